What follows belongs to an exercise in optimizing a design on an open flow for a short achievable clock period and few clock cycles; a production flow would make more cautious choices. The RTL was checked by simulation tests, not by an equivalence proof against the original design. The runs stand in the order in which they began. Some may have run side by side, so a run need not build on the results above it, and the first need not be the original design. The series may have gaps, and a smaller design here may also do less where the tests do not look. No activity file was given, so power comes from the tool's default toggle rates.

[flow/run.sh]
#!/bin/bash
# synth_recipe.tcl (not shown) runs the flow's synth.tcl, then flattens the netlist and writes it again
# the make line also repeats each setting of config.mk as NAME=value (left out here)
make -C /OpenROAD-flow-scripts/flow DESIGN_CONFIG=/design/flow/config.mk WORK_HOME=/design/flow/orfs CLKGATE_MAP_FILE= SYNTH_SCRIPT=/design/flow/synth_recipe.tcl finish
[flow/config.mk]
export PLATFORM = sky130hd
export DESIGN_NAME = openmips
export DESIGN_NICKNAME = openmips
export VERILOG_FILES = /design/flow/design.v
export SDC_FILE = /design/flow/constraint.sdc
export NUM_CORES = 4
export LEC_CHECK = 0
export ABC_CLOCK_PERIOD_IN_PS = 4000
export CAP_MARGIN = 20
export CORE_MARGIN = 2
export CORE_UTILIZATION = 40
export SETUP_SLACK_MARGIN = 5
export SLEW_MARGIN = 20
[flow/constraint.sdc]
create_clock -name core_clock -period 12.0 [get_ports {clk}]
set_input_delay 2.4000 -clock core_clock [delete_from_list [all_inputs] [get_ports {clk}]]
set_output_delay 2.4000 -clock core_clock [all_outputs]
set_load 0.01 [all_outputs]
[flow/design.v]
module openmips(
	input  wire        clk,
	input  wire        rst,
	input  wire [31:0] rom_data_i,
	output wire [31:0] rom_addr_o,
	output wire        rom_ce_o,
	input  wire [31:0] ram_data_i,
	output wire [31:0] ram_addr_o,
	output wire [31:0] ram_data_o,
	output wire        ram_we_o,
	output wire [3:0]  ram_sel_o,
	output wire        ram_ce_o,
	output wire        artificial_go_out
);
	reg  [31:0] pc;
	reg         fd_valid;
	reg  [31:0] fd_inst;
	reg  [31:0] fd_pc;
	reg         fd_pred;           
	reg         dx_valid;
	reg         dx_we;             
	reg  [4:0]  dx_rd;
	reg         dx_early;          
	reg         dx_load;
	reg         dx_mem;            
	reg         dx_store;
	reg  [2:0]  dx_f3;
	reg  [31:0] dx_a, dx_b;
	reg         dx_fa, dx_fb, dx_fs;    
	reg         dx_sub, dx_sra;
	reg  [31:0] dx_addr;
	reg  [3:0]  dx_sel;
	reg  [31:0] dx_sdata;
	reg  [31:0] xw_res;
	reg  [31:0] regs [1:31];
	assign rom_addr_o        = pc;
	assign rom_ce_o          = 1'b1;
	assign ram_addr_o        = dx_addr;
	assign ram_sel_o         = dx_sel;
	assign ram_ce_o          = dx_mem;
	assign artificial_go_out = dx_mem;
	assign ram_we_o          = dx_store & ~rst;
	wire [31:0] st_w = dx_fs ? xw_res : dx_sdata;
	assign ram_data_o = (dx_f3[1:0] == 2'b00) ? {4{st_w[7:0]}} :
	                    (dx_f3[1:0] == 2'b01) ? {2{st_w[7:0], st_w[15:8]}} :
	                    {st_w[7:0], st_w[15:8], st_w[23:16], st_w[31:24]};
	wire [31:0] xa = dx_fa ? xw_res : dx_a;
	wire [31:0] xb = dx_fb ? xw_res : dx_b;
	wire [31:0] x_sum = dx_sub ? (xa - xb) : (xa + xb);
	wire        x_lt  = ($signed(xa) < $signed(xb));
	wire        x_ltu = (xa < xb);
	wire [31:0] x_sll = xa << xb[4:0];
	wire signed [31:0] x_sra = $signed(xa) >>> xb[4:0];
	wire [31:0] x_srl = dx_sra ? x_sra : (xa >> xb[4:0]);
	reg  [31:0] x_alu;
	always @(*) begin
		case (dx_f3)
			3'd0: x_alu = x_sum;
			3'd1: x_alu = x_sll;
			3'd2: x_alu = {31'b0, x_lt};
			3'd3: x_alu = {31'b0, x_ltu};
			3'd4: x_alu = xa ^ xb;
			3'd5: x_alu = x_srl;
			3'd6: x_alu = xa | xb;
			default: x_alu = xa & xb;
		endcase
	end
	wire [1:0] lo = dx_addr[1:0];
	wire [7:0] ld_b = (lo == 2'd0) ? ram_data_i[31:24] : (lo == 2'd1) ? ram_data_i[23:16] :
	                  (lo == 2'd2) ? ram_data_i[15:8] : ram_data_i[7:0];
	wire [15:0] ld_h = lo[1] ? {ram_data_i[7:0], ram_data_i[15:8]} : {ram_data_i[23:16], ram_data_i[31:24]};
	reg  [31:0] x_ld;
	always @(*) begin
		case (dx_f3)
			3'd0: x_ld = {{24{ld_b[7]}}, ld_b};
			3'd1: x_ld = {{16{ld_h[15]}}, ld_h};
			3'd4: x_ld = {24'b0, ld_b};
			3'd5: x_ld = {16'b0, ld_h};
			default: x_ld = {ram_data_i[7:0], ram_data_i[15:8], ram_data_i[23:16], ram_data_i[31:24]};
		endcase
	end
	wire [31:0] x_res = dx_load ? x_ld : dx_early ? dx_a : x_alu;
	wire        x_wr  = dx_valid & dx_we;
	always @(posedge clk) begin
		xw_res <= x_res;
		if (x_wr) regs[dx_rd] <= x_res;
	end
	wire [31:0] ins = fd_inst;
	wire [6:0]  op  = ins[6:0];
	wire [2:0]  f3  = ins[14:12];
	wire [4:0]  rs1 = ins[19:15];
	wire [4:0]  rs2 = ins[24:20];
	wire [4:0]  rd  = ins[11:7];
	wire is_lui   = (op == 7'b0110111);
	wire is_auipc = (op == 7'b0010111);
	wire is_jal   = (op == 7'b1101111);
	wire is_jalr  = (op == 7'b1100111);
	wire is_br    = (op == 7'b1100011);
	wire is_load  = (op == 7'b0000011);
	wire is_store = (op == 7'b0100011);
	wire is_opi   = (op == 7'b0010011);
	wire is_op    = (op == 7'b0110011);
	wire [31:0] imm_i = {{20{ins[31]}}, ins[31:20]};
	wire [31:0] imm_s = {{20{ins[31]}}, ins[31:25], ins[11:7]};
	wire [31:0] imm_b = {{19{ins[31]}}, ins[31], ins[7], ins[30:25], ins[11:8], 1'b0};
	wire [31:0] imm_u = {ins[31:12], 12'b0};
	wire [31:0] rf1 = (rs1 == 5'd0) ? 32'b0 : regs[rs1];
	wire [31:0] rf2 = (rs2 == 5'd0) ? 32'b0 : regs[rs2];
	wire m1 = dx_valid & dx_we & (dx_rd == rs1);
	wire m2 = dx_valid & dx_we & (dx_rd == rs2);
	wire [31:0] c1 = m1 ? x_res : rf1;
	wire [31:0] c2 = m2 ? x_res : rf2;
	wire [31:0] e1 = m1 ? dx_a : rf1;
	wire needs_base = is_jalr | is_load | is_store;
	wire d_stall = fd_valid & needs_base & m1 & ~dx_early;
	reg br_taken;
	always @(*) begin
		case (f3)
			3'd0: br_taken = (c1 == c2);
			3'd1: br_taken = (c1 != c2);
			3'd4: br_taken = ($signed(c1) < $signed(c2));
			3'd5: br_taken = ($signed(c1) >= $signed(c2));
			3'd6: br_taken = (c1 < c2);
			default: br_taken = (c1 >= c2);
		endcase
	end
	wire [31:0] pc_plus4  = fd_pc + 32'd4;
	wire [31:0] br_target = fd_pc + imm_b;
	wire [31:0] jalr_target = (e1 + imm_i) & 32'hfffffffe;
	wire br_mis = is_br & (br_taken != fd_pred);
	wire d_go = fd_valid & ~d_stall;
	wire d_redirect = d_go & (is_jalr | br_mis);
	wire [31:0] d_target = is_jalr ? jalr_target : (fd_pred ? pc_plus4 : br_target);
	wire [31:0] mem_addr = e1 + (is_store ? imm_s : imm_i);
	always @(posedge clk) begin
		if (rst) begin
			dx_valid <= 1'b0;
			dx_mem   <= 1'b0;
			dx_store <= 1'b0;
		end else begin
			dx_valid <= d_go;
			dx_mem   <= d_go & (is_load | is_store);
			dx_store <= d_go & is_store;
		end
		dx_we    <= (is_lui | is_auipc | is_jal | is_jalr | is_load | is_opi | is_op) & (rd != 5'd0);
		dx_rd    <= rd;
		dx_early <= is_lui | is_auipc | is_jal | is_jalr;
		dx_load  <= is_load;
		dx_f3    <= is_load | is_store ? f3 : (is_opi | is_op) ? f3 : 3'd0;
		dx_sub   <= is_op & ins[30] & (f3 == 3'd0);
		dx_sra   <= ins[30];
		dx_a     <= is_lui ? imm_u : is_auipc ? (fd_pc + imm_u) : (is_jal | is_jalr) ? pc_plus4 : rf1;
		dx_fa    <= m1 & (is_opi | is_op);
		dx_b     <= is_op ? rf2 : imm_i;
		dx_fb    <= m2 & is_op;
		dx_fs    <= m2;
		dx_sdata <= rf2;
		dx_addr  <= mem_addr;
		dx_sel   <= (f3[1:0] == 2'b00) ? (4'b0001 << mem_addr[1:0]) :
		            (f3[1:0] == 2'b01) ? (mem_addr[1] ? 4'b1100 : 4'b0011) : 4'b1111;
	end
	reg  [31:0] ic_data [0:15];
	reg  [9:0]  ic_tag  [0:15];
	reg  [15:0] ic_valid;
	wire [3:0]  ic_idx = pc[5:2];
	wire ic_hit = ic_valid[ic_idx] & (ic_tag[ic_idx] == pc[15:6]) &
	              ~(dx_store & (dx_addr[15:2] == pc[15:2]));
	wire [3:0]  st_idx = dx_addr[5:2];
	wire st_inv = dx_store & (ic_tag[st_idx] == dx_addr[15:6]);
	always @(posedge clk) begin
		if (!dx_mem) begin
			ic_data[ic_idx] <= rom_data_i;
			ic_tag[ic_idx]  <= pc[15:6];
		end
		if (rst)
			ic_valid <= 16'b0;
		else if (!dx_mem)
			ic_valid[ic_idx] <= 1'b1;
		else if (st_inv)
			ic_valid[st_idx] <= 1'b0;
	end
	wire [31:0] f_ins = dx_mem ? ic_data[ic_idx] : rom_data_i;
	wire f_jal = (f_ins[6:0] == 7'b1101111);
	wire f_bbr = (f_ins[6:0] == 7'b1100011) & f_ins[31];
	wire f_pred = f_jal | f_bbr;
	wire [31:0] f_off = f_jal ? {{12{f_ins[31]}}, f_ins[19:12], f_ins[20], f_ins[30:21], 1'b0}
	                          : {{20{f_ins[31]}}, f_ins[7], f_ins[30:25], f_ins[11:8], 1'b0};
	wire f_fetch = ~dx_mem | ic_hit;
	always @(posedge clk) begin
		if (rst) begin
			pc       <= 32'b0;
			fd_valid <= 1'b0;
		end else if (d_redirect) begin
			pc       <= d_target;
			fd_valid <= 1'b0;
		end else if (d_stall) begin
		end else if (f_fetch) begin
			pc       <= f_pred ? (pc + f_off) : (pc + 32'd4);
			fd_valid <= 1'b1;
		end else begin
			fd_valid <= 1'b0;
		end
		if (!d_stall) begin
			fd_inst <= f_ins;
			fd_pc   <= pc;
			fd_pred <= f_pred;
		end
	end
endmodule
==> impl.org, run 1 <==
** Logic synthesis
- Top cells by area, synth :: sky130_fd_sc_hd__edfxtp_1 50%, sky130_fd_sc_hd__mux4_2 17%, sky130_fd_sc_hd__dfxtp_1 4.7%
- The share of synthesized area in the top cell type comes to 0.500.
- Post-Syn Area per Cell :: 14.1 sq um
- Counting flops with an async set or reset pin after synthesis yields a share of 0.
- Synthesized instance count :: 7347
- In this run, synthesis inferred 1729 flip-flops with an integrated enable.
- Dominant cell type by area after synthesis :: sky130_fd_sc_hd__edfxtp_1
- Of the synthesized area, sequential elements account for 0.547.
- The mapped netlist covers 0.104 sq mm.
- Syn Nets :: 7674
- For this run, the number of Yosys warnings is 1.
- Flip-flop and latch count after synthesis :: 1975
- Most instantiated flip-flop cell in the synthesis netlist :: sky130_fd_sc_hd__edfxtp_1
- The synthesized netlist contains 95 unique library cells.

** Worst hold path
- Start point of the worst min-delay path :: pc[9]$_SDFFE_PP0P_
- The path with the worst hold slack has its endpoint at fd_pc[9]$_DFFE_PN_.
- Hold crit path type :: reg2reg
- WHS Path Cells :: 0

** Worst setup path
- In this run the critical register-to-register path is launched from dx_fa$_DFF_P_.
- The worst setup path is captured at a register.
- Capture instance of the worst register-to-register path :: pc[29]$_SDFFE_PP0P_
- Measured in cells, the most critical reg-to-reg path has a length of 29.
- The setup check on the worst reg-to-reg path leaves a slack of 4280 ps.
- Critical path's largest stage delay :: 770 ps
- Data on the critical path arrives at its endpoint at 8510 ps.
- Critical path class :: reg2reg
- In this design, the critical path's most frequently occurring cell is sky130_fd_sc_hd__mux2i_1.
- Crit path max-delay cell type :: sky130_fd_sc_hd__a2111oi_0
- Critical path launch point type :: register
- At the worst endpoint, the required time is 12790 ps.
- Crit path max fanout :: 7

** Power
- Across the VDD grid, the largest voltage drop is 0.000150 V.
- Power dissipated by switching net loads :: 5.75 mW
- Of the total power, the share spent switching nets is 0.306.
- Leak pwr :: 40.6 nW
- Power consumption :: 18.8 mW
- Power spread over the standard cell area amounts to 158 mW/mm^2.
- Sequential Power Share :: 0.449
- Gate power share :: 0.215
- Internal power comes to 13.1 mW.
- The share of total power dissipated in the clock network is 0.336.

** STA
- Actual transition at the worst max-transition pin :: 1280 ps
- For the final database, setup skew stands at 77.5 ps.
- Unrepaired setup endpoints after global routing :: true
- Maximum clock frequency :: 130 MHz
- Fin Setup TNS :: 0 ps
- Count of final max-slew check failures :: 0
- Setup slack closes at 4280 ps.
- Max-slew headroom :: 0.149
- Setup violations remaining at the end of the flow were counted as 0.
- In the finished design, the share of the clock period the worst path needs comes to 0.643.
- Shortest clock period the worst path allows after layout :: 7720 ps
- The tightest hold path in the finished design has a slack of 444 ps.
- The final-report hold violation count is 0.

** Global routing
- Initial antenna violation count :: 22
- The via count of the first global-routing pass was 70000.
- Maximum number of pins on one net before global-route repair :: 123
- For this run, the total global-route usage over all layers was measured as 0.275.
- Aggregate global routing overflow :: 0
- Global-route wire length before repair :: 521000 um

** Die
- The floorplan step defined a die boundary enclosing 0.264 sq mm.
- For this design the top-level I/O count stands at 170.
- Std-Cell Rows :: 187
- Measured along the y axis, the die boundary spans 514 um.
- For this configuration, the core starts out at a cell density of 0.401.
- Area of the core :: 0.259 sq mm
- In this run the horizontal extent of the chip is 514 um.

** Detailed routing
- Using the TritonRoute via totals, the vias-per-cell ratio works out to 6.43.
- The routed layout has 71200 vias.
- For this block, the routed nets add up to 371000 um of wire.
- Pre-Repair DR Iteration Count :: 8
- In this run, the number of DRC markers left after iteration 0 of detailed routing was 9133.
- After detailed routing, the average wire length per cell comes to 33.4 um.
- DRC viols :: 0
- Number of nets still failing antenna checks after routing :: 0

** Placement
- Post-placement worst setup slack :: 2690 ps
- The number of placed instances, taps included, is 10600.
- Sum of net half-perimeters after detailed placement :: 234000 um
- After detailed placement, the total cell area comes to 0.110 sq mm.
- The congestion estimate from routability-driven global placement came to 0.980.
- Input and output buffers added on the ports amount to 168.

** Clock tree
- Clock tree from TritonCTS :: done
- Buffer depth of the longest clock path :: 3
- Clk Tree Root Cell :: sky130_fd_sc_hd__clkbuf_16
- Number of buffers created by CTS :: 205
- In this run the number of H-tree levels came out at 4.
- Counting every sink on the clock net gives 1975.
- Clock transition at path regs :: 70 ps
- Clock latency on the worst-skew pair, taken at its later pin, is 870 ps.

** Final layout
- In the final layout, the share of cells above drive strength 1 is 0.230.
- Post-layout util :: 0.459
- The register with the most flip-flops in the layout has 992 of them.
- The largest registers in the layout are regs x992, ic_data x512, ic_tag x160.
- The filler cells instantiated in the layout total 22500.
- Once layout is complete, the cells apart from fillers number 11100.
- Ranked by flip-flop count, first place goes to regs.
- Layout Area Growth over Synthesis :: 14.5%
- The finished cells cover 0.119 sq mm.
- After the last flow step, the layout net total stands at 7828.

** Outcome
- The run finished with no timing, DRC or antenna violations.

** Run
- Max-cap violations :: 0
[Yosys cell counts (18+ instances only)]
cell type / number
sky130_fd_sc_hd__a211oi_1: 69
sky130_fd_sc_hd__a21o_1: 126
sky130_fd_sc_hd__a21oi_1: 519
sky130_fd_sc_hd__a221oi_1: 48
sky130_fd_sc_hd__a22oi_1: 33
sky130_fd_sc_hd__a31oi_1: 34
sky130_fd_sc_hd__and3_1: 43
sky130_fd_sc_hd__buf_1: 85
sky130_fd_sc_hd__buf_2: 70
sky130_fd_sc_hd__clkbuf_1: 332
sky130_fd_sc_hd__dfxtp_1: 246
sky130_fd_sc_hd__edfxtp_1: 1729
sky130_fd_sc_hd__ha_1: 254
sky130_fd_sc_hd__inv_1: 168
sky130_fd_sc_hd__mux2_2: 71
sky130_fd_sc_hd__mux2i_1: 430
sky130_fd_sc_hd__mux4_2: 803
sky130_fd_sc_hd__nand2_1: 352
sky130_fd_sc_hd__nand2b_1: 38
sky130_fd_sc_hd__nand3_1: 84
sky130_fd_sc_hd__nand4_1: 47
sky130_fd_sc_hd__nor2_1: 539
sky130_fd_sc_hd__nor2b_1: 59
sky130_fd_sc_hd__nor3_1: 123
sky130_fd_sc_hd__nor4_1: 18
sky130_fd_sc_hd__o211ai_1: 62
sky130_fd_sc_hd__o21a_1: 25
sky130_fd_sc_hd__o21ai_0: 307
sky130_fd_sc_hd__o21bai_1: 41
sky130_fd_sc_hd__o221ai_1: 23
sky130_fd_sc_hd__o22ai_1: 49
sky130_fd_sc_hd__o31ai_1: 29
sky130_fd_sc_hd__xnor2_1: 136
sky130_fd_sc_hd__xor2_1: 90
[kinds of logic after synthesis]
logic type	after synthesis	share of synthesized area
buffers and inverters	675	0.0260
AND/OR/NAND/NOR	1392	0.0607
flip-flops	1975	0.547
adder cells (fa/ha/maj)	261	0.0320
AO/OA/AOI/OAI	1511	0.0913
multiplexers	1306	0.224
XOR/XNOR	226	0.0191
other	1	0.0000361
[area by class of cell]
| class | count | area [sq um] | area share |
|---|---|---|---|
| Antenna cell | 7 | 17.5 | 0.000147 |
| Multi-Input combinational cell | 4706 | 46200 | 0.388 |
| Clock inverter | 128 | 1290 | 0.0108 |
| Timing Repair Buffer | 439 | 4280 | 0.0360 |
| Inverter | 174 | 661 | 0.00555 |
| Clock buffer | 251 | 5360 | 0.0451 |
| Sequential cell | 1975 | 56900 | 0.479 |
| Tap cell | 3402 | 4260 | 0.0358 |
[critical path, delay by kind of cell, from the launching register on]
family | cells | cell delay (ps)
AO/OA/AOI/OAI | 9 | 2530
adder cells (fa/ha/maj) | 1 | 280
buffers and inverters | 7 | 1190
flip-flops | 1 | 410
multiplexers | 6 | 2110
AND/OR/NAND/NOR | 6 | 1130
[power groups by stage]
stage | sequential (mW) | combinational [mW] | clock [mW]
2_1_floorplan | 8.38 | 2.27 | 0
6_report | 8.45 | 4.04 | 6.32
3_5_place_dp | 8.57 | 3.73 | 0
5_1_grt | 8.45 | 4.25 | 6.67
3_3_place_gp | 8.56 | 3.70 | 0
4_1_cts | 8.43 | 3.93 | 6.41
[timing repair]
item / in CTS / in global routing
setup endpoints to repair: 37 / 37
gates resized for setup: 183 / 67
hold buffers: 0 / 0
pin swaps: 50 / 32
cloned: 14 / 3
buffers inserted: 51 / 19
[worst max-delay path by stage]
| stage | slack, ps | startpoint | depth (start not counted) | to |
|---|---|---|---|---|
| after floorplan | 4850 | dx_fb$_DFF_P_ | 31 | pc[31]$_SDFFE_PP0P_ |
| after global placement | 2890 | dx_fb$_DFF_P_ | 28 | register |
| after detailed placement | 2690 | dx_fa$_DFF_P_ | 29 | register |
| after CTS | 4550 | dx_fa$_DFF_P_ | 30 | pc[31]$_SDFFE_PP0P_ |
| after global routing | 4190 | dx_fa$_DFF_P_ | 32 | pc[5]$_SDFFE_PP0P_ |
| final | 4280 | dx_fa$_DFF_P_ | 29 | pc[29]$_SDFFE_PP0P_ |
[routing by layer]
| layer | track usage | share of wire |
|---|---|---|
| met2 | 0.430 | 0.46 |
| met1 | 0.363 | 0.39 |
| met4 | 0.139 | 0.059 |
| met5 | 0 | 0.00043 |
| met3 | 0.0567 | 0.087 |
[layout by cell type (no fill, tap or decap), types with 108 or more instances in the layout]
master / count
sky130_fd_sc_hd__edfxtp_1: 1729
sky130_fd_sc_hd__mux4_2: 803
sky130_fd_sc_hd__a21oi_1: 500
sky130_fd_sc_hd__nor2_1: 489
sky130_fd_sc_hd__mux2i_1: 389
sky130_fd_sc_hd__nand2_1: 352
sky130_fd_sc_hd__o21ai_0: 287
sky130_fd_sc_hd__ha_1: 237
sky130_fd_sc_hd__dfxtp_1: 221
sky130_fd_sc_hd__buf_4: 220
sky130_fd_sc_hd__clkbuf_16: 209
sky130_fd_sc_hd__inv_1: 163
sky130_fd_sc_hd__clkdlybuf4s50_1: 160
sky130_fd_sc_hd__xnor2_1: 135
sky130_fd_sc_hd__a21o_1: 126
sky130_fd_sc_hd__nor3_1: 108
Testbench counts, summed over its fixed seeds: cycles 61,282.
==> run 2, diff against run 1 <==
==> flow/design.v (replaced) <==
module openmips(
	input  wire        clk,
	input  wire        rst,
	input  wire [31:0] rom_data_i,
	output wire [31:0] rom_addr_o,
	output wire        rom_ce_o,
	input  wire [31:0] ram_data_i,
	output wire [31:0] ram_addr_o,
	output wire [31:0] ram_data_o,
	output wire        ram_we_o,
	output wire [3:0]  ram_sel_o,
	output wire        ram_ce_o,
	output wire        artificial_go_out
);
	reg  [31:0] pc;
	reg         fd_valid;
	reg  [31:0] fd_inst;
	reg  [31:0] fd_pc;
	reg         fd_pred;           
	reg  [31:0] fd_rf1, fd_rf2;    
	reg         fd_m1, fd_m2;      
	reg  [8:0]  fd_dec;            
	reg         fd_we;             
	reg         dx_valid;
	reg         dx_we;             
	reg  [4:0]  dx_rd;
	reg         dx_early;          
	reg         p_go, p_we;
	reg  [31:0] p_addr;
	reg  [3:0]  p_sel;
	reg  [31:0] p_data;
	reg         dx_br;             
	reg         dx_pred;           
	reg  [31:0] dx_alt;            
	reg  [2:0]  dx_f3;
	reg  [31:0] dx_a, dx_b;        
	reg  [31:0] dx_sa;             
	reg  [4:0]  dx_sh;             
	reg         dx_sub, dx_sra;
	reg  [31:0] dx_ca, dx_cb;      
	reg         dx_csub;
	reg         s_sum, s_sll, s_slt, s_sltu, s_xor, s_sr, s_or, s_and, s_ld, s_early;
	reg  [3:0]  sb_v;
	reg  [31:0] sb_a [0:3];
	reg  [3:0]  sb_s [0:3];
	reg  [31:0] sb_d [0:3];
	reg  [1:0]  sb_h, sb_t;
	reg  [2:0]  sb_n;
	reg         xw_we;
	reg  [4:0]  xw_rd;
	reg  [31:0] xw_res;
	reg  [31:0] regs [1:31];
	assign rom_addr_o        = pc;
	assign rom_ce_o          = 1'b1;
	assign ram_addr_o        = p_addr;
	assign ram_sel_o         = p_sel;
	assign ram_ce_o          = p_go;
	assign artificial_go_out = p_go;
	assign ram_we_o          = p_we & ~rst;
	assign ram_data_o        = p_data;
	wire [31:0] xa = dx_a;
	wire [31:0] xb = dx_b;
	wire [31:0] x_sum = dx_sub ? (xa - xb) : (xa + xb);
	wire        x_lt  = ($signed(xa) < $signed(xb));
	wire        x_ltu = (xa < xb);
	wire [31:0] x_sll = dx_sa << dx_sh;
	wire signed [31:0] x_sra = $signed(dx_sa) >>> dx_sh;
	wire [31:0] x_srl = dx_sa >> dx_sh;
	wire [31:0] x_sr  = dx_sra ? x_sra : x_srl;
	wire [1:0] lo = p_addr[1:0];
	wire [7:0] ld_b = (lo == 2'd0) ? ram_data_i[31:24] : (lo == 2'd1) ? ram_data_i[23:16] :
	                  (lo == 2'd2) ? ram_data_i[15:8] : ram_data_i[7:0];
	wire [15:0] ld_h = lo[1] ? {ram_data_i[7:0], ram_data_i[15:8]} : {ram_data_i[23:16], ram_data_i[31:24]};
	reg  [31:0] x_ld;
	always @(*) begin
		case (dx_f3)
			3'd0: x_ld = {{24{ld_b[7]}}, ld_b};
			3'd1: x_ld = {{16{ld_h[15]}}, ld_h};
			3'd4: x_ld = {24'b0, ld_b};
			3'd5: x_ld = {16'b0, ld_h};
			default: x_ld = {ram_data_i[7:0], ram_data_i[15:8], ram_data_i[23:16], ram_data_i[31:24]};
		endcase
	end
	reg x_taken;
	always @(*) begin
		case (dx_f3)
			3'd0: x_taken = (xa == xb);
			3'd1: x_taken = (xa != xb);
			3'd4: x_taken = x_lt;
			3'd5: x_taken = ~x_lt;
			3'd6: x_taken = x_ltu;
			default: x_taken = ~x_ltu;
		endcase
	end
	wire x_redirect = dx_valid & dx_br & (x_taken != dx_pred);
	wire [31:0] x_res = ({32{s_sum}}   & x_sum) |
	                    ({32{s_sll}}   & x_sll) |
	                    ({32{s_sr}}    & x_sr) |
	                    ({32{s_xor}}   & (xa ^ xb)) |
	                    ({32{s_or}}    & (xa | xb)) |
	                    ({32{s_and}}   & (xa & xb)) |
	                    ({32{s_early}} & xa) |
	                    ({32{s_ld}}    & x_ld) |
	                    {31'b0, (s_slt & x_lt) | (s_sltu & x_ltu)};
	wire        x_wr  = dx_valid & dx_we;
	always @(posedge clk) begin
		xw_we  <= x_wr;
		xw_rd  <= dx_rd;
		xw_res <= x_res;
		if (xw_we) regs[xw_rd] <= xw_res;
	end
	wire [31:0] ins = fd_inst;
	wire [6:0]  op  = ins[6:0];
	wire [2:0]  f3  = ins[14:12];
	wire [4:0]  rs1 = ins[19:15];
	wire [4:0]  rs2 = ins[24:20];
	wire [4:0]  rd  = ins[11:7];
	wire is_lui   = fd_dec[8];
	wire is_auipc = fd_dec[7];
	wire is_jal   = fd_dec[6];
	wire is_jalr  = fd_dec[5];
	wire is_br    = fd_dec[4];
	wire is_load  = fd_dec[3];
	wire is_store = fd_dec[2];
	wire is_opi   = fd_dec[1];
	wire is_op    = fd_dec[0];
	wire is_alu   = is_opi | is_op;
	wire is_shift = is_alu & (f3[1:0] == 2'b01);
	wire d_we     = fd_we;
	wire [31:0] imm_i = {{20{ins[31]}}, ins[31:20]};
	wire [31:0] imm_s = {{20{ins[31]}}, ins[31:25], ins[11:7]};
	wire [31:0] imm_b = {{19{ins[31]}}, ins[31], ins[7], ins[30:25], ins[11:8], 1'b0};
	wire [31:0] imm_u = {ins[31:12], 12'b0};
	wire r1 = ~fd_m1 | dx_early;
	wire r2 = ~fd_m2 | dx_early;
	wire [31:0] e1 = fd_m1 ? dx_a : fd_rf1;
	wire [31:0] e2 = fd_m2 ? dx_a : fd_rf2;
	wire [31:0] v1 = fd_m1 ? x_res : fd_rf1;
	wire [31:0] v2 = fd_m2 ? x_res : fd_rf2;
	wire needs_base = is_jalr | is_load | is_store;
	wire [31:0] addr_i = e1 + imm_i;
	wire [31:0] addr_s = e1 + imm_s;
	wire [31:0] mem_addr = is_store ? addr_s : addr_i;
	wire [3:0] sb_hitv;
	genvar gi;
	generate for (gi = 0; gi < 4; gi = gi + 1) begin : sbm
		assign sb_hitv[gi] = sb_v[gi] & ~(p_we & (sb_h == gi)) & (sb_a[gi][11:2] == addr_i[11:2]);
	end endgenerate
	wire ld_blk = is_load & (|sb_hitv);
	wire st_blk = is_store & sb_n[2] & ~p_we;
	wire d_stall = fd_valid & ((needs_base & ~r1) | ld_blk | st_blk);
	reg d_taken;
	always @(*) begin
		case (f3)
			3'd0: d_taken = (e1 == e2);
			3'd1: d_taken = (e1 != e2);
			3'd4: d_taken = ($signed(e1) < $signed(e2));
			3'd5: d_taken = ($signed(e1) >= $signed(e2));
			3'd6: d_taken = (e1 < e2);
			default: d_taken = (e1 >= e2);
		endcase
	end
	wire [31:0] fk  = fd_m1 ? fd_rf2 : fd_rf1;
	wire [31:0] fbb = dx_csub ? ~dx_cb : dx_cb;
	wire [31:0] ft  = dx_ca ^ fbb ^ fk;                              
	wire [31:0] fco = (dx_ca & fbb) | ((dx_ca ^ fbb) & ~fk);          
	wire f_sumeq = (fd_m1 & fd_m2) | ((ft[0] == dx_csub) & (fco[30:0] == ft[31:1]));
	wire d_fast = is_br & (f3[2:1] == 2'b00) & s_sum & (fd_m1 | fd_m2);
	wire d_brready = (r1 & r2) | d_fast;
	wire [31:0] pc_plus4  = fd_pc + 32'd4;
	wire [31:0] br_target = fd_pc + imm_b;
	wire [31:0] jalr_target = addr_i & 32'hfffffffe;
	wire d_go = fd_valid & ~d_stall & ~x_redirect;
	wire d_tk = d_fast ? (f_sumeq ^ f3[0]) : d_taken;
	wire d_brmis = is_br & d_brready & (d_tk != fd_pred);
	wire d_redirect = d_go & ((is_jalr & ~fd_pred) | d_brmis);
	wire [31:0] d_target = is_jalr ? jalr_target : (fd_pred ? pc_plus4 : br_target);
	wire [31:0] st_w = v2;
	always @(posedge clk) begin
		if (rst) begin
			dx_valid <= 1'b0;
			dx_br    <= 1'b0;
		end else begin
			dx_valid <= d_go;
			dx_br    <= d_go & is_br & ~d_brready;
		end
		dx_we    <= d_we;
		dx_rd    <= rd;
		dx_early <= is_lui | is_auipc | is_jal | is_jalr;
		dx_f3    <= f3;
		dx_pred  <= fd_pred;
		dx_alt   <= fd_pred ? pc_plus4 : br_target;
		dx_sub   <= is_op & ins[30];
		dx_sra   <= ins[30];
		dx_a     <= d_early ? d_eval : (is_jal | is_jalr) ? pc_plus4 : v1;
		dx_b     <= (is_op | is_br) ? v2 : imm_i;
		dx_sa    <= is_shift ? v1 : 32'b0;
		dx_ca    <= (is_alu & (f3 == 3'd0)) ? v1 : 32'b0;
		dx_cb    <= (is_alu & (f3 == 3'd0)) ? (is_op ? v2 : imm_i) : 32'b0;
		dx_csub  <= is_op & ins[30] & (f3 == 3'd0);
		dx_sh    <= is_shift ? (is_op ? v2[4:0] : ins[24:20]) : 5'b0;
		s_sum    <= is_alu & (f3 == 3'd0);
		s_sll    <= is_alu & (f3 == 3'd1);
		s_slt    <= is_alu & (f3 == 3'd2);
		s_sltu   <= is_alu & (f3 == 3'd3);
		s_xor    <= is_alu & (f3 == 3'd4);
		s_sr     <= is_alu & (f3 == 3'd5);
		s_or     <= is_alu & (f3 == 3'd6);
		s_and    <= is_alu & (f3 == 3'd7);
		s_ld     <= is_load;
		s_early  <= is_lui | is_auipc | is_jal | is_jalr;
	end
	wire [3:0]  st_sel  = (f3[1:0] == 2'b00) ? (4'b0001 << mem_addr[1:0]) :
	                      (f3[1:0] == 2'b01) ? (mem_addr[1] ? 4'b1100 : 4'b0011) : 4'b1111;
	wire [31:0] st_data = (f3[1:0] == 2'b00) ? {4{st_w[7:0]}} :
	                      (f3[1:0] == 2'b01) ? {2{st_w[7:0], st_w[15:8]}} :
	                      {st_w[7:0], st_w[15:8], st_w[23:16], st_w[31:24]};
	wire sb_enq = d_go & is_store;
	wire [2:0] sb_n_deq  = sb_n - {2'b0, p_we};
	wire [2:0] sb_n_next = sb_n_deq + {2'b0, sb_enq};
	wire [1:0] sb_hn = sb_h + {1'b0, p_we};
	wire ld_next = d_go & is_load;
	wire drain_next = ~ld_next & (sb_n_next != 3'd0) & (ic_seen | sb_n_next[2] | (fd_valid & ld_blk));
	wire head_new = (sb_n_deq == 3'd0);
	always @(posedge clk) begin
		if (rst) begin
			p_go <= 1'b0;
			p_we <= 1'b0;
			sb_v <= 4'b0;
			sb_h <= 2'd0;
			sb_t <= 2'd0;
			sb_n <= 3'd0;
		end else begin
			p_go <= ld_next | drain_next;
			p_we <= drain_next;
			sb_n <= sb_n_next;
			sb_h <= sb_hn;
			if (p_we) sb_v[sb_h] <= 1'b0;
			if (sb_enq) begin
				sb_v[sb_t] <= 1'b1;
				sb_t <= sb_t + 2'd1;
			end
		end
		if (sb_enq) begin
			sb_a[sb_t] <= mem_addr;
			sb_s[sb_t] <= st_sel;
			sb_d[sb_t] <= st_data;
		end
		p_addr <= ld_next ? mem_addr : head_new ? mem_addr : sb_a[sb_hn];
		p_sel  <= head_new ? st_sel : sb_s[sb_hn];
		p_data <= head_new ? st_data : sb_d[sb_hn];
	end
	reg  [31:0] ic_data [0:15];
	reg  [25:0] ic_tag  [0:15];
	reg         ic_pp   [0:15];    
	reg  [31:0] ic_pt   [0:15];
	reg  [15:0] ic_valid;
	wire [3:0]  ic_idx = pc[5:2];
	wire ic_seen = ic_valid[ic_idx] & (ic_tag[ic_idx] == pc[31:6]);
	wire ic_hit = ic_seen & ~(p_we & (p_addr[15:2] == pc[15:2]));
	wire [3:0]  st_idx = p_addr[5:2];
	wire [25:0] st_tag = ic_tag[st_idx];
	wire st_inv = p_we & (st_tag[9:0] == p_addr[15:6]);
	always @(posedge clk) begin
		if (!p_go) begin
			ic_data[ic_idx] <= rom_data_i;
			ic_tag[ic_idx]  <= pc[31:6];
			ic_pp[ic_idx]   <= sp_rom;
			ic_pt[ic_idx]   <= st_rom;
		end
		if (rst)
			ic_valid <= 16'b0;
		else if (!p_go)
			ic_valid[ic_idx] <= 1'b1;
		else if (st_inv)
			ic_valid[st_idx] <= 1'b0;
	end
	wire [31:0] f_ins = p_go ? ic_data[ic_idx] : rom_data_i;
	wire [6:0]  f_op  = f_ins[6:0];
	wire [8:0]  f_dec = {f_op == 7'b0110111, f_op == 7'b0010111, f_op == 7'b1101111, f_op == 7'b1100111,
	                     f_op == 7'b1100011, f_op == 7'b0000011, f_op == 7'b0100011, f_op == 7'b0010011,
	                     f_op == 7'b0110011};
	wire        f_we  = (|{f_dec[8:5], f_dec[3], f_dec[1:0]}) & (f_ins[11:7] != 5'd0);
	wire [4:0]  f_rs1 = f_ins[19:15];
	wire [4:0]  f_rs2 = f_ins[24:20];
	wire [31:0] f_rf1 = (f_rs1 == 5'd0) ? 32'b0 : regs[f_rs1];
	wire [31:0] f_rf2 = (f_rs2 == 5'd0) ? 32'b0 : regs[f_rs2];
	wire [31:0] ic_word = ic_data[ic_idx];
	wire        fp_rom, sp_rom;
	wire [31:0] ft_rom, st_rom;
	wire        d_early = is_lui | is_auipc;
	wire        jok = fd_valid & d_early & (rd != 5'd0);
	wire [31:0] d_eval = is_lui ? imm_u : (fd_pc + imm_u);
	fpredict fpr (.pc(pc), .ins(rom_data_i), .jok(jok), .jrd(rd), .jv(d_eval), .pred(fp_rom), .target(ft_rom),
	              .spred(sp_rom), .starget(st_rom));
	wire        f_pred   = p_go ? ic_pp[ic_idx] : fp_rom;
	wire [31:0] f_target = p_go ? ic_pt[ic_idx] : ft_rom;
	wire [31:0] pc_seq = pc + 32'd4;
	wire f_fetch = ~p_go | ic_hit;
	wire take_f = ~rst & ~x_redirect & ~d_redirect & ~d_stall & f_fetch;
	wire [31:0] pc_other = rst ? 32'b0 : x_redirect ? dx_alt : d_redirect ? d_target :
	                       (~d_stall & f_fetch) ? pc_seq : pc;
	always @(posedge clk) begin
		pc <= (take_f & f_pred) ? f_target : pc_other;
		if (rst | x_redirect | d_redirect)
			fd_valid <= 1'b0;
		else if (!d_stall)
			fd_valid <= f_fetch;
		if (!d_stall) begin
			fd_inst <= f_ins;
			fd_pc   <= pc;
			fd_pred <= f_pred;
			fd_dec  <= f_dec;
			fd_we   <= f_we;
			fd_m1   <= fd_valid & d_we & (rd == f_rs1);
			fd_m2   <= fd_valid & d_we & (rd == f_rs2);
			fd_rf1  <= (x_wr && dx_rd == f_rs1) ? x_res : (xw_we && xw_rd == f_rs1) ? xw_res : f_rf1;
			fd_rf2  <= (x_wr && dx_rd == f_rs2) ? x_res : (xw_we && xw_rd == f_rs2) ? xw_res : f_rf2;
		end else begin
			fd_m1   <= 1'b0;
			fd_m2   <= 1'b0;
			if (x_wr && dx_rd == rs1) fd_rf1 <= x_res;
			if (x_wr && dx_rd == rs2) fd_rf2 <= x_res;
		end
	end
endmodule
module fpredict(
	input  wire [31:0] pc,
	input  wire [31:0] ins,
	input  wire        jok,
	input  wire [4:0]  jrd,
	input  wire [31:0] jv,
	output wire        pred,
	output wire [31:0] target,
	output wire        spred,       
	output wire [31:0] starget
);
	wire jal  = (ins[6:0] == 7'b1101111);
	wire bbr  = (ins[6:0] == 7'b1100011) & ins[31];
	wire jalr = (ins[6:0] == 7'b1100111) & jok & (ins[19:15] == jrd);
	assign pred = jal | bbr | jalr;
	wire [20:0] offj = {ins[31], ins[19:12], ins[20], ins[30:21], 1'b0};
	wire [12:0] offb = {ins[31], ins[7], ins[30:25], ins[11:8], 1'b0};
	wire [21:0] loj = {1'b0, pc[20:0]} + {1'b0, offj};
	wire [13:0] lob = {1'b0, pc[12:0]} + {1'b0, offb};
	wire [10:0] hj_p1 = pc[31:21] + 11'd1;
	wire [10:0] hj_m1 = pc[31:21] - 11'd1;
	wire [18:0] hb_p1 = pc[31:13] + 19'd1;
	wire [18:0] hb_m1 = pc[31:13] - 19'd1;
	wire [10:0] hj = (loj[21] & ~offj[20]) ? hj_p1 : (~loj[21] & offj[20]) ? hj_m1 : pc[31:21];
	wire [18:0] hb = (lob[13] & ~offb[12]) ? hb_p1 : (~lob[13] & offb[12]) ? hb_m1 : pc[31:13];
	wire [31:0] tr = (jv + {{20{ins[31]}}, ins[31:20]}) & 32'hfffffffe;
	assign spred = jal | bbr;
	assign starget = jal ? {hj, loj[20:0]} : {hb, lob[12:0]};
	assign target = jalr ? tr : starget;
endmodule
==> flow/flow/run.sh (new file) <==
#!/bin/bash
set -euo pipefail
export SETUP_SLACK_MARGIN=7.0
bash standard.sh SETUP_SLACK_MARGIN=7.0 finish > standard.log 2>&1
==> flow/standard.sh (new file) <==
#!/bin/bash
# synth_recipe.tcl (not shown) runs the flow's synth.tcl, then flattens the netlist and writes it again
# the make line also repeats each setting of config.mk as NAME=value (left out here)
make -C /OpenROAD-flow-scripts/flow DESIGN_CONFIG=/design/flow/config.mk WORK_HOME=/design/flow/orfs CLKGATE_MAP_FILE= SYNTH_SCRIPT=/design/flow/synth_recipe.tcl "${@:-finish}"
--- a/flow/config.mk
+++ b/flow/config.mk
@@ -8,6 +8,5 @@
 export ABC_CLOCK_PERIOD_IN_PS = 4000
 export CAP_MARGIN = 20
 export CORE_MARGIN = 2
-export CORE_UTILIZATION = 40
-export SETUP_SLACK_MARGIN = 5
+export CORE_UTILIZATION = 30
 export SLEW_MARGIN = 20
removed: flow/run.sh
==> run 2 against run 1 <==
  * Still clean
  * Utilization is 11 points lower
  * Clock skew grew 30 ps
  * Non-clock buffer count rose by 311
  * Register-to-register slack better by 2600 ps
  * Clock power rose by 68%
  * Flip-flop and latch count increased by 1273
  * Sequential share of layout area rose by 2.2 points
  * Wire length grew 63%
  * Design area up 58%
  * Cell count increased by 86%
  * Combinational power rose to 3.7 times the previous value
  * Critical endpoint is now p_data[4]$_DFF_P_
  * Largest power group unchanged
  * Highest routed layer unchanged
==> impl.org, run 2 <==
** STA
- Count of final max-slew check failures :: 0 (unchanged)
- The maximum clock skew at final layout was 108 ps (+30.2 ps).
- The number of setup violations in the final report came to 0 (unchanged).
- Shortest clock period the worst path allows after layout :: 5150 ps (-2570 ps)
- Actual transition at the worst max-transition pin :: 1250 ps (-27.0 ps)
- The share of the clock period used by the worst path after layout came to 0.429 (-0.214).
- The relative slew slack was 0.158 (+0.00917).
- The final-report hold violation count came to 0 (unchanged).
- The setup total negative slack is 0 ps (unchanged).
- Setup repair after global routing could not meet its margin everywhere.
- The worst setup margin came to 6850 ps (+2570 ps).
- Maximum clock frequency :: 194 MHz (+50%)

** Final layout
- Flip-flop count of the largest register after layout :: 992 (unchanged)
- Registers with the most flip-flops :: regs x992, ic_data x512, ic_pt x512
- Most frequent standard cell in the layout excluding fill and tap cells :: sky130_fd_sc_hd__edfxtp_1
- The final core area utilization was 0.352 (-0.107).
- Final layout net count :: 13700 (+75%)
- Most frequent cells in the layout :: 2884 x sky130_fd_sc_hd__edfxtp_1, 2373 x sky130_fd_sc_hd__nand2_1, 601 x sky130_fd_sc_hd__mux4_2
- Area occupied by registers :: 0.0940 sq mm (+65%)
- Count of filler cells inserted in the layout :: 51400 (+130%)
- Proportion of layout cells with a drive suffix above 1 :: 0.174 (-0.0560)
- Post-route design area :: 0.188 sq mm (+58%)
- The area taken by multi-input logic gates came to 0.0648 sq mm (+40%).
- Layout Area Growth over Synthesis :: 17.0%
- The register with the most flip-flops in the final layout is regs.

** Placement
- Sum of net half-perimeters after detailed placement :: 369000 um (+58%)
- Post-placement worst setup slack :: 4340 ps (+1650 ps)
- Cell area after placement :: 0.171 sq mm (+55%)
- The number of port buffers came to 168 (unchanged).
- GPL Wtd Cong :: 0.967 (-1.3%)

** Worst setup path
- Critical Path RT :: 12840 ps (+50 ps)
- Data arrival at the endpoint of the critical path :: 5990 ps (-2520 ps)
- Launch instance of the worst register-to-register path :: dx_csub$_DFF_P_
- Crit path max fanout :: 10 (+3)
- Worst reg-to-reg path cell count :: 16 (-45%)
- Capture instance of the worst register-to-register path :: pc[13]$_DFFE_PN_
- Critical path launch point type :: primary input
- The worst setup path is captured at a register.
- Critical path class :: in2reg
- Reg-to-reg slack, setup :: 6900 ps (+2620 ps)

** Detailed routing
- DRC viols :: 0 (unchanged)
- Initial drt markers :: 18100 (+98%)
- Number of nets still failing antenna checks after routing :: 0 (unchanged)
- The vias after detailed routing was 119000 (+67%).
- Post-Route WL :: 605000 um (+63%)
- The detailed-router iteration count before antenna repair was 7 (-1).
- Drt wl/cell :: 29.4 um (-12%)
- The routed via count divided by cell count is 5.78 (-10%).

** Power
- Ratio of total power to cell area :: 217 mW/mm^2 (+37%)
- Leak pwr :: 63.9 nW (+58%)
- Power consumption :: 40.7 mW (+120%)
- Worst-case vdd ir drop :: 0.000174 V (+16%)

** Logic synthesis
- Sequential share of the synthesized area :: 0.586 (+0.0381)
- The portion of synthesized cell area occupied by the leading cell type was 0.540 (+0.0401).
- The distinct cell type count of the synthesized netlist is 104 (+9.5%).
- Share of flip-flops with an asynchronous set or reset :: 0 (unchanged)
- Sorting the synthesized cells by area gives the leading types as sky130_fd_sc_hd__edfxtp_1 54%, sky130_fd_sc_hd__mux4_2 8.4%, sky130_fd_sc_hd__nand2_1 5.6%.
- Most instantiated flip-flop cell in the synthesis netlist :: sky130_fd_sc_hd__edfxtp_1
- Synthesized instance count :: 13100 (+78%)
- Top cell types by occurrence after synthesis :: 2884 x sky130_fd_sc_hd__edfxtp_1, 2394 x sky130_fd_sc_hd__nand2_1, 619 x sky130_fd_sc_hd__nor2_1
- The number of synthesized register bits came to 3248 (+64%).
- Summed over all instances, the cell type with the most area after synthesis is sky130_fd_sc_hd__edfxtp_1.
- Post-Syn Area :: 0.160 sq mm (+54%)
- The mean area per synthesized cell was 12.3 sq um (-13%).
- The net count after synthesis is 13500 (+75%).
- Most numerous cell in the Yosys netlist :: sky130_fd_sc_hd__edfxtp_1
- The number of warnings printed during yosys synthesis is 1 (unchanged).
- The number of enable-type register cells in the synthesized netlist was 2884 (+67%).

** Run
- Max-cap violations :: 0 (unchanged)

** Global routing
- The largest net degree at the start of global routing came to 158 (+28%).
- Global-route wire length before repair :: 843000 um (+62%)
- Initial antenna violation count :: 24 (+9.1%)
- Vias in the first global route :: 112000 (+60%)
- The overall global routing resource usage was 0.213 (-0.0618).
- Aggregate global routing overflow :: 0 (unchanged)

** Clock tree
- The maximum clock insertion buffer count is 4 (+1).
- TritonCTS built the clock tree.
- The number of clock sinks seen by CTS came to 3248 (+64%).
- The clock slew at the register clock pins of the worst setup and hold paths is 60 ps (about the same).
- Clk Tree Root Cell :: sky130_fd_sc_hd__clkbuf_16
- H-tree Lvls :: 5 (+1)
- The clock latency reported for the late side of the worst-skew pair was 1030 ps (+160 ps).
- The hold-fix buffer count after cts came to 0 (unchanged).
- The total CTS buffers was 346 (+69%).

** Die
- Die Span Y :: 735 um (+43%)
- Total die area :: 0.540 sq mm (+100%)
- The top-level I/O count was 170 (unchanged).
- The area of the core came to 0.532 sq mm (+110%).
- The horizontal die dimension came to 735 um (+43%).
- The number of placement rows came to 268 (+43%).
- Initial core utilization :: 0.301 (-0.0998)

** Outcome
- Status :: no timing/DRC/antenna violations

** Worst hold path
- Start point of the worst min-delay path :: dx_rd[0]$_DFF_P_
- The worst hold path belongs to the class reg2reg.
- Endpoint of the worst hold-timing path :: xw_rd[0]$_DFF_P_
- WHS Path Cells :: 0 (unchanged)
[run 2: area by class of cell]
class	count	area share
flip-flops and latches	3248	0.501
multi-input cells	8627	0.345
clock buffers	469	0.0500
well taps	7020	0.0468
repair buffers	750	0.0420
clock inverters	157	0.00884
inverters	282	0.00627
diodes	13	0.000173
repair inverters	2	0.0000867
[run 2: report_power, final]
| part | internal [mW] | switching [mW] |
|---|---|---|
| Clock | 5.90 | 4.68 |
| Sequential | 14.3 | 0.955 |
| Combinational | 5.42 | 9.50 |
[run 2: logic make-up after synthesis]
group	count (synthesis)	share of synthesized area
fa+ha+maj	337	0.0282
simple gates	4406	0.120
compound gates	2466	0.102
flops	3248	0.586
xor+xnor	454	0.0256
other cells	1	0.0000234
mux	957	0.108
buf+inv	1192	0.0306
[run 2: critical path: stages]
cell and delay (ps):
sky130_fd_sc_hd__clkdlybuf4s50_1 480, sky130_fd_sc_hd__mux2_2 310, sky130_fd_sc_hd__nor2_1 100, sky130_fd_sc_hd__a31oi_1 60
sky130_fd_sc_hd__o221ai_1 450, sky130_fd_sc_hd__nand4_1 340, sky130_fd_sc_hd__a221oi_1 420, sky130_fd_sc_hd__buf_4 310
sky130_fd_sc_hd__a21oi_1 100, sky130_fd_sc_hd__buf_4 210, sky130_fd_sc_hd__mux2_2 290, sky130_fd_sc_hd__a22o_1 230
sky130_fd_sc_hd__a31o_2 260
[run 2: how the worst max path moves through the flow]
stage | end | from | cells after the start
2_1_floorplan | ic_data[5][0]$_DFFE_PP_ | p_go$_SDFF_PP0_ | 6
3_3_place_gp | pc[10]$_DFFE_PN_ | rom_data_i[0] | 9
3_5_place_dp | pc[10]$_DFFE_PN_ | rom_data_i[1] | 9
4_1_cts | ram_we_o | rst | 3
5_1_grt | pc[30]$_DFFE_PN_ | dx_a[7]$_DFF_P_ | 15
6_report | p_data[4]$_DFF_P_ | ram_data_i[4] | 13
[run 2: repair_timing]
item | in CTS | in global routing
endpoints found under the setup margin | 1157 | 637
buffers inserted | 134 | 76
pin swaps | 69 | 76
gates resized for setup | 536 | 235
gates cloned | 19 | 10
[run 2: routing by layer]
| metal | share of wire | up-vias | GRT usage |
|---|---|---|---|
| li1 | - | 49900 | - |
| met1 | 0.40 | 60000 | 0.295 |
| met2 | 0.44 | 7622 | 0.321 |
| met3 | 0.12 | 1272 | 0.0461 |
| met4 | 0.051 | 6 | 0.0937 |
| met5 | 0.000073 | - | 0 |
[run 2: per-stage QoR]
step	instances	hold slack, ps
global placement	19700	475
finish	20600	431
global route	20600	455
detailed placement	19700	475
CTS	20500	426
floorplan	13100	329
Testbench counts for the RTL of run 2, summed over its fixed seeds: cycles 59,558.
==> run 3, diff against run 2 <==
--- a/flow/design.v
+++ b/flow/design.v
@@ -40,6 +40,10 @@
 	reg  [31:0] dx_ca, dx_cb;      
 	reg         dx_csub;
 	reg         s_sum, s_sll, s_slt, s_sltu, s_xor, s_sr, s_or, s_and, s_ld, s_early;
+	reg         lst_v;
+	reg  [1:0]  lst_idx;
+	reg  [4:0]  lst_rs1;
+	reg  [11:0] lst_imm;
 	reg  [3:0]  sb_v;
 	reg  [31:0] sb_a [0:3];
 	reg  [3:0]  sb_s [0:3];
@@ -50,7 +54,7 @@
 	reg  [4:0]  xw_rd;
 	reg  [31:0] xw_res;
 	reg  [31:0] regs [1:31];
-	assign rom_addr_o        = pc;
+	assign rom_addr_o        = rom_addr;
 	assign rom_ce_o          = 1'b1;
 	assign ram_addr_o        = p_addr;
 	assign ram_sel_o         = p_sel;
@@ -68,9 +72,10 @@
 	wire [31:0] x_srl = dx_sa >> dx_sh;
 	wire [31:0] x_sr  = dx_sra ? x_sra : x_srl;
 	wire [1:0] lo = p_addr[1:0];
-	wire [7:0] ld_b = (lo == 2'd0) ? ram_data_i[31:24] : (lo == 2'd1) ? ram_data_i[23:16] :
-	                  (lo == 2'd2) ? ram_data_i[15:8] : ram_data_i[7:0];
-	wire [15:0] ld_h = lo[1] ? {ram_data_i[7:0], ram_data_i[15:8]} : {ram_data_i[23:16], ram_data_i[31:24]};
+	wire [31:0] ld_w = ram_data_i;
+	wire [7:0] ld_b = (lo == 2'd0) ? ld_w[31:24] : (lo == 2'd1) ? ld_w[23:16] :
+	                  (lo == 2'd2) ? ld_w[15:8] : ld_w[7:0];
+	wire [15:0] ld_h = lo[1] ? {ld_w[7:0], ld_w[15:8]} : {ld_w[23:16], ld_w[31:24]};
 	reg  [31:0] x_ld;
 	always @(*) begin
 		case (dx_f3)
@@ -78,7 +83,7 @@
 			3'd1: x_ld = {{16{ld_h[15]}}, ld_h};
 			3'd4: x_ld = {24'b0, ld_b};
 			3'd5: x_ld = {16'b0, ld_h};
-			default: x_ld = {ram_data_i[7:0], ram_data_i[15:8], ram_data_i[23:16], ram_data_i[31:24]};
+			default: x_ld = {ld_w[7:0], ld_w[15:8], ld_w[23:16], ld_w[31:24]};
 		endcase
 	end
 	reg x_taken;
@@ -142,11 +147,17 @@
 	wire [31:0] addr_s = e1 + imm_s;
 	wire [31:0] mem_addr = is_store ? addr_s : addr_i;
 	wire [3:0] sb_hitv;
+	wire ld_c2 = (e1[1] & imm_i[1]) | ((e1[1] | imm_i[1]) & e1[0] & imm_i[0]);
 	genvar gi;
 	generate for (gi = 0; gi < 4; gi = gi + 1) begin : sbm
-		assign sb_hitv[gi] = sb_v[gi] & ~(p_we & (sb_h == gi)) & (sb_a[gi][11:2] == addr_i[11:2]);
+		wire [11:2] k  = sb_a[gi][11:2];
+		wire [11:2] t  = e1[11:2] ^ imm_i[11:2] ^ k;
+		wire [11:2] co = (e1[11:2] & imm_i[11:2]) | ((e1[11:2] ^ imm_i[11:2]) & ~k);
+		assign sb_hitv[gi] = sb_v[gi] & ~(p_we & (sb_h == gi)) & (t[2] == ld_c2) & (co[10:2] == t[11:3]);
 	end endgenerate
-	wire ld_blk = is_load & (|sb_hitv);
+	wire [31:0] fwd_w = sb_d[lst_idx];
+	wire ld_fwd = is_load & (f3 == 3'b010) & lst_v & (rs1 == lst_rs1) & (ins[31:20] == lst_imm);
+	wire ld_blk = is_load & (|sb_hitv) & ~ld_fwd;
 	wire st_blk = is_store & sb_n[2] & ~p_we;
 	wire d_stall = fd_valid & ((needs_base & ~r1) | ld_blk | st_blk);
 	reg d_taken;
@@ -186,13 +197,14 @@
 		end
 		dx_we    <= d_we;
 		dx_rd    <= rd;
-		dx_early <= is_lui | is_auipc | is_jal | is_jalr;
+		dx_early <= is_lui | is_auipc | is_jal | is_jalr | ld_fwd;
 		dx_f3    <= f3;
 		dx_pred  <= fd_pred;
 		dx_alt   <= fd_pred ? pc_plus4 : br_target;
 		dx_sub   <= is_op & ins[30];
 		dx_sra   <= ins[30];
-		dx_a     <= d_early ? d_eval : (is_jal | is_jalr) ? pc_plus4 : v1;
+		dx_a     <= d_early ? d_eval : (is_jal | is_jalr) ? pc_plus4 :
+		            ld_fwd ? fwd_v : v1;
 		dx_b     <= (is_op | is_br) ? v2 : imm_i;
 		dx_sa    <= is_shift ? v1 : 32'b0;
 		dx_ca    <= (is_alu & (f3 == 3'd0)) ? v1 : 32'b0;
@@ -207,8 +219,8 @@
 		s_sr     <= is_alu & (f3 == 3'd5);
 		s_or     <= is_alu & (f3 == 3'd6);
 		s_and    <= is_alu & (f3 == 3'd7);
-		s_ld     <= is_load;
-		s_early  <= is_lui | is_auipc | is_jal | is_jalr;
+		s_ld     <= is_load & ~ld_fwd;
+		s_early  <= is_lui | is_auipc | is_jal | is_jalr | ld_fwd;
 	end
 	wire [3:0]  st_sel  = (f3[1:0] == 2'b00) ? (4'b0001 << mem_addr[1:0]) :
 	                      (f3[1:0] == 2'b01) ? (mem_addr[1] ? 4'b1100 : 4'b0011) : 4'b1111;
@@ -219,9 +231,10 @@
 	wire [2:0] sb_n_deq  = sb_n - {2'b0, p_we};
 	wire [2:0] sb_n_next = sb_n_deq + {2'b0, sb_enq};
 	wire [1:0] sb_hn = sb_h + {1'b0, p_we};
-	wire ld_next = d_go & is_load;
-	wire drain_next = ~ld_next & (sb_n_next != 3'd0) & (ic_seen | sb_n_next[2] | (fd_valid & ld_blk));
-	wire head_new = (sb_n_deq == 3'd0);
+	wire ld_next = d_go & is_load & ~ld_fwd;
+	wire ld_cand = fd_valid & is_load & ~ld_fwd & ~ld_blk;
+	wire drain_next = ~ld_cand & (sb_n_deq != 3'd0) &
+	                  (ic_seen | sb_n_deq[2] | ((sb_n_deq == 3'd3) & fd_valid & is_store) | (fd_valid & ld_blk));
 	always @(posedge clk) begin
 		if (rst) begin
 			p_go <= 1'b0;
@@ -230,7 +243,12 @@
 			sb_h <= 2'd0;
 			sb_t <= 2'd0;
 			sb_n <= 3'd0;
+			lst_v <= 1'b0;
 		end else begin
+			if (sb_enq)
+				lst_v <= (f3 == 3'b010);
+			else if ((p_we & (sb_h == lst_idx)) | (d_go & d_we & (rd == lst_rs1)))
+				lst_v <= 1'b0;
 			p_go <= ld_next | drain_next;
 			p_we <= drain_next;
 			sb_n <= sb_n_next;
@@ -242,40 +260,56 @@
 			end
 		end
 		if (sb_enq) begin
+			lst_idx <= sb_t;
+			lst_rs1 <= rs1;
+			lst_imm <= {ins[31:25], ins[11:7]};
 			sb_a[sb_t] <= mem_addr;
 			sb_s[sb_t] <= st_sel;
 			sb_d[sb_t] <= st_data;
 		end
-		p_addr <= ld_next ? mem_addr : head_new ? mem_addr : sb_a[sb_hn];
-		p_sel  <= head_new ? st_sel : sb_s[sb_hn];
-		p_data <= head_new ? st_data : sb_d[sb_hn];
+		p_addr <= ld_next ? mem_addr : sb_a[sb_hn];
+		p_sel  <= sb_s[sb_hn];
+		p_data <= sb_d[sb_hn];
 	end
-	reg  [31:0] ic_data [0:15];
-	reg  [25:0] ic_tag  [0:15];
-	reg         ic_pp   [0:15];    
-	reg  [31:0] ic_pt   [0:15];
-	reg  [15:0] ic_valid;
-	wire [3:0]  ic_idx = pc[5:2];
-	wire ic_seen = ic_valid[ic_idx] & (ic_tag[ic_idx] == pc[31:6]);
+	reg  [31:0] ic_data [0:31];
+	reg  [24:0] ic_tag  [0:31];
+	reg         ic_pp   [0:31];    
+	reg  [31:0] ic_pt   [0:31];
+	reg         ic_lp   [0:31];    
+	reg  [31:0] ic_valid;
+	wire [4:0]  ic_idx = pc[6:2];
+	reg         pf_on, pf_now;
+	reg  [29:0] pf_addr;           
+	reg  [4:0]  pf_top;            
+	reg  [29:0] pf_br;             
+	reg         pf_brv;
+	reg         pf_trig;           
+	reg  [29:0] pf_tpc;
+	reg  [4:0]  pf_ttop;
+	reg  [31:0] rom_addr;          
+	wire [4:0]  rom_idx  = rom_addr[6:2];
+	wire        f_src_ic = p_go | pf_now;
+	wire ic_seen = ic_valid[ic_idx] & (ic_tag[ic_idx] == pc[31:7]);
 	wire ic_hit = ic_seen & ~(p_we & (p_addr[15:2] == pc[15:2]));
-	wire [3:0]  st_idx = p_addr[5:2];
-	wire [25:0] st_tag = ic_tag[st_idx];
-	wire st_inv = p_we & (st_tag[9:0] == p_addr[15:6]);
+	wire [4:0]  st_idx = p_addr[6:2];
+	wire [24:0] st_tag = ic_tag[st_idx];
+	wire st_inv = p_we & (st_tag[8:0] == p_addr[15:7]);
 	always @(posedge clk) begin
 		if (!p_go) begin
-			ic_data[ic_idx] <= rom_data_i;
-			ic_tag[ic_idx]  <= pc[31:6];
-			ic_pp[ic_idx]   <= sp_rom;
-			ic_pt[ic_idx]   <= st_rom;
+			ic_data[rom_idx] <= rom_data_i;
+			ic_tag[rom_idx]  <= rom_addr[31:7];
+			ic_pp[rom_idx]   <= sp_rom;
+			ic_pt[rom_idx]   <= st_rom;
+			ic_lp[rom_idx]   <= lp_rom;
 		end
 		if (rst)
-			ic_valid <= 16'b0;
+			ic_valid <= 32'b0;
 		else if (!p_go)
-			ic_valid[ic_idx] <= 1'b1;
+			ic_valid[rom_idx] <= 1'b1;
 		else if (st_inv)
 			ic_valid[st_idx] <= 1'b0;
 	end
-	wire [31:0] f_ins = p_go ? ic_data[ic_idx] : rom_data_i;
+	wire [31:0] f_ins = f_src_ic ? ic_data[ic_idx] : rom_data_i;
 	wire [6:0]  f_op  = f_ins[6:0];
 	wire [8:0]  f_dec = {f_op == 7'b0110111, f_op == 7'b0010111, f_op == 7'b1101111, f_op == 7'b1100111,
 	                     f_op == 7'b1100011, f_op == 7'b0000011, f_op == 7'b0100011, f_op == 7'b0010011,
@@ -286,22 +320,60 @@
 	wire [31:0] f_rf1 = (f_rs1 == 5'd0) ? 32'b0 : regs[f_rs1];
 	wire [31:0] f_rf2 = (f_rs2 == 5'd0) ? 32'b0 : regs[f_rs2];
 	wire [31:0] ic_word = ic_data[ic_idx];
-	wire        fp_rom, sp_rom;
+	wire        fp_rom, sp_rom, lp_rom;
 	wire [31:0] ft_rom, st_rom;
 	wire        d_early = is_lui | is_auipc;
-	wire        jok = fd_valid & d_early & (rd != 5'd0);
+	wire        jok = fd_valid & (d_early | ld_fwd) & (rd != 5'd0);
+	wire [31:0] fwd_v = {fwd_w[7:0], fwd_w[15:8], fwd_w[23:16], fwd_w[31:24]};
+	wire [31:0] d_jv  = ld_fwd ? fwd_v : d_eval;
 	wire [31:0] d_eval = is_lui ? imm_u : (fd_pc + imm_u);
-	fpredict fpr (.pc(pc), .ins(rom_data_i), .jok(jok), .jrd(rd), .jv(d_eval), .pred(fp_rom), .target(ft_rom),
-	              .spred(sp_rom), .starget(st_rom));
-	wire        f_pred   = p_go ? ic_pp[ic_idx] : fp_rom;
-	wire [31:0] f_target = p_go ? ic_pt[ic_idx] : ft_rom;
+	fpredict fpr (.pc(rom_addr), .ins(rom_data_i), .jok(jok), .jrd(rd), .jv(d_jv), .pred(fp_rom), .target(ft_rom),
+	              .spred(sp_rom), .starget(st_rom), .loop(lp_rom));
+	wire        dz_ok = fd_valid & is_alu & (f3 == 3'd0) & ~fd_m1 & (is_opi | ~fd_m2) & (rd != 5'd0);
+	wire        dz_sub = is_op & ins[30];
+	wire [31:0] dz_b = is_op ? (dz_sub ? ~fd_rf2 : fd_rf2) : imm_i;
+	wire [31:0] dz_t = fd_rf1 ^ dz_b;
+	wire [31:0] dz_c = fd_rf1 | dz_b;
+	wire        dz = (dz_t[0] == dz_sub) & (dz_c[30:0] == dz_t[31:1]);
+	wire        fz = dz_ok & (f_ins[6:0] == 7'b1100011) & (f_ins[14:13] == 2'b00) &
+	                 (((f_rs1 == rd) & (f_rs2 == 5'd0)) | ((f_rs2 == rd) & (f_rs1 == 5'd0)));
+	wire        fz_taken = f_ins[12] ^ dz;
+	wire        f_pred   = fz ? fz_taken : f_src_ic ? ic_pp[ic_idx] : fp_rom;
+	wire [31:0] f_target = f_src_ic ? ic_pt[ic_idx] : ft_rom;
+	wire        f_loop   = f_src_ic ? ic_lp[ic_idx] : lp_rom;
 	wire [31:0] pc_seq = pc + 32'd4;
-	wire f_fetch = ~p_go | ic_hit;
+	wire f_fetch = ~f_src_ic | ic_hit;
 	wire take_f = ~rst & ~x_redirect & ~d_redirect & ~d_stall & f_fetch;
 	wire [31:0] pc_other = rst ? 32'b0 : x_redirect ? dx_alt : d_redirect ? d_target :
 	                       (~d_stall & f_fetch) ? pc_seq : pc;
+	wire pf_done  = pf_now & ((pf_addr[4:0] + 5'd1) == pf_top);
+	wire pf_on_next = pf_trig | (pf_on & ~pf_done);
+	wire pf_next = pf_on_next & ~ld_cand & ~drain_next & ic_seen & ~rst;
+	wire [31:0] pc_next = (take_f & f_pred) ? f_target : pc_other;
+	wire [29:0] pf_addr_next = pf_trig ? pf_tpc + 30'd1 : pf_now ? pf_addr + 30'd1 : pf_addr;
 	always @(posedge clk) begin
-		pc <= (take_f & f_pred) ? f_target : pc_other;
+		if (rst) begin
+			pf_on   <= 1'b0;
+			pf_now  <= 1'b0;
+			pf_trig <= 1'b0;
+			pf_brv  <= 1'b0;
+		end else begin
+			if (pf_trig) pf_brv <= 1'b1;
+			pf_on   <= pf_on_next;
+			pf_now  <= pf_next;
+			pf_trig <= take_f & f_loop & (~pf_brv | (pc[31:2] != pf_br));
+		end
+		pf_tpc  <= pc[31:2];
+		pf_ttop <= f_target[6:2];
+		pf_addr <= pf_addr_next;
+		if (pf_trig) begin
+			pf_br   <= pf_tpc;
+			pf_top  <= pf_ttop;
+		end
+	end
+	always @(posedge clk) begin
+		pc <= pc_next;
+		rom_addr <= pf_next ? {pf_addr_next, 2'b00} : pc_next;
 		if (rst | x_redirect | d_redirect)
 			fd_valid <= 1'b0;
 		else if (!d_stall)
@@ -333,10 +405,12 @@
 	output wire        pred,
 	output wire [31:0] target,
 	output wire        spred,       
-	output wire [31:0] starget
+	output wire [31:0] starget,
+	output wire        loop         
 );
 	wire jal  = (ins[6:0] == 7'b1101111);
 	wire bbr  = (ins[6:0] == 7'b1100011) & ins[31];
+	assign loop = bbr & (&{ins[7], ins[30:27]}) & (|{ins[26:25], ins[11:10]});
 	wire jalr = (ins[6:0] == 7'b1100111) & jok & (ins[19:15] == jrd);
 	assign pred = jal | bbr | jalr;
 	wire [20:0] offj = {ins[31], ins[19:12], ins[20], ins[30:21], 1'b0};
==> flow/flow/run.sh (replaced) <==
#!/bin/bash
set -euo pipefail
export SETUP_SLACK_MARGIN=7.15
export BUFFER_PORTS_ARGS="-buffer_cell sky130_fd_sc_hd__buf_4"
bash standard.sh SETUP_SLACK_MARGIN=7.15 "BUFFER_PORTS_ARGS=-buffer_cell sky130_fd_sc_hd__buf_4" finish > standard.log 2>&1
==> run 3 against run 2 <==
  * Largest power group unchanged
  * Flip-flop and latch count increased by 1626
  * Still clean on timing, DRC and antenna
  * Synthesized cell count grew 24%
  * Clock power increased by about 40%
==> impl.org, run 3 <==
** Worst setup path
- The number of buffer and inverter instances along the worst setup path is 1 (-2).
- The largest individual stage delay along the critical path comes from the cell sky130_fd_sc_hd__edfxtp_1.
- Capture instance of the worst register-to-register path :: rom_addr[31]$_DFF_P_
- The critical path's largest stage delay was 500 ps (+20 ps).
- The internal reg-to-reg setup slack came to 6700 ps (-200 ps).
- In this run the worst setup path begins at fd_pc[12]$_DFFE_PN_.
- Cell with the most instances on the worst path :: sky130_fd_sc_hd__xnor2_1
- Crit. End Element :: register
- Critical path class :: reg2reg
- Critical Path RT :: 13070 ps (+230 ps)
- The endpoint arrival time on the critical path came to 6360 ps (+370 ps).
- The startpoint identified for the worst register-to-register timing path is fd_pc[12]$_DFFE_PN_.
- Worst reg-to-reg path cell count :: 25 (+9)
- Critical path's top delay family :: compound AO/OA/AOI/OAI gates
- The worst-path maximum fanout is 3 (-7).
- Critical path launch point type :: register

** Die
- The die area came to 0.764 sq mm (+41%).
- Count of pins on the block boundary :: 170 (unchanged)
- The area of the core is 0.754 sq mm (+42%).
- Std-Cell Rows :: 319 (+19%)
- The initial standard-cell utilization of the core was 0.301 (about the same).
- Die Span Y :: 874 um (+19%)
- The horizontal die dimension is 874 um (+19%).

** Final layout
- Post-layout util :: 0.356 (+0.00325)
- Layout Area Growth over Synthesis :: 18.2%
- Proportion of layout cells with a drive suffix above 1 :: 0.223 (+0.0484)
- The post-layout instance count excluding filler cells was 27100 (+32%).
- Most frequent cells in the layout :: 4362 x sky130_fd_sc_hd__edfxtp_1, 2123 x sky130_fd_sc_hd__nand2_1, 1031 x sky130_fd_sc_hd__mux4_2
- Registers with the most flip-flops :: ic_data x1024, ic_pt x1024, regs x992
- The cell area after layout is 0.268 sq mm (+43%).
- Final layout net count :: 17200 (+26%)
- Most frequent standard cell in the layout excluding fill and tap cells :: sky130_fd_sc_hd__edfxtp_1

** STA
- Fin Setup TNS :: 0 ps (unchanged)
- Setup repair after global routing could not meet its margin everywhere.
- The fmax was 189 MHz (-2.8%).
- Actual transition at the worst max-transition pin :: 1360 ps (+111 ps)
- Shortest clock period the worst path allows after layout :: 5300 ps (+148 ps)
- The final-report hold violation count was 0 (unchanged).
- The number of setup violations in the final report came to 0 (unchanged).
- Max-slew headroom :: 0.0927 (-0.0652)
- The share of the clock period used by the worst path after layout was 0.441 (+0.0123).
- Worst clock skew :: 133 ps (+25.8 ps)
- Count of final max-slew check failures :: 0 (unchanged)

** Logic synthesis
- Top cell types by occurrence after synthesis :: 4362 x sky130_fd_sc_hd__edfxtp_1, 2161 x sky130_fd_sc_hd__nand2_1, 1027 x sky130_fd_sc_hd__mux4_2
- The number of synthesized register bits is 4874 (+50%).
- The gate count of the mapped netlist came to 16200 (+24%).
- Number of synthesis warnings :: 1 (unchanged)
- Most instantiated flip-flop cell in the synthesis netlist :: sky130_fd_sc_hd__edfxtp_1
- Post-Syn Area per Cell :: 14.0 sq um (+14%)
- The portion of synthesized cell area occupied by the leading cell type is 0.577 (+0.0370).
- Sequential share of the synthesized area :: 0.622 (+0.0367)
- Share of flip-flops with an asynchronous set or reset :: 0 (unchanged)
- The distinct cell type count of the synthesized netlist came to 117 (+13%).
- The number of enable-type register cells in the synthesized netlist came to 4362 (+51%).
- Post-Syn Area :: 0.227 sq mm (+42%)
- Syn Nets :: 16700 (+24%)
- Dominant cell type by area after synthesis :: sky130_fd_sc_hd__edfxtp_1
- Top cells by area, synth :: sky130_fd_sc_hd__edfxtp_1 58%, sky130_fd_sc_hd__mux4_2 10%, sky130_fd_sc_hd__dfxtp_1 4.5%
- Among all cell types in the netlist, the one instantiated most often is sky130_fd_sc_hd__edfxtp_1.

** Clock tree
- Hold buffers post-CTS :: 0 (unchanged)
- The maximum clock insertion buffer count was 4 (unchanged).
- The number of clock sinks seen by CTS came to 4874 (+50%).
- Clk Tree Root Cell :: sky130_fd_sc_hd__clkbuf_16
- The clock latency reported for the late side of the worst-skew pair was 1120 ps (+90 ps).
- The clock slew at the register clock pins of the worst setup and hold paths is 70 ps (about the same).
- Clock tree from TritonCTS :: done
- H-tree Lvls :: 5 (unchanged)
- Number of buffers created by CTS :: 469 (+36%)

** Detailed routing
- The detailed-route wire length is 886000 um (+46%).
- DRC viols :: 0 (unchanged)
- Initial drt markers :: 23900 (+32%)
- The routed length per instance was 32.7 um (+11%).
- Pre-Repair DR Iteration Count :: 8 (+1)
- Vias per std cell :: 5.81 (+0.66%)
- The residual antenna-violating net count after detailed routing is 0 (unchanged).
- Number of vias in the routed layout :: 158000 (+33%)

** Global routing
- Aggregate global routing overflow :: 0 (unchanged)
- The number of antenna violations at the first check in global routing was 54 (+130%).
- The via count of the first global-routing pass is 148000 (+32%).
- The largest net degree at the start of global routing is 144 (-8.9%).
- The overall global routing resource usage was 0.220 (+0.00718).
- Global-route wire length before repair :: 1200000 um (+43%)

** Run
- The count of max-cap constraint violations came to 0 (unchanged).

** Power
- The static power due to leakage is 91.4 nW (+43%).
- Ratio of total power to cell area :: 209 mW/mm^2 (-3.6%)
- Worst-case vdd ir drop :: 0.000209 V (+20%)

** Worst hold path
- Start point of the worst min-delay path :: pf_ttop[1]$_DFF_P_
- Hold crit path type :: reg2reg
- The number of cells on the worst hold path is 0 (unchanged).
- Endpoint of the worst hold-timing path :: pf_top[1]$_DFFE_PP_

** Placement
- GPL Wtd Cong :: 0.968 (+0.19%)
- The cell count after placement came to 25700 (+31%).
- Cell area after placement :: 0.242 sq mm (+41%)
- Sum of net half-perimeters after detailed placement :: 517000 um (+40%)
- # port buffers :: 168 (unchanged)

** Outcome
- Status :: no timing/DRC/antenna violations
run 3: cell count changes after synthesis, moves of 148 or more:
cell / change
sky130_fd_sc_hd__mux4_2: +426
sky130_fd_sc_hd__nand3_1: +409
sky130_fd_sc_hd__nand2_1: -233
sky130_fd_sc_hd__edfxtp_1: +1478
sky130_fd_sc_hd__mux2i_1: +285
sky130_fd_sc_hd__dfxtp_1: +148
sky130_fd_sc_hd__xor2_1: +148
run 3: logic make-up after synthesis:
kind of cell | share of synthesized area
flops | 0.622
fa+ha+maj | 0.0247
xor+xnor | 0.0222
simple gates | 0.0936
mux | 0.134
other cells | 0.0000165
buf+inv | 0.0270
compound gates | 0.0765
run 3: worst max path at each step:
stage	slack [ps]	cells past startpoint	end
after floorplan	6300	7	ic_data[12][0]$_DFFE_PP_
after global placement	4420	16	rom_addr[23]$_DFF_P_
after detailed placement	4390	16	rom_addr[23]$_DFF_P_
after CTS	6750	3	ram_we_o
after global routing	6580	26	rom_addr[29]$_DFF_P_
final	6700	25	rom_addr[31]$_DFF_P_
run 3: layout make-up:
cell class | count | area [sq um]
diodes | 35 | 87.6
multi-input cells | 9974 | 85500
well taps | 9951 | 12500
fillers | 71300 | 486000
repair inverters | 6 | 51.3
inverters | 356 | 1490
clock buffers | 605 | 12500
flip-flops and latches | 4874 | 141000
repair buffers | 1062 | 12400
clock inverters | 262 | 2480
run 3: layer usage:
metal  share of wire  vias up  track usage  wire length, um
li1                -    63900            -                -
met2            0.44    10600        0.332           388000
met1            0.39    81200        0.301           342000
met4           0.058       22        0.107            51400
met5         0.00034        -            0              299
met3            0.12     1895       0.0483           104000
run 3: repair_timing:
action                     4_1_cts  5_1_grt
resized for setup              821      383
setup endpoints to repair     1524      846
cloned                          79       27
buffers inserted               235      133
pin swaps                      155      169
run 3: stage by stage:
| stage | total power, mW | hold WS [ps] | setup WS [ps] |
|---|---|---|---|
| 2_1_floorplan | 32.0 | 329 | 6300 |
| 4_1_cts | 55.2 | 414 | 6750 |
| 3_3_place_gp | 38.6 | 389 | 4420 |
| 3_5_place_dp | 38.7 | 391 | 4390 |
| 5_1_grt | 57.7 | 418 | 6580 |
| 6_report | 56.1 | 416 | 6700 |
run 3: power breakdown:
part	total (mW)	internal, mW	switching, mW
combinational	19.7	7.24	12.5
sequential	21.6	20.6	0.983
clock	14.8	8.10	6.68
Testbench counts for the RTL of run 3, summed over its fixed seeds: cycles 55,453.
==> run 4, diff against run 3 <==
--- a/flow/design.v
+++ b/flow/design.v
@@ -12,6 +12,8 @@
 	output wire        ram_ce_o,
 	output wire        artificial_go_out
 );
+	reg         rst_q;
+	always @(posedge clk) rst_q <= rst;
 	reg  [31:0] pc;
 	reg         fd_valid;
 	reg  [31:0] fd_inst;
@@ -19,6 +21,9 @@
 	reg         fd_pred;           
 	reg  [31:0] fd_rf1, fd_rf2;    
 	reg         fd_m1, fd_m2;      
+	reg  [31:0] fd_pc4;            
+	reg  [31:0] fd_tgt;            
+	reg  [31:0] fd_uval;           
 	reg  [8:0]  fd_dec;            
 	reg         fd_we;             
 	reg         dx_valid;
@@ -50,6 +55,8 @@
 	reg  [31:0] sb_d [0:3];
 	reg  [1:0]  sb_h, sb_t;
 	reg  [2:0]  sb_n;
+	reg  [2:0]  sb_age;            
+	wire        sb_old = (sb_age == 3'd7);
 	reg         xw_we;
 	reg  [4:0]  xw_rd;
 	reg  [31:0] xw_res;
@@ -60,7 +67,7 @@
 	assign ram_sel_o         = p_sel;
 	assign ram_ce_o          = p_go;
 	assign artificial_go_out = p_go;
-	assign ram_we_o          = p_we & ~rst;
+	assign ram_we_o          = p_we & ~rst;      
 	assign ram_data_o        = p_data;
 	wire [31:0] xa = dx_a;
 	wire [31:0] xb = dx_b;
@@ -178,17 +185,16 @@
 	wire f_sumeq = (fd_m1 & fd_m2) | ((ft[0] == dx_csub) & (fco[30:0] == ft[31:1]));
 	wire d_fast = is_br & (f3[2:1] == 2'b00) & s_sum & (fd_m1 | fd_m2);
 	wire d_brready = (r1 & r2) | d_fast;
-	wire [31:0] pc_plus4  = fd_pc + 32'd4;
-	wire [31:0] br_target = fd_pc + imm_b;
+	wire [31:0] pc_plus4  = fd_pc4;
+	wire [31:0] br_target = fd_tgt;
 	wire [31:0] jalr_target = addr_i & 32'hfffffffe;
 	wire d_go = fd_valid & ~d_stall & ~x_redirect;
 	wire d_tk = d_fast ? (f_sumeq ^ f3[0]) : d_taken;
 	wire d_brmis = is_br & d_brready & (d_tk != fd_pred);
 	wire d_redirect = d_go & ((is_jalr & ~fd_pred) | d_brmis);
-	wire [31:0] d_target = is_jalr ? jalr_target : (fd_pred ? pc_plus4 : br_target);
 	wire [31:0] st_w = v2;
 	always @(posedge clk) begin
-		if (rst) begin
+		if (rst_q) begin
 			dx_valid <= 1'b0;
 			dx_br    <= 1'b0;
 		end else begin
@@ -234,15 +240,16 @@
 	wire ld_next = d_go & is_load & ~ld_fwd;
 	wire ld_cand = fd_valid & is_load & ~ld_fwd & ~ld_blk;
 	wire drain_next = ~ld_cand & (sb_n_deq != 3'd0) &
-	                  (ic_seen | sb_n_deq[2] | ((sb_n_deq == 3'd3) & fd_valid & is_store) | (fd_valid & ld_blk));
+	                  (ic_seen | sb_old | sb_n_deq[2] | ((sb_n_deq == 3'd3) & fd_valid & is_store) | (fd_valid & ld_blk));
 	always @(posedge clk) begin
-		if (rst) begin
+		if (rst_q) begin
 			p_go <= 1'b0;
 			p_we <= 1'b0;
 			sb_v <= 4'b0;
 			sb_h <= 2'd0;
 			sb_t <= 2'd0;
 			sb_n <= 3'd0;
+			sb_age <= 3'd0;
 			lst_v <= 1'b0;
 		end else begin
 			if (sb_enq)
@@ -252,6 +259,10 @@
 			p_go <= ld_next | drain_next;
 			p_we <= drain_next;
 			sb_n <= sb_n_next;
+			if (p_we | (sb_n == 3'd0))
+				sb_age <= 3'd0;
+			else if (!sb_old)
+				sb_age <= sb_age + 3'd1;
 			sb_h <= sb_hn;
 			if (p_we) sb_v[sb_h] <= 1'b0;
 			if (sb_enq) begin
@@ -291,6 +302,9 @@
 	wire        f_src_ic = p_go | pf_now;
 	wire ic_seen = ic_valid[ic_idx] & (ic_tag[ic_idx] == pc[31:7]);
 	wire ic_hit = ic_seen & ~(p_we & (p_addr[15:2] == pc[15:2]));
+	wire [31:0] pc_n4  = pc + 32'd4;
+	wire [4:0]  ic_nidx = pc_n4[6:2];
+	wire hit_pred = ic_seen & ic_valid[ic_nidx] & (ic_tag[ic_nidx] == pc_n4[31:7]);
 	wire [4:0]  st_idx = p_addr[6:2];
 	wire [24:0] st_tag = ic_tag[st_idx];
 	wire st_inv = p_we & (st_tag[8:0] == p_addr[15:7]);
@@ -302,7 +316,7 @@
 			ic_pt[rom_idx]   <= st_rom;
 			ic_lp[rom_idx]   <= lp_rom;
 		end
-		if (rst)
+		if (rst_q)
 			ic_valid <= 32'b0;
 		else if (!p_go)
 			ic_valid[rom_idx] <= 1'b1;
@@ -323,11 +337,12 @@
 	wire        fp_rom, sp_rom, lp_rom;
 	wire [31:0] ft_rom, st_rom;
 	wire        d_early = is_lui | is_auipc;
-	wire        jok = fd_valid & (d_early | ld_fwd) & (rd != 5'd0);
+	wire        jok = fd_valid ? ((d_early | ld_fwd) & (rd != 5'd0)) : (dx_valid & dx_early & dx_we);
+	wire [4:0]  jrd = fd_valid ? rd : dx_rd;
 	wire [31:0] fwd_v = {fwd_w[7:0], fwd_w[15:8], fwd_w[23:16], fwd_w[31:24]};
-	wire [31:0] d_jv  = ld_fwd ? fwd_v : d_eval;
-	wire [31:0] d_eval = is_lui ? imm_u : (fd_pc + imm_u);
-	fpredict fpr (.pc(rom_addr), .ins(rom_data_i), .jok(jok), .jrd(rd), .jv(d_jv), .pred(fp_rom), .target(ft_rom),
+	wire [31:0] d_jv  = ~fd_valid ? dx_a : ld_fwd ? fwd_v : d_eval;
+	wire [31:0] d_eval = fd_uval;
+	fpredict fpr (.pc(rom_addr), .ins(rom_data_i), .jok(jok), .jrd(jrd), .jv(d_jv), .pred(fp_rom), .target(ft_rom),
 	              .spred(sp_rom), .starget(st_rom), .loop(lp_rom));
 	wire        dz_ok = fd_valid & is_alu & (f3 == 3'd0) & ~fd_m1 & (is_opi | ~fd_m2) & (rd != 5'd0);
 	wire        dz_sub = is_op & ins[30];
@@ -343,16 +358,24 @@
 	wire        f_loop   = f_src_ic ? ic_lp[ic_idx] : lp_rom;
 	wire [31:0] pc_seq = pc + 32'd4;
 	wire f_fetch = ~f_src_ic | ic_hit;
-	wire take_f = ~rst & ~x_redirect & ~d_redirect & ~d_stall & f_fetch;
-	wire [31:0] pc_other = rst ? 32'b0 : x_redirect ? dx_alt : d_redirect ? d_target :
-	                       (~d_stall & f_fetch) ? pc_seq : pc;
+	wire take_f = ~rst_q & ~x_redirect & ~d_redirect & ~d_stall & f_fetch;
+	wire go_f   = ~d_stall & f_fetch;
+	wire sel_x  = ~rst_q & x_redirect;
+	wire sel_dj = ~rst_q & ~x_redirect & d_redirect & is_jalr;
+	wire sel_db = ~rst_q & ~x_redirect & d_redirect & ~is_jalr;
+	wire sel_h  = ~rst_q & ~x_redirect & ~d_redirect & ~go_f;
 	wire pf_done  = pf_now & ((pf_addr[4:0] + 5'd1) == pf_top);
 	wire pf_on_next = pf_trig | (pf_on & ~pf_done);
-	wire pf_next = pf_on_next & ~ld_cand & ~drain_next & ic_seen & ~rst;
-	wire [31:0] pc_next = (take_f & f_pred) ? f_target : pc_other;
+	wire pf_next = pf_on_next & ~ld_cand & ~drain_next & hit_pred & ~rst_q;
+	wire [31:0] pc_next = ({32{sel_x}}  & dx_alt) |
+	                      ({32{sel_dj}} & jalr_target) |
+	                      ({32{sel_db}} & (fd_pred ? pc_plus4 : br_target)) |
+	                      ({32{take_f & f_pred}}  & f_target) |
+	                      ({32{take_f & ~f_pred}} & pc_seq) |
+	                      ({32{sel_h}}  & pc);
 	wire [29:0] pf_addr_next = pf_trig ? pf_tpc + 30'd1 : pf_now ? pf_addr + 30'd1 : pf_addr;
 	always @(posedge clk) begin
-		if (rst) begin
+		if (rst_q) begin
 			pf_on   <= 1'b0;
 			pf_now  <= 1'b0;
 			pf_trig <= 1'b0;
@@ -374,13 +397,16 @@
 	always @(posedge clk) begin
 		pc <= pc_next;
 		rom_addr <= pf_next ? {pf_addr_next, 2'b00} : pc_next;
-		if (rst | x_redirect | d_redirect)
+		if (rst_q | x_redirect | d_redirect)
 			fd_valid <= 1'b0;
 		else if (!d_stall)
 			fd_valid <= f_fetch;
 		if (!d_stall) begin
 			fd_inst <= f_ins;
 			fd_pc   <= pc;
+			fd_pc4  <= pc_seq;
+			fd_tgt  <= f_src_ic ? ic_pt[ic_idx] : st_rom;
+			fd_uval <= (f_op == 7'b0110111) ? {f_ins[31:12], 12'b0} : (pc + {f_ins[31:12], 12'b0});
 			fd_pred <= f_pred;
 			fd_dec  <= f_dec;
 			fd_we   <= f_we;
==> run 4 against run 3 <==
  * Hold slack got worse by 18 ps
  * Global-route usage increased by 1.6 points
  * Sequential share of layout area decreased by 2.0 points
  * Flip-flop and latch count increased by 68
  * Setup slack improved by 80 ps
  * Maximum frequency increased by 1.5%
  * Largest power group unchanged
==> impl.org, run 4 <==
** Detailed routing
- The residual antenna-violating net count after detailed routing is 0 (unchanged).
- Pre-Repair DR Iteration Count :: 9 (+1)
- The routed via count divided by cell count is 5.94 (+2.2%).
- The post-route DRC violation count is 0 (unchanged).
- The routed length per instance was 34.6 um (+5.8%).
- The vias after detailed routing is 170000 (+7.7%).
- The detailed-route wire length is 988000 um (+11%).
- The detailed router's first-iteration violation count was 29100 (+22%).

** Power
- The power density relative to cell area came to 202 mW/mm^2 (-3.5%).
- Design internal power :: 38.0 mW (+5.6%)
- The register share of total power was 0.375 (-0.010).
- Clock network power share :: 0.283 (+0.020)
- Net switching fraction of the power :: 0.336 (-0.0232)
- Power consumption :: 57.2 mW (+1.9%)
- Worst-case vdd ir drop :: 0.000187 V (-11%)
- Gate power share :: 0.342 (-0.010)
- Leak pwr :: 96.2 nW (+5.2%)
- The total net switching power came to 19.2 mW (-4.7%).

** STA
- Shortest clock period the worst path allows after layout :: 5220 ps (-79.7 ps)
- The maximum clock skew at final layout was 112 ps (-21.7 ps).
- Post-route fraction of the period consumed by the critical path :: 0.435 (-0.00664)
- Unrepaired setup endpoints after global routing :: true
- The final count of pins violating max slew was 0 (unchanged).
- The post-route worst hold slack was 399 ps (-17.7 ps).
- Setup violation total in the final timing report :: 0 (unchanged)
- The final-report hold violation count is 0 (unchanged).
- The slew at the pin closest to its max-slew limit is 1350 ps (-10.3 ps).
- The setup total negative slack was 0 ps (unchanged).
- The fmax was 192 MHz (+1.5%).
- The relative slew slack is 0.0900 (-0.00264).

** Worst setup path
- Data arrival at the endpoint of the critical path :: 6220 ps (-140 ps)
- Cell with the most instances on the worst path :: sky130_fd_sc_hd__buf_6
- Crit. End Element :: register
- Critical path's largest stage delay :: 470 ps (-30 ps)
- The worst-path maximum fanout is 36 (+33).
- Crit path max-delay cell type :: sky130_fd_sc_hd__a221o_2
- The required time of the critical path is 13010 ps (-60 ps).
- The signal on the critical path passes through buf_6, ha_1, nor2b_4, o311ai_4, a221o_2, o211a_4, o211ai_1, nand2_2, buf_6, mux2_4, o22ai_4, xor2_4, o21a_1, and3_1, or3_1.
- The worst setup path is launched from a primary input.
- The worst setup path is of the in2reg kind.

** Logic synthesis
- The number of warnings printed during yosys synthesis came to 1 (unchanged).
- Top cell types by occurrence after synthesis :: 4426 x sky130_fd_sc_hd__edfxtp_1, 2531 x sky130_fd_sc_hd__nand2_1, 1271 x sky130_fd_sc_hd__mux4_2
- Area share of the leading cell type in the synthesized netlist :: 0.566 (-0.0109)
- By instance count, the leading cell after synthesis is sky130_fd_sc_hd__edfxtp_1.
- The gate count of the mapped netlist came to 17000 (+4.7%).
- Sequential share of the synthesized area :: 0.610 (-0.0120)
- Post-Syn Area per Cell :: 13.8 sq um (-1.2%)
- Post-Syn Area :: 0.235 sq mm (+3.4%)
- The most used flip-flop cell after synthesis is sky130_fd_sc_hd__edfxtp_1.
- The number of enable-type register cells in the synthesized netlist came to 4426 (+1.5%).
- Flip-flop and latch count after synthesis :: 4942 (+1.4%)
- Distinct cell type count after synthesis :: 112 (-4.3%)
- The net count after synthesis came to 17500 (+4.4%).
- The largest total area in the synthesized netlist belongs to sky130_fd_sc_hd__edfxtp_1.
- The share of synthesized flip-flops with an asynchronous set or reset is 0 (unchanged).
- Top cells by area, synth :: sky130_fd_sc_hd__edfxtp_1 57%, sky130_fd_sc_hd__mux4_2 12%, sky130_fd_sc_hd__dfxtp_1 4.4%

** Global routing
- The overall global routing resource usage is 0.236 (+0.0160).
- Maximum number of pins on one net before global-route repair :: 89 (-38%)
- Global-route wire length before repair :: 1320000 um (+9.7%)
- Vias in the first global route :: 159000 (+7.5%)
- Initial antenna violation count :: 77 (+43%)
- Aggregate global routing overflow :: 0 (unchanged)

** Final layout
- The library cells used most frequently in the layout, excluding fill and tap cells, are 4426 x sky130_fd_sc_hd__edfxtp_1, 2506 x sky130_fd_sc_hd__nand2_1, 1271 x sky130_fd_sc_hd__mux4_2.
- Final layout net count :: 18100 (+5.4%)
- Total area of multi-input combinational cells :: 0.0914 sq mm (+6.9%)
- The total area of sequential cells is 0.143 sq mm (+1.4%).
- Compared with the post-synthesis result, the final layout area differs by 20.6%.
- Post-layout util :: 0.363 (+0.00770)
- The count of fill cells added during filler insertion came to 73300 (+2.8%).
- Proportion of layout cells with a drive suffix above 1 :: 0.245 (+0.0222)
- Most frequent standard cell in the layout excluding fill and tap cells :: sky130_fd_sc_hd__edfxtp_1
- The cell area after layout is 0.283 sq mm (+5.5%).
- In the final layout, the registers with the most flip-flops are ic_data x1024, ic_pt x1024, regs x992.

** Clock tree
- Number of buffers created by CTS :: 519 (+11%)
- Clk Tree Root Cell :: sky130_fd_sc_hd__clkbuf_16
- TritonCTS built the clock tree.
- H-tree Lvls :: 6 (+1)
- The number of clock sinks seen by CTS was 4942 (+1.4%).
- The hold-fix buffer count after cts came to 0 (unchanged).
- The maximum clock insertion buffer count was 4 (unchanged).
- The clock slew at the register clock pins of the worst setup and hold paths is 70 ps (about the same).
- Source-to-sink clock delay at the later pin of the worst-skew pair :: 1150 ps (+30 ps)

** Die
- Die Span Y :: 889 um (+1.7%)
- Std-Cell Rows :: 324 (+1.6%)
- The die area is 0.790 sq mm (+3.4%).
- The area of the core came to 0.779 sq mm (+3.3%).
- Initial core utilization :: 0.301 (+0.000381)
- Count of pins on the block boundary :: 170 (unchanged)
- The horizontal die dimension was 889 um (+1.7%).

** Placement
- Cell area after placement :: 0.250 sq mm (+3.5%)
- The half-perimeter wire length of the detailed placement result is 573000 um (+11%).
- # port buffers :: 168 (unchanged)
- The routability-driven placement congestion ratio was 0.979 (+1.1%).

** Worst hold path
- Hold crit path type :: reg2reg

** Outcome
- The flow ran to the end and the layout has no timing, DRC or antenna violations.

** Run
- The count of max-cap constraint violations is 0 (unchanged).
-- run 4: cell count changes after synthesis, moves of 76 or more --
cell | previous run | this run
sky130_fd_sc_hd__nand2_1 | 2161 | 2531
sky130_fd_sc_hd__mux4_2 | 1027 | 1271
sky130_fd_sc_hd__mux2i_1 | 506 | 348
sky130_fd_sc_hd__a21oi_1 | 559 | 684
sky130_fd_sc_hd__nand3_1 | 952 | 856
sky130_fd_sc_hd__clkbuf_1 | 718 | 794
-- run 4: layout make-up --
cell class | count | area share
Inverter | 360 | 0.00548
Timing Repair inverter | 7 | 0.000212
Clock buffer | 651 | 0.0492
Antenna cell | 42 | 0.000371
Sequential cell | 4942 | 0.506
Clock inverter | 276 | 0.00939
Tap cell | 10400 | 0.0461
Timing Repair Buffer | 1314 | 0.0600
Multi-Input combinational cell | 10600 | 0.323
-- run 4: critical path, delay by kind of cell --
kind,cells,cell delay (ps)
buffers and inverters,2,350
adders and majority gates,1,420
muxes,1,300
AOI/OAI and AO/OA,6,1660
xor gates and xnor gates,1,120
and+or+nand+nor,4,880
-- run 4: layer usage --
layer / GRT usage / share of wire
met5: 0.000240 / 0.00022
met3: 0.0558 / 0.12
met2: 0.356 / 0.44
met1: 0.314 / 0.37
met4: 0.133 / 0.069
-- run 4: final timing paths --
check                   startpoint                   end  slack (ps)  cells after the start
max                 rom_data_i[23]        pc[31]$_DFF_P_        6780                     15
min             pf_ttop[4]$_DFF_P_   pf_top[4]$_DFFE_PP_         400                      0
max reg2reg  fd_inst[20]$_DFFE_PN_  rom_addr[24]$_DFF_P_        6840                     21
min reg2reg     pf_ttop[4]$_DFF_P_   pf_top[4]$_DFFE_PP_         400                      0
-- run 4: power by group through the flow --
stage / registers (mW) / clock network (mW) / logic [mW]
final: 21.5 / 16.2 / 19.5
after global routing: 21.5 / 16.9 / 20.0
after CTS: 21.4 / 16.2 / 18.5
after detailed placement: 21.9 / 0 / 15.5
after global placement: 21.8 / 0 / 15.4
after floorplan: 21.5 / 0 / 10.2
-- run 4: kinds of logic after synthesis --
| kind of cell | after synthesis | synth area share |
|---|---|---|
| xor+xnor | 575 | 0.0215 |
| buf+inv | 1535 | 0.0276 |
| simple gates | 5067 | 0.0963 |
| fa+ha+maj | 376 | 0.0224 |
| other cells | 1 | 0.0000160 |
| flops | 4942 | 0.610 |
| compound gates | 2749 | 0.0782 |
| mux | 1768 | 0.144 |
-- run 4: metrics by stage --
| step | setup slack (ps) | cells |
|---|---|---|
| detailed placement | 4350 | 26900 |
| global route | 6660 | 28500 |
| CTS | 6830 | 28400 |
| floorplan | 4290 | 17000 |
| global placement | 4060 | 26900 |
| finish | 6780 | 28600 |
-- run 4: repair_timing --
item	in CTS	in global routing
gates resized for setup	1059	395
setup buffers	362	134
gates cloned	124	45
pin swaps	195	186
setup endpoints to repair	1871	1040
Testbench counts for the RTL of run 4, summed over its fixed seeds: cycles 55,407.
==> run 5, diff against run 4 <==
==> flow/flow/run.sh (replaced) <==
#!/bin/bash
set -euo pipefail
export SETUP_SLACK_MARGIN=7.3
export BUFFER_PORTS_ARGS="-buffer_cell sky130_fd_sc_hd__buf_4"
bash standard.sh SETUP_SLACK_MARGIN=7.3 "BUFFER_PORTS_ARGS=-buffer_cell sky130_fd_sc_hd__buf_4" finish > standard.log 2>&1
==> run 5 against run 4 <==
  * Now fails the layout checks on max-capacitance violations, max-slew violations
  * Wire length rose by 1.6%
  * Clock-buffer cell count rose by 31
  * Register-to-register slack worse by 50 ps
  * Clock power grew 3%
  * Power is 0.93% higher
  * Critical path depth is 8 higher
  * Non-clock buffer count grew 28
  * Area after synthesis did not move
  * Maximum frequency up 0.19%
  * Global-route usage increased by 0.33 points
  * Combinational power about the same
  * Largest cell class unchanged
==> impl.org, run 5 <==
** Outcome
- Status :: finished with violations
- The layout checks failed on max-capacitance violations, max-slew violations.

** STA
- The slew at the pin closest to its max-slew limit was 2810 ps (+1460 ps).
- The final critical-path required period is 5210 ps (-10.0 ps).
- Count of final max-slew check failures :: 7 (+7)
- Setup repair after global routing could not meet its margin everywhere.
- Setup violation total in the final timing report :: 0 (unchanged)
- Maximum clock frequency :: 192 MHz (+0.19%)
- Number of endpoints with negative hold slack in the final report :: 0 (unchanged)
- Post-route fraction of the period consumed by the critical path :: 0.434 (-0.000836)
- Fin Setup TNS :: 0 ps (unchanged)
- The maximum clock skew at final layout is 85.6 ps (-26.1 ps).
- Max-slew headroom :: -0.893 (-0.983)

** Worst setup path
- The worst register-to-register path begins at fd_inst[12]$_DFFE_PN_.
- Reg-to-reg slack, setup :: 6790 ps (-50 ps)
- Critical path class :: reg2reg
- Data arrival at the endpoint of the critical path :: 6200 ps (-20 ps)
- The required time of the critical path came to 12990 ps (-20 ps).
- The worst-path maximum fanout is 8 (-78%).
- CP Launch Point :: fd_inst[12]$_DFFE_PN_
- Crit. End Element :: register
- The worst setup path is launched from a register.
- Worst reg-to-reg path cell count :: 23 (+9.5%)
- In this run the critical register-to-register path is captured at pc[30]$_DFF_P_.
- Following the worst setup path forward leads to its endpoint at pc[30]$_DFF_P_.

** Logic synthesis
- The adder-cell share of the synthesized area is 0.0224 (unchanged).
- After synthesis, the cell types taking the most area are sky130_fd_sc_hd__edfxtp_1 57%, sky130_fd_sc_hd__mux4_2 12%, sky130_fd_sc_hd__dfxtp_1 4.4%.
- The net count after synthesis came to 17500 (unchanged).
- Post-Syn Area per Cell :: 13.8 sq um (unchanged)
- Sequential share of the synthesized area :: 0.610 (unchanged)
- Most numerous cell in the Yosys netlist :: sky130_fd_sc_hd__edfxtp_1
- Number of synthesis warnings :: 1 (unchanged)
- Most instantiated flip-flop cell in the synthesis netlist :: sky130_fd_sc_hd__edfxtp_1
- Synthesized instance count :: 17000 (unchanged)
- The fraction of the mapped netlist area in compound gates is 0.0782 (unchanged).
- Distinct cell type count after synthesis :: 112 (unchanged)
- The number of enable-type register cells in the synthesized netlist is 4426 (unchanged).
- The biggest area contributor in the post-synthesis netlist is sky130_fd_sc_hd__edfxtp_1.
- Simple logic cell fraction of the synthesized area :: 0.0963 (unchanged)
- Flip-flop and latch count after synthesis :: 4942 (unchanged)
- Area share of the leading cell type in the synthesized netlist :: 0.566 (unchanged)
- Largest family of logic cells by synthesized area :: multiplexers
- Xor and xnor fraction of the mapped netlist area :: 0.0215 (unchanged)
- Multiplexer share of the synthesized area :: 0.144 (unchanged)
- The post-synth design cell area is 0.235 sq mm (unchanged).
- The share of synthesized flip-flops with an asynchronous set or reset came to 0 (unchanged).
- Top cell types by occurrence after synthesis :: 4426 x sky130_fd_sc_hd__edfxtp_1, 2531 x sky130_fd_sc_hd__nand2_1, 1271 x sky130_fd_sc_hd__mux4_2

** Clock tree
- TritonCTS built the clock tree.
- The total CTS buffers was 526 (+1.3%).
- The number of clock sinks seen by CTS is 4942 (unchanged).
- The H-tree depth reported by CTS was 6 (unchanged).
- Source-to-sink clock delay at the later pin of the worst-skew pair :: 1140 ps (about the same)
- The maximum clock insertion buffer count is 4 (unchanged).
- Clock transition at path regs :: 70 ps (about the same)
- The hold-fix buffer count after cts came to 0 (unchanged).
- Clk Tree Root Cell :: sky130_fd_sc_hd__clkbuf_16

** Global routing
- met2 is the most crowded layer.
- The met2 global-route usage came to 0.362 (+0.00619).
- Met3 global-route usage :: 0.0651 (+0.00926)
- The largest net degree at the start of global routing was 101 (+13%).
- The residual overflow from global routing is 0 (unchanged).
- The via count of the first global-routing pass was 160000 (+0.68%).
- Overall routing resource usage :: 0.239 (+0.00325)
- The wire length of the first global-routing pass came to 1330000 um (+1.1%).
- The number of antenna violations at the first check in global routing came to 67 (-13%).
- Met1 usage :: 0.306 (-0.00789)

** Die
- The area of the core came to 0.779 sq mm (unchanged).
- Die Span Y :: 889 um (unchanged)
- Std-Cell Rows :: 324 (unchanged)
- Die extent in x :: 889 um (unchanged)
- Initial core utilization :: 0.301 (unchanged)
- Count of pins on the block boundary :: 170 (unchanged)
- Total die area :: 0.790 sq mm (unchanged)

** Final layout
- The final core area utilization came to 0.367 (+0.00345).
- Layout Area Growth over Synthesis :: 21.8%
- The area taken by multi-input logic gates came to 0.0921 sq mm (+0.68%).
- The largest registers in the layout are ic_data x1024, ic_pt x1024, regs x992.
- The count of fill cells added during filler insertion came to 73100 (-0.30%).
- Most frequent cells in the layout :: 4426 x sky130_fd_sc_hd__edfxtp_1, 2509 x sky130_fd_sc_hd__nand2_1, 1271 x sky130_fd_sc_hd__mux4_2
- The final-stage net count is 18200 (+0.23%).
- Proportion of layout cells with a drive suffix above 1 :: 0.253 (+0.00833)
- The total area of sequential cells came to 0.143 sq mm (about the same).
- Leaving out fill and tap cells, the most frequent cell in the layout is sky130_fd_sc_hd__edfxtp_1.

** Power
- Power dissipated by switching net loads :: 19.4 mW (+0.89%)
- Sequential Power Share :: 0.371 (-0.004)
- The static power due to leakage came to 97.1 nW (+0.87%).
- Clock network power share :: 0.290 (+0.007)
- The relative contribution of combinational cells to total power came to 0.339 (-0.003).
- Net switching fraction of the power :: 0.336 (about the same)
- The power density relative to cell area is 202 mW/mm^2 (about the same).
- Worst-case vdd ir drop :: 0.000232 V (+24%)
- The internal cell power was 38.3 mW (+0.96%).
- Power consumption :: 57.7 mW (+0.93%)

** Detailed routing
- Drt wl/cell :: 35.0 um (+1.4%)
- The detailed-route wire length was 1000000 um (+1.6%).
- Pre-Repair DR Iteration Count :: 14 (+5)
- The detailed router's first-iteration violation count came to 29100 (-0.082%).
- DRC viols :: 0 (unchanged)
- The vias after detailed routing was 170000 (+0.31%).
- Vias per std cell :: 5.95 (+0.11%)
- Number of nets still failing antenna checks after routing :: 0 (unchanged)

** Worst hold path
- The tightest min-delay check is of the reg2reg type.

** Placement
- The half-perimeter wire length of the detailed placement result was 573000 um (about the same).
- The routability-driven placement congestion ratio was 1.00 (+2.2%).
- # port buffers :: 168 (unchanged)

** Run
- Max-cap violations :: 3 (+3)
==> run 5: cell counts after synthesis <==
No cell type changed its count.
==> run 5: critical path, cell delays in order, from the launching register on <==
cell                        delay [ps]
sky130_fd_sc_hd__edfxtp_1          440
sky130_fd_sc_hd__buf_12            160
sky130_fd_sc_hd__or3b_4            410
sky130_fd_sc_hd__nor4_4            230
sky130_fd_sc_hd__nand3_2           170
sky130_fd_sc_hd__nor2_4            200
sky130_fd_sc_hd__buf_12            150
sky130_fd_sc_hd__nand2_4            60
sky130_fd_sc_hd__a31oi_4           270
sky130_fd_sc_hd__ha_4              250
sky130_fd_sc_hd__and2_4            130
sky130_fd_sc_hd__or3_4             340
sky130_fd_sc_hd__o31ai_4           330
sky130_fd_sc_hd__a21oi_2           100
sky130_fd_sc_hd__buf_6             140
sky130_fd_sc_hd__o2111ai_4         220
sky130_fd_sc_hd__buf_6             140
sky130_fd_sc_hd__nand2_4            50
sky130_fd_sc_hd__a311oi_4          320
sky130_fd_sc_hd__o21ai_2           130
sky130_fd_sc_hd__a31oi_2           270
sky130_fd_sc_hd__xnor2_2           160
sky130_fd_sc_hd__o21ai_2           260
sky130_fd_sc_hd__o2111ai_1         140
==> run 5: stage by stage <==
stage | cells | instance area [sq um] | hold slack, ps | setup WS [ps]
5_1_grt | 28600 | 286000 | 409 | 6760
6_report | 28600 | 286000 | 407 | 6790
4_1_cts | 28400 | 281000 | 407 | 6900
2_1_floorplan | 17000 | 236000 | 329 | 4300
3_3_place_gp | 26900 | 250000 | 392 | 4470
3_5_place_dp | 26900 | 250000 | 390 | 4390
==> run 5: logic make-up after synthesis <==
group,count (synthesis)
simple gates,5067
flops,4942
compound gates,2749
mux,1768
buf+inv,1535
xor+xnor,575
fa+ha+maj,376
other cells,1
==> run 5: power by group through the flow <==
stage / combinational [mW] / sequential, mW / clock, mW
after CTS: 18.6 / 21.4 / 16.8
after global routing: 20.1 / 21.5 / 17.5
after floorplan: 10.2 / 21.5 / 0
final: 19.5 / 21.4 / 16.7
after detailed placement: 15.6 / 21.8 / 0
after global placement: 15.5 / 21.8 / 0
==> run 5: layer usage <==
layer | vias to the layer above | wire (um)
met2 | 12900 | 435000
li1 | 67500 | -
met3 | 2788 | 127000
met4 | 38 | 79100
met1 | 87200 | 361000
met5 | - | 469
==> run 5: worst min path at each step <==
| stage | startpoint | to | slack, ps | cells past startpoint |
|---|---|---|---|---|
| after floorplan | pc[8]$_DFF_P_ | pf_tpc[6]$_DFF_P_ | 330 | 0 |
| after global placement | pf_ttop[0]$_DFF_P_ | pf_top[0]$_DFFE_PP_ | 390 | 0 |
| after detailed placement | pf_ttop[1]$_DFF_P_ | pf_top[1]$_DFFE_PP_ | 390 | 0 |
| after CTS | pf_ttop[3]$_DFF_P_ | pf_top[3]$_DFFE_PP_ | 410 | 0 |
| after global routing | pf_ttop[3]$_DFF_P_ | pf_top[3]$_DFFE_PP_ | 410 | 0 |
| final | pf_ttop[2]$_DFF_P_ | pf_top[2]$_DFFE_PP_ | 410 | 0 |
==> run 5: layout make-up <==
type                            count  share of cell area
Sequential cell                  4942               0.502
Multi-Input combinational cell  10600               0.322
Timing Repair Buffer             1342              0.0632
Clock buffer                      682              0.0500
Tap cell                        10400              0.0457
Clock inverter                    271              0.0109
Inverter                          360             0.00566
Timing Repair inverter             14            0.000573
Antenna cell                       38            0.000333
==> run 5: what timing repair did <==
item	in CTS	in global routing
cloned	127	58
buffers inserted	395	139
setup endpoints to repair	1951	1009
pin swaps	210	169
resized for setup	1254	503

[afterwards: timing with drivers on the ports]
How much do the figures lean on ideal ports? The routed layouts below were timed once more, with nothing changed but the port constraints. Step 1 (the two cells are an assumption about what drives the block):
set clk [get_ports {clk}]
set_driving_cell -lib_cell sky130_fd_sc_hd__clkbuf_16 $clk
set_driving_cell -lib_cell sky130_fd_sc_hd__buf_2 [delete_from_list [all_inputs] $clk]
Step 2, shift: input delay + t, output delay - t, t = (earliest + latest rising clock arrival at the registers) / 2. This alone moves slack from input paths to output paths. Three values: no drivers, after step 1, after step 2; two values: the first two.
| run | t, ns | slack for setup (ns) | worst setup path at the end |
|---|---|---|---|
| run 1 | 0.933 | 4.279 / 4.279 / 3.568 | input to register |
| run 2 | 1.098 | 6.850 / 6.847 / 5.842 | input to register |
| run 3 | 1.190 | 6.702 / 6.366 / 5.524 | input to register |
| run 4 | 1.232 | 6.782 / 6.605 / 5.372 | input to register |
| run 5 | 1.238 | 6.792 / 6.727 / 5.489 | input to register |
For run 4, which loses most, drivers alone change the setup slack by -0.177 ns; drivers and shift together by -1.410 ns.
